From an optimization exercise on the open Yosys and OpenROAD flow, aimed at small area; shortcuts taken in it are not production practice.
Where RTL was checked, it was by simulation tests only, not by an equivalence proof against the original.
The runs stand in the order in which they began. Some may have run side by side, so a run need not build on the results above it, and the first need not be the original design.
Not every run is shown, and edits may drop behaviour that the tests do not exercise.
No functional check of the RTL was part of run 2.
Power figures rest on the tool's default switching activity, not on a simulated workload.

**flow/design.v**
```verilog
module freq_decoder (
	input[3:0] decoder_in, 
	output reg[0:6] decoder_out
	);
	always@(*)
	begin
		case(decoder_in)
		0:
			decoder_out=7'b0000001;
		1:
			decoder_out=7'b1001111;
		2:
			decoder_out=7'b0010010;
		3:
			decoder_out=7'b0000110;
		4:
			decoder_out=7'b1001100;
		5:
			decoder_out=7'b0100100;
		6:
			decoder_out=7'b0100000;
		7:
			decoder_out=7'b0001111;
		8:
			decoder_out=7'b0000000;
		9:
			decoder_out=7'b0000100;
		default:
			decoder_out=7'b1111111;
		endcase
	end
endmodule
module frecuenciometro (
    input wire clk,
    input wire rst,
    input wire signal_in,
    output wire[0:6] display_unidad, display_decena, display_centena, display_mil, display_dmil, display_cmil
);
    reg [31:0] pulse_count;
    reg [31:0] time_count;
    reg [31:0] frequency;
    reg prev_signal;
	 wire [0:6] AUX_unidad;
     wire [0:6] AUX_decena;
     wire [0:6] AUX_centena;
     wire [0:6] AUX_mil;
     wire [0:6] AUX_dmil;
     wire [0:6] AUX_cmil;
    localparam BASE_TIME = 999_999;
    reg [23:0] freq_bcd;
    always @(posedge clk) begin
        prev_signal <= signal_in;
        if (rst) 
        begin
            pulse_count <= 0;
            time_count <= 0;
            frequency <= 0;
        end 
        else 
        begin
            if (prev_signal == 0 && signal_in == 1)
                pulse_count <= pulse_count + 1;
            if (time_count < BASE_TIME) 
            begin
                time_count <= time_count + 1;
            end 
            else 
            begin
                frequency <= pulse_count;
                pulse_count <= 0;
                time_count <= 0;
            end
        end
    end
    always @(posedge clk) begin
        freq_bcd[3:0]   <= frequency % 10;         
        freq_bcd[7:4]   <= (frequency / 10) % 10;  
        freq_bcd[11:8]  <= (frequency / 100) % 10; 
        freq_bcd[15:12] <= (frequency / 1000) % 10; 
        freq_bcd[19:16] <= (frequency / 10000) % 10; 
        freq_bcd[23:20] <= (frequency / 100000) % 10; 
    end
	freq_decoder decoder_unidades (
		.decoder_in(freq_bcd[3:0]),
		.decoder_out(AUX_unidad)
	);
	freq_decoder decoder_decenas (
		.decoder_in(freq_bcd[7:4]),
		.decoder_out(AUX_decena)
	);
	freq_decoder decoder_centenas (
		.decoder_in(freq_bcd[11:8]),
		.decoder_out(AUX_centena)
	);
	freq_decoder decoder_mil (
		.decoder_in(freq_bcd[15:12]),
		.decoder_out(AUX_mil)
	);
    freq_decoder decoder_dmil (
		.decoder_in(freq_bcd[19:16]),
		.decoder_out(AUX_dmil)
	);
	freq_decoder decoder_cmil (
		.decoder_in(freq_bcd[23:20]),
		.decoder_out(AUX_cmil)
	);
    assign display_unidad = AUX_unidad;
    assign display_decena = AUX_decena;
    assign display_centena = AUX_centena;
    assign display_mil = AUX_mil;
    assign display_dmil = AUX_dmil;
    assign display_cmil = AUX_cmil;
endmodule
```
**flow/run.sh**
```bash
#!/bin/bash
# synth_recipe.tcl (not shown) runs the flow's synth.tcl, then flattens the netlist and writes it again
# the make line also repeats each setting of config.mk as NAME=value (left out here)
make -C /OpenROAD-flow-scripts/flow DESIGN_CONFIG=/design/flow/config.mk WORK_HOME=/design/flow/orfs CLKGATE_MAP_FILE= SYNTH_SCRIPT=/design/flow/synth_recipe.tcl finish
```
**flow/config.mk**
```make
export PLATFORM = sky130hd
export DESIGN_NAME = frecuenciometro
export DESIGN_NICKNAME = frecuenciometro
export VERILOG_FILES = /design/flow/design.v
export SDC_FILE = /design/flow/constraint.sdc
export NUM_CORES = 4
export LEC_CHECK = 0
export CAP_MARGIN = 20
export CORE_MARGIN = 2
export CORE_UTILIZATION = 40
export SLEW_MARGIN = 20
```
**flow/constraint.sdc**
```tcl
create_clock -name core_clock -period 45.0 [get_ports {clk}]
set_input_delay 9.0000 -clock core_clock [delete_from_list [all_inputs] [get_ports {clk}]]
set_output_delay 9.0000 -clock core_clock [all_outputs]
set_load 0.01 [all_outputs]
```
==> run summary, run 1 <==
- Post-synth EDFFs: 0
- Distinct cells, synth: just under 200
- Maximum fanout along the worst path: 24
- Sequential share of the synthesized area: 5.39%
- Max_cap viols: 0
- Drt first pass iters: 6
- Data arrival, critical path: between 40 and 50 ns
- FFs w/ async S/R, synth: 0%
- Final Max Tran Viols: 0
- Row Count: 131
- Largest net degree at the start of global routing: 57
- Core Area: around 130000 um^2
- Initial antenna violation count: 0
- Die area: 132000 um^2
- Post-route cell area: ~57000 um^2
- Synth Instances: 7550
- Drt wl/cell: 19.8 um
- Fin crit period: 43.11 ns
- Post-DP Area: 55300 um^2
- Worst hold-check path type: reg2reg
- Drt drc: 0
- Hold Slack: roughly 0.47 ns
- Clock skew: 0.0210 ns
- GPL Wtd Cong: between 0.9 and 1
- Nets@finish: 7798
- Clock Tree Root: clkbuf_16
- Final period utilization: 95.8%
- H-tree Lvls: 4
- Sink Count: 139
- Vias post-DR: 60200
- Vias in the first global route: 54000
- Clk pin slew, worst setup/hold paths: 0.08 ns
- R2r startpoint: frequency[25]
- Critical path launch point type: register
- Final setup vio count: 0
- Num CTS Buffers: 17
- Most used cell, CP: buf_4
- Worst skew pair latency: about 0.46 ns
- CTS tree: built
- IO Port Bufs: 44
- Max Clk Rate: 23.2 MHz
- Ys Warns: 2
- Dpl ws: -0.277 ns
- Min-Delay Path Depth: 1
- Final ANT Viol Nets: 0
- Least-Margin Pin Slew: roughly 1.1 ns
- Worst r2r dst: display_dmil[5]
- Share of cells above drive strength 1: between 10% and 20%
- Final Hold Fails: 0
- Status: complete, no violations
- CP max stage delay: 0.75 ns
- Family with the most delay on the worst path: simple AND/OR/NAND/NOR gates
- Worst path buffer plus inverter count: 23
- Critical Path RT: roughly 45 ns
- Die H: 363 um
- Post-layout util: 44.8%
- Slew headroom: 28.0%
- Worst path depth: 148
- Critical path type: reg2reg
- Area growth, synth to finish: 10.9%
- FF-to-FF setup slack: 1.89 ns
- Post-DR vias/cell: 6.40
- HPWL Detailed: 147000 um
- GR Overflow Total: 0
- Top FF cell, synth: dfxtp_1
- Largest buffer count on any clock path: 2
- Yosys reg bits: about 140
- Mean Syn Cell Area: about 6.8 um^2
- Final Worst Setup Slack: approximately 1.9 ns
- Starting Density: 40.4%
- Worst reg-to-reg path cell count: 148
- Mapped cell area: 51700 um^2
- Starting DRT DRC Count: roughly 5800
- GRT Resource Usage Total: 26.5%
- Worst Hold Endpoint: time_count[0]
- Crit end category: register
- DRT Wirelength: 186000 um
- I/O pins: between 40 and 50
- First-pass GRT wire length: 296000 um
- Hold_sp: time_count[0]
- Die width: 363 um
- Critical path's slowest cell: or4_2
==> stage by stage <==
| stage | setup TNS, ns | instances |
|---|---|---|
| floorplan | 0 | 7561 |
| global placement | 0 | 9338 |
| detailed placement | -0.829 | 9338 |
| CTS | 0 | 9371 |
| global route | -0.347 | 9417 |
| finish | 0 | 9418 |
==> per-layer routing <==
metal	GRT usage, %	vias to the layer above	share of wire (%)
li1	-	29100	-
met1	36.6	28500	45
met2	44.1	2360	46
met3	2.41	299	6.4
met4	6.51	0	2.4
met5	0	-	0
==> placed cells by master, fill, tap and decap left out, drive strengths merged, types with 39 or more instances in the layout <==
cell type	synthesis	routed
and3	116	116
o2111ai	55	55
a31oi	138	138
dfxtp	139	139
nand3	305	305
and4	45	45
o21a	67	67
o31ai	103	103
mux2	47	47
nor2	859	859
and2	117	117
a21o	65	65
o221ai	39	39
nand2	720	720
a22oi	45	45
a311oi	41	41
ha	53	53
a21oi	543	543
nand2b	77	77
mux2i	181	181
or4	64	64
nand4	118	118
o21ai	450	450
xor2	230	230
xnor2	510	510
nor4	118	118
maj3	49	49
o22ai	57	57
nor3	304	304
or2	79	79
or3	101	101
inv	194	204
a211oi	105	105
buf	206	549
o211ai	129	129
clkdlybuf4s50	0	44
a2111oi	62	62
==> worst reg2reg max path: cells and delay by family, from the launching register on <==
family	cells	cell delay [ns]
AOI/OAI and AO/OA	61	16.81
xor gates and xnor gates	6	1.40
adders and majority gates	1	0.23
buffers and inverters	23	4.93
DFF	1	0.48
muxes	4	1.34
and+or+nand+nor	53	17.80
==> flip-flops by register name, summed over array words and instances (netlist names) <==
| register | flops |
|---|---|
| frequency | 32 |
| pulse_count | 32 |
| time_count | 32 |
| display_centena | 7 |
| display_cmil | 7 |
| display_decena | 7 |
| display_dmil | 7 |
| display_mil | 7 |
| display_unidad | 7 |
| prev_signal | 1 |
==> Yosys cell counts (31+ instances only) <==
cell,number,area share [%]
a21oi_1,519,5.0
o21a_1,60,0.87
nor2b_1,37,0.45
nor2_1,841,6.1
clkbuf_1,194,1.4
o31ai_1,89,1.3
buf_6,55,1.2
and2_1,104,1.3
a211oi_1,96,1.4
xnor2_1,493,8.4
or4_1,52,0.76
nand2_1,709,5.2
buf_4,83,1.2
o21ai_0,374,3.6
o221ai_1,35,0.59
o22ai_1,56,0.68
nand4_1,107,1.3
mux2i_1,175,3.4
o21ai_1,66,0.64
a211o_1,35,0.59
nor3b_1,31,0.45
o2111ai_1,51,0.86
ha_1,53,1.3
a21o_1,64,0.93
a311oi_1,32,0.54
a31oi_1,126,1.5
a22oi_1,41,0.60
nor3_1,280,2.7
and4_1,45,0.76
o211ai_1,115,1.7
or3_1,96,1.2
buf_2,37,0.36
and3_1,101,1.2
inv_1,189,1.4
dfxtp_1,139,5.4
nor4_1,100,1.2
or2_2,46,0.56
mux2_2,31,0.68
maj3_1,48,0.93
nand3_1,298,2.9
xor2_1,222,3.8
nand2b_1,74,0.90
==> area by class of cell <==
cell class	instances	area, um^2
clock buffers	18	429
multi-input cells	6789	46500
clock inverters	14	149
inverters	202	759
well taps	1662	2080
flip-flops and latches	139	2790
fillers	13100	70500
diodes	1	2.50
repair buffers	593	4590
==> how the worst max path moves through the flow <==
stage	startpoint	to	slack (ns)
4_1_cts	frequency[26]	display_dmil[5]	0.04
6_report	frequency[25]	display_dmil[5]	1.89
2_1_floorplan	frequency[31]	display_dmil[5]	4.30
5_1_grt	frequency[25]	display_dmil[5]	-0.20
3_3_place_gp	frequency[29]	display_dmil[5]	0.14
3_5_place_dp	frequency[26]	display_dmil[5]	-0.28
==> kinds of logic after synthesis <==
group           count (synthesis)  synth area share, %
simple gates                 3263                 33.4
compound gates               2441                 34.6
xor+xnor                      742                 13.0
buf+inv                       633                 6.78
mux                           229                 4.63
flops                         139                 5.39
fa+ha+maj                     102                 2.24
other cells                     1              0.00726
==> what timing repair did <==
| item | CTS | global route |
|---|---|---|
| hold buffers | 0 | 0 |
| pin swaps | 2 | 30 |
| gates resized for setup | 9 | 174 |
| setup endpoints to repair | 5 | 7 |
| setup buffers | 1 | 45 |
Power of run 1 is not shown: the default activity estimate is doubtful for this run.
==> run 2: changes to the inputs <==
==> flow/design.v (replaced) <==
module freq_decoder (
	input [3:0] decoder_in,
	output [0:6] decoder_out
	);
	assign decoder_out[0] = (decoder_in == 4'd1) | (decoder_in == 4'd4);
	assign decoder_out[1] = (decoder_in == 4'd5) | (decoder_in == 4'd6) | (decoder_in == 4'd13) | (decoder_in == 4'd14);
	assign decoder_out[2] = (decoder_in == 4'd2) | (decoder_in == 4'd10);
	assign decoder_out[3] = (decoder_in == 4'd1) | (decoder_in == 4'd4) | (decoder_in == 4'd7) | (decoder_in == 4'd15);
	assign decoder_out[4] = (decoder_in == 4'd1) | (decoder_in == 4'd3) | (decoder_in == 4'd4) | (decoder_in == 4'd5) | (decoder_in == 4'd7) | (decoder_in == 4'd9) | (decoder_in == 4'd11) | (decoder_in == 4'd12) | (decoder_in == 4'd13) | (decoder_in == 4'd15);
	assign decoder_out[5] = (decoder_in == 4'd1) | (decoder_in == 4'd2) | (decoder_in == 4'd3) | (decoder_in == 4'd7) | (decoder_in == 4'd11) | (decoder_in == 4'd15);
	assign decoder_out[6] = (decoder_in == 4'd0) | (decoder_in == 4'd1) | (decoder_in == 4'd7) | (decoder_in == 4'd15);
endmodule
module freq_decoder_top (
	input [2:0] decoder_in,
	output [0:6] decoder_out
	);
	assign decoder_out[0] = (decoder_in == 3'd1) | (decoder_in == 3'd4);
	assign decoder_out[1] = (decoder_in == 3'd5) | (decoder_in == 3'd7);
	assign decoder_out[2] = (decoder_in == 3'd2) | (decoder_in == 3'd6);
	assign decoder_out[3] = (decoder_in == 3'd1) | (decoder_in == 3'd4);
	assign decoder_out[4] = (decoder_in == 3'd1) | (decoder_in == 3'd3) | (decoder_in == 3'd4) | (decoder_in == 3'd5) | (decoder_in == 3'd6) | (decoder_in == 3'd7);
	assign decoder_out[5] = (decoder_in == 3'd1) | (decoder_in == 3'd2) | (decoder_in == 3'd3) | (decoder_in == 3'd6);
	assign decoder_out[6] = (decoder_in == 3'd0) | (decoder_in == 3'd1);
endmodule
module frecuenciometro (
    input wire clk,
    input wire rst,
    input wire signal_in,
    output wire[0:6] display_unidad, display_decena, display_centena, display_mil, display_dmil, display_cmil
);
    localparam [19:0] TEND = 20'hC3AF5;
    reg        prev_signal;
    reg [19:0] timer;
    reg        ld;             
    reg [22:0] cnt;            
    reg [22:0] disp;           
    wire tend = (timer == TEND);
    wire clr  = rst | tend;
    wire inc  = signal_in & ~prev_signal & ~clr;
    wire [22:0] base = (ld | rst) ? 23'd0 : cnt;
    wire c0 = inc;
    wire c1 = c0 & (base[3:0]   == 4'd9);
    wire c2 = c1 & (base[7:4]   == 4'd9);
    wire c3 = c2 & (base[11:8]  == 4'd9);
    wire c4 = c3 & (base[15:12] == 4'd9);
    wire c5 = c4 & (base[19:16] == 4'd9);
    function [3:0] dinc(input [3:0] d, input c);
        dinc = c ? ((d == 4'd9) ? 4'd0 : d + 4'd1) : d;
    endfunction
    always @(posedge clk) begin
        prev_signal <= signal_in;
        timer <= clr ? 20'd0 : {timer[18:0], ~(timer[19] ^ timer[16])};
        ld <= clr;
        if (ld) disp <= cnt;
        cnt[3:0]   <= dinc(base[3:0],   c0);
        cnt[7:4]   <= dinc(base[7:4],   c1);
        cnt[11:8]  <= dinc(base[11:8],  c2);
        cnt[15:12] <= dinc(base[15:12], c3);
        cnt[19:16] <= dinc(base[19:16], c4);
        cnt[22:20] <= c5 ? base[22:20] + 3'd1 : base[22:20];
    end
    freq_decoder decoder_unidades (.decoder_in(disp[3:0]),          .decoder_out(display_unidad));
    freq_decoder decoder_decenas  (.decoder_in(disp[7:4]),          .decoder_out(display_decena));
    freq_decoder decoder_centenas (.decoder_in(disp[11:8]),         .decoder_out(display_centena));
    freq_decoder decoder_mil      (.decoder_in(disp[15:12]),        .decoder_out(display_mil));
    freq_decoder decoder_dmil     (.decoder_in(disp[19:16]),        .decoder_out(display_dmil));
    freq_decoder_top decoder_cmil (.decoder_in(disp[22:20]), .decoder_out(display_cmil));
endmodule
--- a/flow/config.mk
+++ b/flow/config.mk
@@ -7,2 +7,3 @@
 export LEC_CHECK = 0
+export ABC_AREA = 1
 export CAP_MARGIN = 20
==> run 2 against run 1 <==
Net effect: still clean; die area is 94% lower; clock skew is 0.015 ns lower; non-clock buffer count is 549 lower; design area is 93% lower; critical path depth is 139 lower; sequential share of layout area is 36 points higher; hold slack worse by 0.043 ns.
==> run summary, run 2 <==
- Final std cells w/o fill: 551 (-94%)
- Largest buffer count on any clock path: 2 (unchanged)
- Mean Syn Cell Area: 7.91 um^2 (+16%)
- Static Leak: ~1.6 nW
- Slew headroom: 40.8% (+13 points)
- Die H: 92.3 um (-75%)
- Final period utilization: 25.1% (-71 points)
- Data arrival, critical path: 11.52 ns (-31.95 ns)
- Critical Path RT: 45.24 ns (-0.12 ns)
- Ys Warns: 1 (-1)
- Power Density: between 30 and 40 nW/um^2
- Max_cap viols: 0 (unchanged)
- Final ANT Viol Nets: 0 (unchanged)
- Mapped cell area: 3120 um^2 (-94%)
- Starting Density: 40.8% (+0.35 points)
- Yosys top cell area share: 28.9% (+21 points)
- H-tree Lvls: 3 (-1)
- Critical path type: in2reg
- Drt first pass iters: 4 (-2)
- Num CTS Buffers: 9 (-8)
- Worst skew pair latency: 0.34 ns (-0.12 ns)
- Crit end category: register
- Critical path launch point type: input port
- Distinct cells, synth: 33 (-83%)
- Placed insts: 535 (-94%)
- Commonest non-fill, non-tap cells in the layout: nand2_1, nor2_1, inv_1, dfxtp_1, clkdlybuf4s50_1
- Clock skew: 0.00612 ns (-0.0149 ns)
- Clock Tree Root: clkbuf_8
- Critical path's slowest cell: nor2_2
- Vias in the first global route: 2380 (-96%)
- Fin crit period: 11.28 ns (-31.83 ns)
- Least-Margin Pin Slew: 0.887 ns (-0.190 ns)
- Top-count cell post-synth: nand2_1
- Final setup vio count: 0 (unchanged)
- Final Hold Fails: 0 (unchanged)
- I/O pins: 45 (unchanged)
- CP cell instances: clkdlybuf4s50_1 > nor2_2 > nand3_1 > nor2_4 > nand4_4 > nor3_4 > nand2_2 > nand2_1 > nand2_1
- Synth area leader: dfxtp_1
- HPWL Detailed: 4080 um (-97%)
- Hold_buf cts: 0 (unchanged)
- Synth Instances: 394 (-95%)
- Nets@finish: 448 (-94%)
- Starting DRT DRC Count: 125 (-98%)
- FFs w/ async S/R, synth: 0% (unchanged)
- Setup TNS: 0 ns (unchanged)
- Post_cts resized: 0 (-9)
- Initial antenna violation count: 0 (unchanged)
- Max Clk Rate: 88.7 MHz (+280%)
- DRT Wirelength: 5420 um (-97%)
- Top cells by count, synth: nand2_1, nor2_1, inv_1
- GR Overflow Total: 0 (unchanged)
- GRT Resource Usage Total: 14.1% (-12 points)
- CTS tree: built
- Post-layout util: 50.6% (+5.8 points)
- CP max stage delay: 0.72 ns (-0.03 ns)
- Regs by FF count: cnt x23, disp x23, timer x20
- Final Max Tran Viols: 0 (unchanged)
- Post CTS Setup Buffer Count: 0 (-1)
- Clk pin slew, worst setup/hold paths: 0.07 ns (about the same)
- Worst-case vdd ir drop: approximately 24 uV
- Core Area: 7650 um^2 (-94%)
- RSZ-0062 raised after global routing: false
- IO Port Bufs: 44 (unchanged)
- Synth top area cells: dfxtp_1, edfxtp_1, nand2_1, nor2_1, inv_1
- Most used cell, CP: nand2_1
- Die width: 92.3 um (-75%)
- Worst hold-check path type: reg2reg
- Drt drc: 0 (unchanged)
- Area growth, synth to finish: 24.2%
- Die area: 8510 um^2 (-94%)
- First-pass GRT wire length: 9560 um (-97%)
- Yosys reg bits: 68 (-51%)
- Row Count: 32 (-76%)
- Most common cell after layout, fill and taps aside: nand2_1
- Largest net degree at the start of global routing: 26 (-54%)
- Inserted Diodes: 0 (-1)
- Vias post-DR: 2502 (-96%)
- GPL Wtd Cong: 0.817 (-17%)
- Maximum fanout along the worst path: 20 (-17%)
- Drt wl/cell: 9.83 um (-50%)
- Post-DR vias/cell: 4.54 (-29%)
- Status: complete, no violations
- Top FF cell, synth: dfxtp_1
- Share of cells above drive strength 1: 8.91% (-6.9 points)
- Post-synth EDFFs: 23 (+23)
- Sequential share of the synthesized area: 51.1% (+46 points)
- Sink Count: 68 (-51%)
[run 2: metrics by stage]
step	power (mW)	instance area [um^2]	setup slack, ns	hold WS [ns]
after floorplan	0.0726	3120	34.81	0.408
after global placement	0.0780	3650	33.42	0.414
after detailed placement	0.0782	3650	33.34	0.418
after CTS	0.132	3870	33.70	0.429
after global routing	0.136	3870	33.48	0.438
final	0.130	3870	33.72	0.425
[run 2: worst paths after layout]
check	start	endpoint	slack [ns]	cells after the start
worst max-delay path	rst	cnt[17]	33.72	9
worst min register to register	timer[11]	timer[12]	0.43	2
worst max register to register	ld	cnt[17]	42.32	8
worst min-delay path	timer[11]	timer[12]	0.43	2
[run 2: power by group]
| part | switching, mW | total [mW] | leakage, nW | internal, mW |
|---|---|---|---|---|
| registers | 0.00142 | 0.0662 | 0.587 | 0.0648 |
| logic | 0.00505 | 0.0105 | 0.901 | 0.00540 |
| clock network | 0.0221 | 0.0533 | 0.102 | 0.0312 |
[run 2: logic make-up after synthesis]
family                     Yosys count  synth area share (%)
buffers and inverters               71                  8.95
xor gates and xnor gates             6                  1.69
and+or+nand+nor                    211                  30.9
DFF                                 68                  51.1
adders and majority gates            1                 0.401
AOI/OAI and AO/OA                   37                  7.03
[run 2: area by class of cell]
type / count / area (um^2)
Tap cell: 102 / 128
Inverter: 66 / 248
Clock inverter: 6 / 88.8
Sequential cell: 68 / 1590
Multi-Input combinational cell: 255 / 1250
Clock buffer: 10 / 128
Timing Repair Buffer: 44 / 440
Fill cell: 759 / 3780
[run 2: worst max-delay path, delay by kind of cell]
| kind | cells | cell delay, ns |
|---|---|---|
| and+or+nand+nor | 8 | 2.04 |
| buffers and inverters | 1 | 0.47 |
[run 2: routing by layer]
layer	GRT usage [%]	vias up	part of all wire (%)
met4	6.47	0	2.0
met5	0	-	0
met2	23.4	48	47
li1	-	1327	-
met3	4.35	10	4.8
met1	16.8	1117	46
==> run 3: changes to the inputs <==
--- a/flow/design.v
+++ b/flow/design.v
@@ -30,3 +30,3 @@
 );
-    localparam [19:0] TEND = 20'hC3AF5;
+    localparam [19:0] TEND = 20'h41653;
     reg        prev_signal;
@@ -51,3 +51,3 @@
         prev_signal <= signal_in;
-        timer <= clr ? 20'd0 : {timer[18:0], ~(timer[19] ^ timer[16])};
+        timer <= ~({timer[18:0], timer[19] ^ timer[16]} | {20{clr}});
         ld <= clr;
==> run 3 against run 2 <==
Net effect: global-route usage fell by 0.24 points; via count decreased by 2.5%; wire length grew 0.87%; critical endpoint is now cnt[19]; critical path type unchanged; core utilization increased by 1.1 points.
==> run summary, run 3 <==
- HPWL Detailed: 3920 um (-3.8%)
- Final period utilization: 24.6% (-0.46 points)
- Yosys top cell area share: 29.6% (+0.70 points)
- Nets@finish: 431 (-3.8%)
- Area growth, synth to finish: 24.1%
- Ys Warns: 1 (unchanged)
- I/O pins: 45 (unchanged)
- Fin crit period: 11.07 ns (-0.208 ns)
- Post-DR vias/cell: 4.60 (+1.2%)
- GPL Wtd Cong: 0.784 (-4.1%)
- Die H: 91.2 um (-1.1%)
- CTS tree: built
- Distinct cells, synth: 33 (unchanged)
- Final Max Tran Viols: 0 (unchanged)
- Post_cts resized: 0 (unchanged)
- Inserted Diodes: 0 (unchanged)
- Die area: 8320 um^2 (-2.3%)
- Post CTS Setup Buffer Count: 0 (unchanged)
- Row Count: 31 (-3.1%)
- Worst skew pair latency: 0.34 ns (about the same)
- Mean Syn Cell Area: 8.09 um^2 (+2.3%)
- Filler Cells Inserted: 736 (-3.0%)
- Crit end category: register
- Commonest non-fill, non-tap cells in the layout: nand2_1, nor2_1, dfxtp_1, clkdlybuf4s50_1, inv_1
- Top FF cell, synth: dfxtp_1
- Regs by FF count: cnt x23, disp x23, timer x20
- Maximum fanout along the worst path: 22 (+10%)
- Hold_buf cts: 0 (unchanged)
- Critical path type: in2reg
- FFs w/ async S/R, synth: 0% (unchanged)
- Max Clk Rate: 90.3 MHz (+1.9%)
- GRT Resource Usage Total: 13.9% (-0.24 points)
- Mapped cell area: 3040 um^2 (-2.4%)
- Static Leak: 1.56 nW (-1.8%)
- GR Overflow Total: 0 (unchanged)
- Overall Power: 0.126 mW (-2.8%)
- Sink Count: 68 (unchanged)
- Vias post-DR: 2440 (-2.5%)
- Final setup vio count: 0 (unchanged)
- CP max stage delay: 0.50 ns (-0.22 ns)
- Clock Tree Root: clkbuf_8
- Clock skew: 0.00478 ns (-0.00134 ns)
- Top-count cell post-synth: nand2_1
- Synth top area cells: dfxtp_1, edfxtp_1, nand2_1, nor2_1, inv_1
- DRT Wirelength: 5460 um (+0.87%)
- Family with the most delay on the worst path: simple AND/OR/NAND/NOR gates
- Worst hold-check path type: reg2reg
- RSZ-0062 raised after global routing: false
- CP cell instances: clkdlybuf4s50_1 > nor2_4 > nand3_1 > nor2_4 > nand4_4 > nor3_4 > nand2_2 > nand2_1 > nand2_1
- Most common cell after layout, fill and taps aside: nand2_1
- Synth area leader: dfxtp_1
- Worst path buffer plus inverter count: 1 (unchanged)
- Drt wl/cell: 10.3 um (+4.7%)
- Largest net degree at the start of global routing: 25 (-3.8%)
- Largest buffer count on any clock path: 2 (unchanged)
- Setup TNS: 0 ns (unchanged)
- First-pass GRT wire length: 9270 um (-3.0%)
- Final ANT Viol Nets: 0 (unchanged)
- Worst-case vdd ir drop: 22.7 uV (-5.2%)
- Drt first pass iters: 4 (unchanged)
- Data arrival, critical path: 11.31 ns (-0.21 ns)
- Top cells by count, synth: nand2_1, nor2_1, dfxtp_1
- Critical Path RT: 45.24 ns (about the same)
- Critical path launch point type: input port
- Clk pin slew, worst setup/hold paths: 0.07 ns (about the same)
- H-tree Lvls: 3 (unchanged)
- Vias in the first global route: 2228 (-6.4%)
- IO Port Bufs: 44 (unchanged)
- Share of cells above drive strength 1: 8.33% (-0.58 points)
- Power Density: 33.4 nW/um^2 (-0.36%)
- Max_cap viols: 0 (unchanged)
- Num CTS Buffers: 9 (unchanged)
- Initial antenna violation count: 0 (unchanged)
- Drt drc: 0 (unchanged)
- Starting DRT DRC Count: 94 (-25%)
- Sequential share of the synthesized area: 52.3% (+1.2 points)
- Synth Instances: 376 (-4.6%)
- Final Hold Fails: 0 (unchanged)
- Post-synth EDFFs: 23 (unchanged)
- Critical path's slowest cell: clkdlybuf4s50_1
- Status: complete, no violations
- Yosys reg bits: 68 (unchanged)
- Slew headroom: 61.1% (+20 points)
- Starting Density: 41.7% (+0.97 points)
- Core Area: 7290 um^2 (-4.6%)
- Die width: 91.2 um (-1.1%)
- Least-Margin Pin Slew: 0.583 ns (-0.304 ns)
- FF-to-FF setup slack: 42.82 ns (+0.50 ns)
-- run 3: worst register-to-register path, stage by stage, from the launching register on --
cell     delay, ns
dfxtp_1       0.33
nor2_4        0.44
nand3_1       0.25
nor2_4        0.20
nand4_4       0.21
nor3_4        0.38
nand2_2       0.14
nand2_1       0.08
nand2_1       0.05
-- run 3: area by class of cell --
cell class              count  area (um^2)  share of cell area (%)
flip-flops and latches     68         1590                    42.2
multi-input cells         258         1250                    33.1
repair buffers             45          448                    11.9
clock buffers              15          186                    4.94
inverters                  45          169                    4.47
well taps                  99          124                    3.28
clock inverters             1         5.00                   0.133
-- run 3: metrics by stage --
step	instances	setup WS [ns]	hold WS, ns	instance area (um^2)	util (%)
2_1_floorplan	376	34.79	0.384	3040	-
3_3_place_gp	515	33.64	0.399	3580	49.1
3_5_place_dp	515	33.58	0.406	3580	49.1
4_1_cts	531	33.94	0.415	3770	51.8
5_1_grt	531	33.72	0.429	3770	51.8
6_report	531	33.93	0.411	3770	51.8
-- run 3: report_power, final --
group / total [mW] / switching, mW / internal (mW)
logic: 0.0119 / 0.00600 / 0.00594
clock network: 0.0468 / 0.0209 / 0.0260
registers: 0.0675 / 0.00157 / 0.0659
-- run 3: routing by layer --
metal / GRT usage [%] / vias up / routed length (um)
li1: - / 1304 / -
met1: 17.0 / 1078 / 2610
met2: 22.4 / 49 / 2480
met3: 3.49 / 9 / 232
met4: 7.45 / 0 / 143
met5: 0 / - / 0
-- run 3: final timing paths --
kind                 start       end  cells after the start
setup / recovery       rst   cnt[19]                      9
hold / removal    timer[1]  timer[2]                      1
setup reg to reg        ld   cnt[17]                      8
hold reg to reg   timer[1]  timer[2]                      1
-- run 3: cells by family (layout without fill, tap and decap cells) --
kind of cell / count (synthesis) / after routing / synth area share (%)
AO/OA/AOI/OAI: 37 / 37 / 7.20
XOR/XNOR: 7 / 7 / 2.01
adder cells (fa/ha/maj): 1 / 1 / 0.411
buffers and inverters: 50 / 106 / 6.58
flip-flops: 68 / 68 / 52.3
AND/OR/NAND/NOR: 213 / 213 / 31.5
==> run 4: changes to the inputs <==
==> flow/flow/run.sh (new file) <==
#!/bin/bash
# Standard ORFS layout with smaller port buffers and a leaner clock tree.
set -euo pipefail
W=$PWD
export BUFFER_PORTS_ARGS="-buffer_cell sky130_fd_sc_hd__buf_1"
export CTS_ARGS="-sink_clustering_enable -repair_clock_nets -dont_use_dummy_load"
bash standard.sh synth > $W/synth.log 2>&1
bash standard.sh finish > $W/finish.log 2>&1
==> flow/standard.sh (new file) <==
#!/bin/bash
# synth_recipe.tcl (not shown) runs the flow's synth.tcl, then flattens the netlist and writes it again
# the make line also repeats each setting of config.mk as NAME=value (left out here)
make -C /OpenROAD-flow-scripts/flow DESIGN_CONFIG=/design/flow/config.mk WORK_HOME=/design/flow/orfs CLKGATE_MAP_FILE= SYNTH_SCRIPT=/design/flow/synth_recipe.tcl "${@:-finish}"
removed: flow/run.sh
==> run 4 against run 3 <==
Net effect: wire length shrank 2.7%; power shrank 11%; first-iteration DRC count grew 27%; combinational power shrank about 30%; via count grew 0.70%; sequential share of layout area grew 4.3 points; core utilization shrank 4.8 points; worst setup slack gained 0.41 ns; clock power shrank 23%; sequential power grew 0.7%; critical path type unchanged; highest routed layer unchanged.
==> run summary, run 4 <==
- Num CTS Buffers: 9 (unchanged)
- Commonest non-fill, non-tap cells in the layout: nand2_1, nor2_1, dfxtp_1, buf_1, inv_1
- Final Hold Fails: 0 (unchanged)
- Drt wl/cell: 10.2 um (-1.2%)
- Largest net degree at the start of global routing: 26 (+4.0%)
- Final Max Tran Viols: 0 (unchanged)
- Die H: 91.2 um (unchanged)
- Core Area: 7290 um^2 (unchanged)
- Nets@finish: 430 (-0.23%)
- Die area: 8320 um^2 (unchanged)
- Yosys reg bits: 68 (unchanged)
- Worst hold-check path type: reg2reg
- Distinct cells, synth: 33 (unchanged)
- Critical path launch point type: input port
- Top FF cell, synth: dfxtp_1
- Final ANT Viol Nets: 0 (unchanged)
- Ys Warns: 1 (unchanged)
- Post-synth EDFFs: 23 (unchanged)
- Starting Density: 41.7% (unchanged)
- Vias in the first global route: 2164 (-2.9%)
- Status: complete, no violations
- HPWL Detailed: 3790 um (-3.3%)
- Post CTS Setup Buffer Count: 0 (unchanged)
- GRT Resource Usage Total: 13.7% (-0.16 points)
- Clock skew: 0.00818 ns (+0.00339 ns)
- Post-route cell area: 3430 um^2 (-9.2%)
- Static Leak: 1.41 nW (-9.7%)
- Critical path's slowest cell: nor2_4
- GPL Wtd Cong: 0.799 (+1.9%)
- Sequential share of the synthesized area: 52.3% (unchanged)
- Mean Syn Cell Area: 8.09 um^2 (unchanged)
- Regs by FF count: cnt x23, disp x23, timer x20
- Least-Margin Pin Slew: 0.635 ns (+0.0518 ns)
- Synth Instances: 376 (unchanged)
- Synth area leader: dfxtp_1
- Largest buffer count on any clock path: 2 (unchanged)
- I/O pins: 45 (unchanged)
- Critical Path RT: 45.23 ns (about the same)
- Final period utilization: 23.7% (-0.91 points)
- Starting DRT DRC Count: 119 (+27%)
- Worst-case vdd ir drop: 20.0 uV (-12%)
- Hold_buf cts: 0 (unchanged)
- Post-DR vias/cell: 4.70 (+2.2%)
- CTS tree: built
- Drt first pass iters: 4 (unchanged)
- RSZ-0062 raised after global routing: false
- Max Clk Rate: 93.8 MHz (+3.9%)
- Die width: 91.2 um (unchanged)
- DRT Wirelength: 5320 um (-2.7%)
- CP max stage delay: 0.47 ns (-0.03 ns)
- Synth top area cells: dfxtp_1, edfxtp_1, nand2_1, nor2_1, inv_1
- Yosys top cell area share: 29.6% (unchanged)
- Area growth, synth to finish: 12.6%
- Max_cap viols: 0 (unchanged)
- Clock Tree Root: clkbuf_8
- Placed insts: 514 (-0.19%)
- Most common cell after layout, fill and taps aside: nand2_1
- Critical path type: in2reg
- Inserted Diodes: 0 (unchanged)
- Final setup vio count: 0 (unchanged)
- Hold Slack: 0.407 ns (-0.00386 ns)
- Sink Count: 68 (unchanged)
- Row Count: 31 (unchanged)
- Drt drc: 0 (unchanged)
- Power Density: 32.9 nW/um^2 (-1.7%)
- H-tree Lvls: 3 (unchanged)
- Fin crit period: 10.66 ns (-0.411 ns)
- First-pass GRT wire length: 9160 um (-1.3%)
- Top-count cell post-synth: nand2_1
- Initial antenna violation count: 0 (unchanged)
- Final std cells w/o fill: 523 (-1.5%)
- Crit end category: register
- Worst skew pair latency: 0.33 ns (about the same)
- Clk pin slew, worst setup/hold paths: 0.06 ns (about the same)
- Maximum fanout along the worst path: 22 (unchanged)
- Top cells by count, synth: nand2_1, nor2_1, dfxtp_1
- Post-DP Area: 3300 um^2 (-7.9%)
- Setup TNS: 0 ns (unchanged)
- GR Overflow Total: 0 (unchanged)
- Data arrival, critical path: 10.89 ns (-0.42 ns)
- Worst path buffer plus inverter count: 1 (unchanged)
- Slew headroom: 57.7% (-3.4 points)
- Share of cells above drive strength 1: 7.31% (-1.0 points)
- Mapped cell area: 3040 um^2 (unchanged)
- CP cell instances: buf_1 > nor2_4 > nand3_1 > nor2_4 > nand4_4 > nor3_4 > nand2_2 > nand2_1 > nand2_1
- Post_cts resized: 0 (unchanged)
- Vias post-DR: 2457 (+0.70%)
- Family with the most delay on the worst path: simple AND/OR/NAND/NOR gates
- FFs w/ async S/R, synth: 0% (unchanged)
- IO Port Bufs: 44 (unchanged)
## run 4: worst paths after layout
path,from,end,slack [ns],depth (start not counted)
worst max-delay path,rst,cnt[19],34.34,9
worst min register to register,timer[18],timer[19],0.41,1
worst max register to register,ld,cnt[19],42.58,8
worst min-delay path,timer[18],timer[19],0.41,1
## run 4: report_power, final
group / total, mW / leakage, nW / internal [mW] / switching [mW]
clock network: 0.0362 / 0.0647 / 0.0178 / 0.0185
registers: 0.0680 / 0.593 / 0.0660 / 0.00202
logic: 0.00836 / 0.753 / 0.00286 / 0.00550
## run 4: logic make-up (layout without fill, tap and decap cells)
kind of cell / Yosys count / after routing / share of synthesized area [%]
AOI/OAI and AO/OA: 37 / 37 / 7.20
buffers and inverters: 50 / 98 / 6.58
DFF: 68 / 68 / 52.3
adders and majority gates: 1 / 1 / 0.411
and+or+nand+nor: 213 / 213 / 31.5
xor gates and xnor gates: 7 / 7 / 2.01
## run 4: layout make-up
type                    instances  area, um^2
clock buffers                   9         124
multi-input cells             258        1250
fillers                       748        3870
repair buffers                 44         165
flip-flops and latches         68        1590
inverters                      45         169
well taps                      99         124
## run 4: per-stage QoR
| stage | setup slack (ns) | total power [mW] | util, % |
|---|---|---|---|
| floorplan | 34.79 | 0.0750 | - |
| detailed placement | 33.97 | 0.0778 | 45.3 |
| global placement | 34.04 | 0.0775 | 45.3 |
| global route | 34.19 | 0.118 | 47.0 |
| CTS | 34.33 | 0.114 | 47.0 |
| finish | 34.34 | 0.113 | 47.0 |
## run 4: metal layers
layer,vias up,routed length (um),global-route usage [%]
met5,-,0,0
met4,0,106,6.82
met3,10,253,3.90
met2,58,2370,21.9
met1,1095,2590,17.0
li1,1294,-,-
## run 4: worst register-to-register path: stages, from the launching register on
cell     delay, ns
dfxtp_2       0.52
nor2_4        0.52
nand3_1       0.25
nor2_4        0.19
nand4_4       0.20
nor3_4        0.36
nand2_2       0.14
nand2_1       0.08
nand2_1       0.05
==> run 5: changes to the inputs <==
==> flow/flow/run.sh (replaced) <==
#!/bin/bash
# Own layout flow: the standard synthesis, then the combinational logic
# between the (unchanged) registers is re-mapped by ABC for area; then the
# standard ORFS layout, with buf_1 port buffers and a leaner clock tree.
# Every tool writes its full output to a log file in this folder.
set -euo pipefail
W=$PWD
F=$W/flow
R=$W/orfs/results/sky130hd/frecuenciometro/base
LIB=$FLOW_HOME/platforms/sky130hd/lib/sky130_fd_sc_hd__tt_025C_1v80.lib
YOSYS=$(command -v yosys || echo "$FLOW_HOME/../tools/install/yosys/bin/yosys")

bash standard.sh synth > "$W/synth.log" 2>&1
cp "$R/1_2_yosys.v" "$W/std_synth.v"

cat > "$W/remap.ys" <<EOS
read_liberty -ignore_miss_func $LIB
read_verilog $W/std_synth.v
hierarchy -top $FLOW_TOP
setattr -mod -set keep_hierarchy 1 sky130_fd_sc_hd__dfxtp_1 sky130_fd_sc_hd__edfxtp_1
flatten
opt_clean
abc -liberty $LIB -dont_use sky130_fd_sc_hd__lpflow_* -dont_use sky130_fd_sc_hd__probe* -script $F/remap.abc
opt_clean -purge
setundef -zero
splitnets
opt_clean -purge
hilomap -singleton -hicell sky130_fd_sc_hd__conb_1 HI -locell sky130_fd_sc_hd__conb_1 LO
insbuf -buf sky130_fd_sc_hd__buf_1 A X
blackbox sky130_fd_sc_hd__dfxtp_1 sky130_fd_sc_hd__edfxtp_1
tee -o $W/remap_stat.txt stat -liberty $LIB
write_verilog -noattr -nohex -nodec $W/remap.v
EOS
"$YOSYS" -s "$W/remap.ys" > "$W/remap.log" 2>&1
cp "$W/remap.v" "$R/1_2_yosys.v"
rm -f "$R/1_synth.odb" "$R/1_synth.sdc"

export BUFFER_PORTS_ARGS="-buffer_cell sky130_fd_sc_hd__buf_1"
export CTS_ARGS="-sink_clustering_enable -repair_clock_nets -dont_use_dummy_load"
bash standard.sh finish > "$W/finish.log" 2>&1
==> flow/flow/remap.abc (new file) <==
strash
&get -n
&deepsyn -T 10
&put
&get -n
&dch -f
&nf -R 1000
&put
==> run 5 against run 4 <==
Net effect: still clean on timing, DRC and antenna; clock skew up 0.0027 ns; power down 0.57%; die area down 15%; sequential share of layout area up 7.3 points; register-to-register slack worse by 1.9 ns; clock-buffer cell count unchanged; fmax down 16%; final cell count down 28%.
==> run summary, run 5 <==
- Status: complete, no violations
- Post-layout util: 47.1% (+0.16 points)
- Most common cell after layout, fill and taps aside: nor2_1
- Row Count: 29 (-6.5%)
- Initial antenna violation count: 0 (unchanged)
- First-pass GRT wire length: 7130 um (-22%)
- Hold_buf cts: 0 (unchanged)
- Drt first pass iters: 4 (unchanged)
- Worst Hold Endpoint: timer[16]
- Final ANT Viol Nets: 0 (unchanged)
- HPWL Detailed: 2940 um (-22%)
- CTS tree: built
- Final Max Tran Viols: 0 (unchanged)
- Drt wl/cell: 10.9 um (+7.3%)
- Worst reg-to-reg path cell count: 16 (+8)
- DRT Wirelength: 4140 um (-22%)
- I/O pins: 45 (unchanged)
- FF-to-FF setup slack: 40.70 ns (-1.88 ns)
- Setup TNS: 0 ns (unchanged)
- Hold_sp: timer[15]
- Post-DR vias/cell: 4.93 (+4.9%)
- Die width: 84.3 um (-7.6%)
- Clock skew: 0.0109 ns (+0.00274 ns)
- Final Worst Setup Slack: 32.26 ns (-2.09 ns)
- Commonest non-fill, non-tap cells in the layout: nor2_1, dfxtp_1, buf_1, edfxtp_1, o21ai_0
- Static Leak: 1.06 nW (-25%)
- Final period utilization: 28.3% (+4.6 points)
- Critical Path RT: 45.22 ns (about the same)
- Nets@finish: 307 (-29%)
- Critical path launch point type: input port
- Starting DRT DRC Count: 90 (-24%)
- Regs by FF count: cnt x23, disp x23, timer x20
- Final setup vio count: 0 (unchanged)
- Least-Margin Pin Slew: 0.915 ns (+0.280 ns)
- Share of cells above drive strength 1: 3.31% (-4.0 points)
- Synth Instances: 250 (-34%)
- Vias post-DR: 1868 (-24%)
- IO Port Bufs: 44 (unchanged)
- Core Area: 6280 um^2 (-14%)
- GR Overflow Total: 0 (unchanged)
- Post CTS Setup Buffer Count: 0 (unchanged)
- Worst skew pair latency: 0.33 ns (about the same)
- Ys Warns: 1 (unchanged)
- GRT Resource Usage Total: 12.6% (-1.1 points)
- Starting Density: 41.0% (-0.69 points)
- Max Clk Rate: 78.5 MHz (-16%)
- Sink Count: 68 (unchanged)
- Data arrival, critical path: 12.96 ns (+2.07 ns)
- Mean Syn Cell Area: 10.3 um^2 (+27%)
- Worst-case vdd ir drop: 24.1 uV (+20%)
- Fin crit period: 12.74 ns (+2.09 ns)
- Clock Tree Root: clkbuf_8
- Largest net degree at the start of global routing: 29 (+12%)
- Hold Slack: 0.401 ns (-0.00605 ns)
- Vias in the first global route: 1610 (-26%)
- Worst r2r dst: cnt[22]
- Inserted Diodes: 0 (unchanged)
- Clk pin slew, worst setup/hold paths: 0.06 ns (about the same)
- Largest buffer count on any clock path: 2 (unchanged)
- Area growth, synth to finish: 14.9%
- Min-Delay Path Depth: 1 (unchanged)
- RSZ-0062 raised after global routing: false
- Power Density: 37.8 nW/um^2 (+15%)
- Max_cap viols: 0 (unchanged)
- Critical path type: in2reg
- Dpl ws: 31.91 ns (-2.06 ns)
- Maximum fanout along the worst path: 20 (-9.1%)
- GPL Wtd Cong: 0.748 (-6.4%)
- Post_cts resized: 0 (unchanged)
- Crit end category: register
- Die H: 84.3 um (-7.6%)
- R2r startpoint: timer[9]
- Num CTS Buffers: 9 (unchanged)
- Drt drc: 0 (unchanged)
- Slew headroom: 38.8% (-19 points)
- Die area: 7100 um^2 (-15%)
- Worst hold-check path type: reg2reg
- Mapped cell area: 2580 um^2 (-15%)
- Final Hold Fails: 0 (unchanged)
- H-tree Lvls: 3 (unchanged)
==> run 5: changes by cell type in the layout (fill, tap and decap cells not counted), sizes merged, moves of 6 or more <==
cell and change:
nor3b +7, nand4 -7, nor2 -39, nand2 -83, nor2b +10, inv -45
clkinv +7, nand3 -6, o21ai +7, nand2b +7
==> run 5: worst max-delay path by stage <==
| stage | startpoint | end | slack [ns] |
|---|---|---|---|
| after detailed placement | rst | cnt[22] | 31.91 |
| after global placement | rst | cnt[22] | 32.08 |
| final | rst | cnt[22] | 32.26 |
| after floorplan | rst | cnt[22] | 32.75 |
| after global routing | rst | cnt[21] | 31.73 |
| after CTS | rst | cnt[22] | 32.25 |
==> run 5: layer usage <==
| metal | share of wire (%) | vias up | track usage, % |
|---|---|---|---|
| met4 | 2.0 | 0 | 7.04 |
| met3 | 6.1 | 9 | 3.83 |
| met1 | 48 | 817 | 16.6 |
| met5 | 0 | - | 0 |
| met2 | 44 | 51 | 18.4 |
| li1 | - | 991 | - |
==> run 5: layout make-up <==
type	instances	area, um^2
clock buffer	9	124
fill	594	3320
inverter	7	26.3
multi-input combinational	174	955
sequential	68	1590
tap	77	96.3
timing repair buffer	44	165
==> run 5: power breakdown <==
| group | switching, mW | internal (mW) | leakage, nW |
|---|---|---|---|
| registers | 0.00249 | 0.0661 | 0.597 |
| clock network | 0.0181 | 0.0178 | 0.0647 |
| logic | 0.00444 | 0.00298 | 0.397 |
| total | 0.0251 | 0.0869 | 1.06 |
==> run 5: per-stage QoR <==
stage / instance area [um^2] / power (mW) / std cells
floorplan: 2580 / 0.0745 / 250
global placement: 2830 / 0.0773 / 370
detailed placement: 2830 / 0.0775 / 370
CTS: 2960 / 0.113 / 379
global route: 2960 / 0.117 / 379
finish: 2960 / 0.112 / 379
==> run 5: critical path, stage by stage <==
cell and delay (ns):
buf_1 0.20, a41o_1 0.48, nor3b_1 0.50, nand3_1 0.21
nor3b_1 0.40, nand2_1 0.12, nor3_1 0.24, nand2_1 0.11
nor3_1 0.19, and2_0 0.28, nor2b_1 0.22, and3_1 0.29
nor2b_1 0.22, and4_1 0.27, nand2_1 0.08, xor2_1 0.14
==> run 6: changes to the inputs <==
==> flow/design.v (replaced) <==
module freq_decoder #(
	parameter W = 4,
	parameter [111:0] TT = 112'h0
	) (
	input [3:0] decoder_in,
	output [0:6] decoder_out
	);
	genvar s;
	generate
		for (s = 0; s < 7; s = s + 1) begin : seg
			wire [15:0] t = TT[(6 - s) * 16 +: 16];
			assign decoder_out[s] = t[decoder_in];
		end
	endgenerate
endmodule
module frecuenciometro (
    input wire clk,
    input wire rst,
    input wire signal_in,
    output wire[0:6] display_unidad, display_decena, display_centena, display_mil, display_dmil, display_cmil
);
    localparam [19:0] TEND = 20'h41653;
    localparam [3:0] C0 = 4'd12, C1 = 4'd9;
    localparam [2:0] T0 = 3'd0;
    localparam [15:0] NX0 = 16'h7777, NX1 = 16'hec00, NX2 = 16'ha0af, NX3 = 16'hf8f8;
    localparam [15:0] L9 = 16'h00cc;
    localparam [7:0] TX0 = 8'h76, TX1 = 8'hee, TX2 = 8'h33;
    reg        prev_signal;
    reg [19:0] timer;
    reg        ld;             
    reg [22:0] cnt;            
    reg [22:0] disp;           
    wire tend = (timer == TEND);
    wire clr  = rst | tend;
    wire inc  = signal_in & ~prev_signal & ~clr;
    wire cc   = ld | rst;      
    function [3:0] nxt(input [3:0] q);
        nxt = {NX3[q], NX2[q], NX1[q], NX0[q]};
    endfunction
    function [2:0] nxt_top(input [2:0] q);
        nxt_top = {TX2[q], TX1[q], TX0[q]};
    endfunction
    wire [5:0] en;             
    assign en[0] = inc;
    assign en[1] = en[0] & L9[cnt[3:0]];
    assign en[2] = en[1] & L9[cnt[7:4]];
    assign en[3] = en[2] & L9[cnt[11:8]];
    assign en[4] = en[3] & L9[cnt[15:12]];
    assign en[5] = en[4] & L9[cnt[19:16]];
    always @(posedge clk) begin
        prev_signal <= signal_in;
        timer <= ~({timer[18:0], timer[19] ^ timer[16]} | {20{clr}});
        ld <= clr;
        if (ld) disp <= cnt;
        cnt[3:0]   <= cc ? (inc ? C1 : C0) : (inc ? nxt(cnt[3:0]) : cnt[3:0]);
        cnt[7:4]   <= cc ? C0 : (en[1] ? nxt(cnt[7:4])   : cnt[7:4]);
        cnt[11:8]  <= cc ? C0 : (en[2] ? nxt(cnt[11:8])  : cnt[11:8]);
        cnt[15:12] <= cc ? C0 : (en[3] ? nxt(cnt[15:12]) : cnt[15:12]);
        cnt[19:16] <= cc ? C0 : (en[4] ? nxt(cnt[19:16]) : cnt[19:16]);
        cnt[22:20] <= cc ? T0 : (en[5] ? nxt_top(cnt[22:20]) : cnt[22:20]);
    end
    freq_decoder #(.W(4), .TT({16'h2200, 16'hc000, 16'h0003, 16'h2a00, 16'haaa8, 16'h0a33, 16'h1b11})) decoder_unidades (.decoder_in(disp[3:0]),   .decoder_out(display_unidad));
    freq_decoder #(.W(4), .TT({16'h2200, 16'hc000, 16'h0003, 16'h2a00, 16'haaa8, 16'h0a33, 16'h1b11})) decoder_decenas  (.decoder_in(disp[7:4]),   .decoder_out(display_decena));
    freq_decoder #(.W(4), .TT({16'h2200, 16'hc000, 16'h0003, 16'h2a00, 16'haaa8, 16'h0a33, 16'h1b11})) decoder_centenas (.decoder_in(disp[11:8]),  .decoder_out(display_centena));
    freq_decoder #(.W(4), .TT({16'h2200, 16'hc000, 16'h0003, 16'h2a00, 16'haaa8, 16'h0a33, 16'h1b11})) decoder_mil      (.decoder_in(disp[15:12]), .decoder_out(display_mil));
    freq_decoder #(.W(4), .TT({16'h2200, 16'hc000, 16'h0003, 16'h2a00, 16'haaa8, 16'h0a33, 16'h1b11})) decoder_dmil     (.decoder_in(disp[19:16]), .decoder_out(display_dmil));
    freq_decoder #(.W(3), .TT({16'h5454, 16'h0a0a, 16'h2222, 16'h5454, 16'hdcdc, 16'hf0f0, 16'h1111})) decoder_cmil (.decoder_in({1'b0, disp[22:20]}), .decoder_out(display_cmil));
endmodule
--- a/flow/flow/run.sh
+++ b/flow/flow/run.sh
@@ -38,3 +38,3 @@
 export BUFFER_PORTS_ARGS="-buffer_cell sky130_fd_sc_hd__buf_1"
-export CTS_ARGS="-sink_clustering_enable -repair_clock_nets -dont_use_dummy_load"
+export CTS_ARGS="-sink_clustering_enable -repair_clock_nets -dont_use_dummy_load -buf_list sky130_fd_sc_hd__clkbuf_4"
 bash standard.sh finish > "$W/finish.log" 2>&1
==> run 6 against run 5 <==
Net effect: final cell count is 11% lower; first-iteration DRC count increased by 27%; highest routed layer unchanged; critical endpoint is now cnt[20]; worst setup slack better by 0.84 ns; combinational power down 27%; critical path depth is 2 lower; clock-buffer cell count unchanged; hold slack got worse by 0.014 ns; design area decreased by 8.4%; wire length is 7.0% lower; register-to-register slack better by 0.64 ns; non-clock buffer count unchanged.
==> run summary, run 6 <==
- Sink Count: 68 (unchanged)
- Slew headroom: 51.1% (+12 points)
- Clock Tree Root: clkbuf_4
- Critical path's slowest cell: nor3b_1
- I/O pins: 45 (unchanged)
- NetSw: 0.0222 mW (-11%)
- Worst hold-check path type: reg2reg
- IO Port Bufs: 44 (unchanged)
- Sw frac: 22.2% (-0.17 points)
- GPL Wtd Cong: 0.720 (-3.7%)
- Ys Warns: 1 (unchanged)
- Post_cts resized: 0 (unchanged)
- Die area: 6610 um^2 (-6.9%)
- Inserted Diodes: 0 (unchanged)
- Worst skew pair latency: 0.40 ns (+0.07 ns)
- Static Leak: 0.944 nW (-11%)
- Most common cell after layout, fill and taps aside: buf_1
- Overall Power: 0.100 mW (-11%)
- Filler Cells Inserted: 574 (-3.4%)
- Critical Path RT: 45.31 ns (+0.09 ns)
- Num CTS Buffers: 9 (unchanged)
- Regs by FF count: cnt x23, disp x23, timer x20
- CTS tree: built
- Internal power: 0.0778 mW (-10%)
- Final setup vio count: 0 (unchanged)
- Power Density: 36.9 nW/um^2 (-2.4%)
- Final Max Tran Viols: 0 (unchanged)
- Area growth, synth to finish: 13.4%
- DRT Wirelength: 3850 um (-7.0%)
- Fin crit period: 11.90 ns (-0.841 ns)
- GRT Resource Usage Total: 12.5% (-0.064 points)
- Crit end category: register
- Mapped cell area: 2390 um^2 (-7.2%)
- Commonest non-fill, non-tap cells in the layout: buf_1, dfxtp_1, nor2_1, edfxtp_1, nand2_1
- Gr busiest metal: met2
- Max Clk Rate: 84.0 MHz (+7.1%)
- FF-to-FF setup slack: 41.34 ns (+0.64 ns)
- Hold_buf cts: 0 (unchanged)
- Nets@finish: 269 (-12%)
- H-tree Lvls: 3 (unchanged)
- Die H: 81.3 um (-3.5%)
- Largest buffer count on any clock path: 2 (unchanged)
- Routing usage on met3: 3.33% (-0.50 points)
- Starting DRT DRC Count: 114 (+27%)
- Clock skew: 0.0334 ns (+0.0225 ns)
- Final period utilization: 26.5% (-1.9 points)
- RSZ-0062 raised after global routing: false
- Clock power frac: 26.2% (-5.9 points)
- Largest net degree at the start of global routing: 28 (-3.4%)
- Drt drc: 0 (unchanged)
- First-pass GRT wire length: 6070 um (-15%)
- Logic pwr share: 5.4% (-1.2 points)
- Row Count: 28 (-3.4%)
- Vias post-DR: 1716 (-8.1%)
- Clk pin slew, worst setup/hold paths: 0.11 ns (+0.05 ns)
- Least-Margin Pin Slew: 0.733 ns (-0.182 ns)
- Die width: 81.3 um (-3.5%)
- Core Area: 5850 um^2 (-6.8%)
- Post-DR vias/cell: 5.06 (+2.7%)
- Critical path type: in2reg
- GR Overflow Total: 0 (unchanged)
- Grt met1 use: 15.5% (-1.1 points)
- Drt first pass iters: 5 (+1)
- Post CTS Setup Buffer Count: 0 (unchanged)
- Vias in the first global route: 1403 (-13%)
- Max_cap viols: 0 (unchanged)
- CP max stage delay: 0.47 ns (-0.03 ns)
- Maximum fanout along the worst path: 20 (unchanged)
- Sequential power share: 68.4% (+7.1 points)
- Drt wl/cell: 11.3 um (+4.0%)
- CP cell instances: buf_1 > a41o_1 > nor3b_1 > and3b_1 > and2_0 > nand2_1 > nor2_1 > nand2_1 > nor2_1 > nand2_1 > nor2_1 > and2_0 > a21oi_1 > a311oi_1
- Share of cells above drive strength 1: 3.79% (+0.48 points)
- Status: complete, no violations
- HPWL Detailed: 2650 um (-9.7%)
- Mean Syn Cell Area: 11.2 um^2 (+8.9%)
- Synth Instances: 213 (-15%)
- Worst-case vdd ir drop: 23.8 uV (-1.1%)
- Met2 usage: 18.5% (+0.13 points)
- Data arrival, critical path: 12.22 ns (-0.74 ns)
- Final Hold Fails: 0 (unchanged)
- Setup TNS: 0 ns (unchanged)
- Final ANT Viol Nets: 0 (unchanged)
- Starting Density: 40.8% (-0.19 points)
- Initial antenna violation count: 0 (unchanged)
- Critical path launch point type: input port
## run 6: cell count changes in the layout (fill, tap and decap cells not counted), sizes merged, moves of 6 or more
cell / delta
nor2: -14
clkinv: -6
o21ai: -16
o22ai: +14
nand2: +10
## run 6: cell type report
type | instances | area [um^2] | share of cell area (%)
Multi-Input combinational cell | 142 | 747 | 27.6
Clock buffer | 9 | 67.6 | 2.49
Inverter | 1 | 3.75 | 0.139
Tap cell | 75 | 93.8 | 3.46
Timing Repair Buffer | 44 | 165 | 6.09
Sequential cell | 68 | 1630 | 60.2
## run 6: path summary, 6_finish.rpt
check                                from  cells past startpoint   endpoint
worst max-delay path                  rst                     14    cnt[20]
worst min-delay path            timer[10]                      1  timer[11]
worst max register to register  timer[15]                     15    cnt[20]
worst min register to register  timer[10]                      1  timer[11]
## run 6: per-layer routing
| layer | routed length [um] | vias up |
|---|---|---|
| met5 | 0 | - |
| met1 | 1860 | 766 |
| met4 | 87 | 0 |
| li1 | - | 886 |
| met3 | 223 | 8 |
| met2 | 1680 | 56 |
## run 6: stage by stage
step	setup WS [ns]	cells	utilization [%]	area (um^2)	hold WS (ns)
global route	32.66	339	46.3	2710	0.413
detailed placement	32.69	330	45.1	2640	0.402
floorplan	33.36	213	-	2390	0.383
global placement	32.90	330	45.1	2640	0.397
CTS	33.11	339	46.3	2710	0.398
finish	33.10	339	46.3	2710	0.386
## run 6: power by group through the flow
stage	logic, mW	registers (mW)	clock network [mW]
after CTS	0.00551	0.0685	0.0272
after global routing	0.00622	0.0689	0.0293
after global placement	0.00542	0.0699	0
after floorplan	0.00382	0.0693	0
after detailed placement	0.00551	0.0699	0
final	0.00540	0.0685	0.0262
## run 6: critical path: cells and delay by family
family | cells | cell delay [ns]
and+or+nand+nor | 10 | 2.33
AOI/OAI and AO/OA | 3 | 0.76
buffers and inverters | 1 | 0.13
==> run 7: changes to the inputs <==
--- a/flow/design.v
+++ b/flow/design.v
@@ -26,3 +26,3 @@
     localparam [15:0] L9 = 16'h00cc;
-    localparam [7:0] TX0 = 8'h76, TX1 = 8'hee, TX2 = 8'h33;
+    localparam [7:0] TX0 = 8'h0f, TX1 = 8'h3e, TX2 = 8'hfc;
     reg        prev_signal;
@@ -66,3 +66,3 @@
     freq_decoder #(.W(4), .TT({16'h2200, 16'hc000, 16'h0003, 16'h2a00, 16'haaa8, 16'h0a33, 16'h1b11})) decoder_dmil     (.decoder_in(disp[19:16]), .decoder_out(display_dmil));
-    freq_decoder #(.W(3), .TT({16'h5454, 16'h0a0a, 16'h2222, 16'h5454, 16'hdcdc, 16'hf0f0, 16'h1111})) decoder_cmil (.decoder_in({1'b0, disp[22:20]}), .decoder_out(display_cmil));
+    freq_decoder #(.W(3), .TT({16'h3232, 16'h4444, 16'h0c0c, 16'h3232, 16'hf2f2, 16'haaaa, 16'h0303})) decoder_cmil (.decoder_in({1'b0, disp[22:20]}), .decoder_out(display_cmil));
 endmodule
==> run 7 against run 6 <==
Net effect: core utilization is 0.19 points higher; critical endpoint is now cnt[21]; combinational power is 1% lower; synthesized cell count is 0.94% higher; sequential cell count stayed put; synthesized area is 0.47% higher; fmax is 1.3% higher; sequential share of layout area is 0.25 points lower; design area is 0.42% higher; hold slack better by 0.019 ns; clock power hardly changed; sequential power hardly changed.
==> run summary, run 7 <==
- Status: complete, no violations
- Final Hold Fails: 0 (unchanged)
- CTS tree: built
- Critical path's slowest cell: nor3b_1
- Largest buffer count on any clock path: 2 (unchanged)
- DRT Wirelength: 3790 um (-1.4%)
- Critical Path RT: 45.33 ns (+0.02 ns)
- Critical path type: in2reg
- Fin crit period: 11.75 ns (-0.152 ns)
- Share of cells above drive strength 1: 3.76% (-0.028 points)
- Regs by FF count: cnt x23, disp x23, timer x20
- Hold_buf cts: 0 (unchanged)
- Drt drc: 0 (unchanged)
- FF+latch area: 1630 um^2 (unchanged)
- Power Density: 36.6 nW/um^2 (-0.87%)
- Drt wl/cell: 11.1 um (-2.0%)
- Starting Density: 41.0% (+0.19 points)
- CP cell instances: buf_1 > a41o_1 > nor3b_1 > nand3b_1 > nor2_1 > nand2_1 > or3_1 > nor2_1 > nand2_1 > nor3b_1 > o21a_1 > o21ai_0 > a31oi_1
- Clock skew: 0.0165 ns (-0.0169 ns)
- Starting DRT DRC Count: 65 (-43%)
- Max Clk Rate: 85.1 MHz (+1.3%)
- Post CTS Setup Buffer Count: 0 (unchanged)
- Final Max Tran Viols: 0 (unchanged)
- Crit end category: register
- Setup TNS: 0 ns (unchanged)
- Mapped cell area: 2400 um^2 (+0.47%)
- Slew headroom: 50.6% (-0.49 points)
- Post-DR vias/cell: 4.97 (-1.8%)
- Most common cell after layout, fill and taps aside: buf_1
- RSZ-0062 raised after global routing: false
- Nets@finish: 271 (+0.74%)
- Worst path buffer plus inverter count: 1 (unchanged)
- Filler Cells Inserted: 547 (-4.7%)
- Worst hold-check path type: reg2reg
- Largest net degree at the start of global routing: 28 (unchanged)
- First-pass GRT wire length: 5940 um (-2.1%)
- Final setup vio count: 0 (unchanged)
- CP max stage delay: 0.46 ns (about the same)
- Inserted Diodes: 0 (unchanged)
- Synth Instances: 215 (+0.94%)
- Die area: 6640 um^2 (+0.44%)
- Multi-input gate area: 754 um^2 (+1.0%)
- Worst-case vdd ir drop: 21.0 uV (-12%)
- Mean Syn Cell Area: 11.2 um^2 (-0.46%)
- Worst skew pair latency: 0.40 ns (about the same)
- Die width: 81.5 um (+0.22%)
- Post-route cell area: 2720 um^2 (+0.42%)
- Die H: 81.5 um (+0.22%)
- Final ANT Viol Nets: 0 (unchanged)
- Post_cts resized: 0 (unchanged)
- Least-Margin Pin Slew: 0.738 ns (+0.00470 ns)
- Static Leak: 0.940 nW (-0.41%)
- Drt first pass iters: 4 (-1)
- Critical path launch point type: input port
- Clock Tree Root: clkbuf_4
- Max_cap viols: 0 (unchanged)
- IO Port Bufs: 44 (unchanged)
- Clk pin slew, worst setup/hold paths: 0.08 ns (-0.03 ns)
- Family with the most delay on the worst path: simple AND/OR/NAND/NOR gates
- Sink Count: 68 (unchanged)
- GR Overflow Total: 0 (unchanged)
- Commonest non-fill, non-tap cells in the layout: buf_1, nor2_1, dfxtp_1, edfxtp_1, nand2_1
- Post-DP Area: 2650 um^2 (+0.43%)
- Vias in the first global route: 1381 (-1.6%)
- GPL Wtd Cong: 0.750 (+4.2%)
- H-tree Lvls: 3 (unchanged)
- Row Count: 28 (unchanged)
- Vias post-DR: 1695 (-1.2%)
- Num CTS Buffers: 9 (unchanged)
- Ys Warns: 1 (unchanged)
- HPWL Detailed: 2730 um (+2.9%)
- Area growth, synth to finish: 13.3% (about the same)
- Maximum fanout along the worst path: 20 (unchanged)
- Core Area: 5850 um^2 (unchanged)
- Final period utilization: 26.1% (-0.34 points)
- Data arrival, critical path: 12.08 ns (-0.14 ns)
- GRT Resource Usage Total: 12.4% (-0.17 points)
- I/O pins: 45 (unchanged)
- Initial antenna violation count: 0 (unchanged)
-- run 7: final cells by class --
| class | count | area share (%) |
|---|---|---|
| clock buffers | 9 | 2.48 |
| inverters | 2 | 0.276 |
| multi-input cells | 143 | 27.7 |
| flip-flops and latches | 68 | 60.0 |
| well taps | 75 | 3.45 |
| repair buffers | 44 | 6.07 |
-- run 7: layer usage --
layer  global-route usage (%)  vias to the layer above  routed length (um)
met5                        0                        -                   0
met4                     6.10                        0                  62
met3                     5.93                        8                 229
met2                     18.9                       41                1730
met1                     14.6                      756                1770
li1                         -                      890                   -
-- run 7: where the power goes --
group | total [mW] | switching [mW] | internal (mW) | leakage [nW]
registers | 0.0684 | 0.00200 | 0.0664 | 0.577
logic | 0.00532 | 0.00322 | 0.00211 | 0.322
clock network | 0.0259 | 0.0167 | 0.00927 | 0.0414
-- run 7: worst register-to-register path, stage by stage (launching register included) --
cell and delay [ns]:
dfxtp_1 0.33, nand2b_1 0.13, nor4_1 0.06, a41o_1 0.38, nor3b_1 0.44, nand3b_1 0.17, nor2_1 0.27, nand2_1 0.15
or3_1 0.37, nor2_1 0.13, nand2_1 0.10, nor3b_1 0.46, o21a_1 0.19, o21ai_0 0.07, a31oi_1 0.17
-- run 7: stage by stage --
| stage | setup WS (ns) | instances | hold slack, ns | utilization [%] | power (mW) |
|---|---|---|---|---|---|
| final | 33.25 | 341 | 0.405 | 46.5 | 0.0996 |
| after detailed placement | 32.82 | 332 | 0.396 | 45.3 | 0.0753 |
| after CTS | 33.24 | 341 | 0.402 | 46.5 | 0.102 |
| after global routing | 32.83 | 341 | 0.426 | 46.5 | 0.105 |
| after global placement | 32.92 | 332 | 0.392 | 45.3 | 0.0752 |
| after floorplan | 33.42 | 215 | 0.383 | - | 0.0731 |
-- run 7: path summary, 6_finish.rpt --
check | from | depth (start not counted) | slack, ns | endpoint
worst max-delay path | rst | 13 | 33.25 | cnt[21]
worst min-delay path | timer[12] | 1 | 0.41 | timer[13]
worst max register to register | timer[7] | 14 | 41.53 | cnt[21]
worst min register to register | timer[12] | 1 | 0.41 | timer[13]
==> run 8: changes to the inputs <==
==> flow/flow/remap.abc (replaced) <==
strash
&get -n
&deepsyn -T 30
&put
&get -n
&dch -f
&nf -R 1000
&put
--- a/flow/config.mk
+++ b/flow/config.mk
@@ -7,3 +7,2 @@
 export LEC_CHECK = 0
-export ABC_AREA = 1
 export CAP_MARGIN = 20
==> run 8 against run 7 <==
Net effect: hold slack worse by 0.0022 ns; power is 0.75% higher; synthesized cell count is 1.4% lower; clock power is 3% higher; via count is 1.0% lower; non-clock buffer count stayed put; largest cell class unchanged.
==> run summary, run 8 <==
- Status: complete, no violations
- Worst path buffer plus inverter count: 1 (unchanged)
- GR Overflow Total: 0 (unchanged)
- Critical Path RT: 45.35 ns (+0.02 ns)
- Final Worst Setup Slack: 33.24 ns (-0.0133 ns)
- Post CTS Setup Buffer Count: 0 (unchanged)
- Least-Margin Pin Slew: 0.716 ns (-0.0220 ns)
- Max Clk Rate: 85.0 MHz (-0.11%)
- Sink Count: 68 (unchanged)
- Critical path's slowest cell: nor3b_1
- Family with the most delay on the worst path: simple AND/OR/NAND/NOR gates
- Drt first pass iters: 4 (unchanged)
- Maximum fanout along the worst path: 14 (-30%)
- Power Density: 37.3 nW/um^2 (+1.8%)
- Hold_sp: timer[6]
- Post-route cell area: 2690 um^2 (-1.1%)
- Worst skew pair latency: 0.41 ns (about the same)
- Critical path launch point type: input port
- H-tree Lvls: 3 (unchanged)
- Area growth, synth to finish: 13.5%
- Data arrival, critical path: 12.12 ns (+0.04 ns)
- CTS tree: built
- CP max stage delay: 0.42 ns (-0.04 ns)
- Worst r2r dst: cnt[21]
- Mapped cell area: 2370 um^2 (-1.2%)
- Drt drc: 0 (unchanged)
- Clk pin slew, worst setup/hold paths: 0.11 ns (+0.03 ns)
- Mean Syn Cell Area: 11.2 um^2 (+0.20%)
- Post_cts resized: 0 (unchanged)
- Worst hold-check path type: reg2reg
- Max_cap viols: 0 (unchanged)
- Clock skew: 0.0379 ns (+0.0214 ns)
- GPL Wtd Cong: 0.738 (-1.6%)
- Largest net degree at the start of global routing: 28 (unchanged)
- Static Leak: 0.952 nW (+1.3%)
- Share of cells above drive strength 1: 3.80% (+0.043 points)
- Post-layout util: 46.3% (-0.21 points)
- Commonest non-fill, non-tap cells in the layout: buf_1, dfxtp_1, nor2_1, edfxtp_1, nand2_1
- HPWL Detailed: 2590 um (-5.0%)
- Fin crit period: 11.76 ns (+0.0133 ns)
- Worst reg-to-reg path cell count: 15 (+1)
- Die width: 81.0 um (-0.57%)
- Critical path type: in2reg
- Final setup vio count: 0 (unchanged)
- Worst Hold Endpoint: timer[7]
- GRT Resource Usage Total: 12.4% (+0.082 points)
- Largest buffer count on any clock path: 2 (unchanged)
- Starting DRT DRC Count: 98 (+51%)
- R2r startpoint: timer[12]
- Most common cell after layout, fill and taps aside: buf_1
- Drt wl/cell: 11.1 um (-0.23%)
- Vias in the first global route: 1404 (+1.7%)
- Regs by FF count: cnt x23, disp x23, timer x20
- DRT Wirelength: 3750 um (-1.1%)
- Synth Instances: 212 (-1.4%)
- Setup TNS: 0 ns (unchanged)
- IO Port Bufs: 44 (unchanged)
- Nets@finish: 268 (-1.1%)
- Initial antenna violation count: 0 (unchanged)
- Slew headroom: 52.3% (+1.6 points)
- Min-Delay Path Depth: 1 (unchanged)
- RSZ-0062 raised after global routing: false
- CP cell instances: buf_1 > a41o_1 > nor3b_1 > and3b_1 > and2_0 > nand2_1 > nor2_1 > nand2_1 > nor2_1 > nand2_1 > nor2_1 > and2_0 > o21a_1 > o21ai_0 > a31oi_1
- Ys Warns: 1 (unchanged)
- First-pass GRT wire length: 6020 um (+1.4%)
- Final Max Tran Viols: 0 (unchanged)
- Row Count: 28 (unchanged)
- Starting Density: 40.8% (-0.25 points)
- Final ANT Viol Nets: 0 (unchanged)
- Crit end category: register
- I/O pins: 45 (unchanged)
- Dpl ws: 32.83 ns (+0.0152 ns)
- Vias post-DR: 1678 (-1.0%)
- Post-DR vias/cell: 4.96 (-0.12%)
- FF-to-FF setup slack: 41.61 ns (+0.08 ns)
- Num CTS Buffers: 9 (unchanged)
- Die area: 6560 um^2 (-1.1%)
- Worst-case vdd ir drop: 18.3 uV (-13%)
- Final Hold Fails: 0 (unchanged)
- Core Area: 5820 um^2 (-0.60%)
- Hold_buf cts: 0 (unchanged)
- Post-DP Area: 2620 um^2 (-1.1%)
- Clock Tree Root: clkbuf_4
- Die H: 81.0 um (-0.57%)
- Inserted Diodes: 0 (unchanged)
- Final period utilization: 26.1% (+0.030 points)
[run 8: worst max path at each step]
| stage | start | end | slack, ns | cells past startpoint |
|---|---|---|---|---|
| 2_1_floorplan | rst | cnt[21] | 33.53 | 14 |
| 3_3_place_gp | rst | cnt[21] | 32.96 | 15 |
| 3_5_place_dp | rst | cnt[21] | 32.83 | 15 |
| 4_1_cts | rst | cnt[21] | 33.26 | 15 |
| 5_1_grt | rst | cnt[21] | 32.78 | 15 |
| 6_report | rst | cnt[21] | 33.24 | 15 |
[run 8: area by class of cell]
class                           count  area [um^2]
Tap cell                           75         93.8
Fill cell                         553         3120
Sequential cell                    68         1630
Clock buffer                        9         67.6
Inverter                            1         3.75
Timing Repair Buffer               44          165
Multi-Input combinational cell    141          729
[run 8: metal layers]
| layer | track usage, % | vias up | wire [um] |
|---|---|---|---|
| met5 | 0 | - | 0 |
| met4 | 9.66 | 0 | 119 |
| met3 | 3.67 | 12 | 182 |
| met2 | 19.3 | 40 | 1610 |
| met1 | 14.5 | 757 | 1830 |
| li1 | - | 869 | - |
[run 8: power breakdown]
group | switching (mW) | total [mW] | internal [mW]
clock network | 0.0173 | 0.0266 | 0.00927
logic | 0.00323 | 0.00533 | 0.00210
registers | 0.00208 | 0.0685 | 0.0664
[run 8: per-stage QoR]
step / hold slack (ns) / cells / total power [mW]
2_1_floorplan: 0.378 / 212 / 0.0731
3_3_place_gp: 0.385 / 329 / 0.0752
3_5_place_dp: 0.405 / 329 / 0.0753
4_1_cts: 0.405 / 338 / 0.101
5_1_grt: 0.415 / 338 / 0.105
6_report: 0.403 / 338 / 0.100

[what the ideal ports hide]
In the flow no input, the clock included, has a driving cell. The finished layouts below were timed again as built, in two steps.
Step 1 (the two cells are an assumption about what drives the block):
set clk [get_ports {clk}]
set_driving_cell -lib_cell sky130_fd_sc_hd__clkbuf_16 $clk
set_driving_cell -lib_cell sky130_fd_sc_hd__buf_2 [delete_from_list [all_inputs] $clk]
Step 2 times the ports against the registers' clock, not the clock port: input delays grow and output delays shrink by t, the midpoint of the rising clock arrivals with the driver on.
Slacks: ideal ports / drivers / drivers and shift; pairs: ideal ports / drivers.
| run | t (ns) | slack for setup (ns) | worst hold slack (ns) | worst setup path after step 2 |
|---|---|---|---|---|
| run 1 | 0.514 | 1.893 / 1.893 / 1.893 | 0.469 / 0.469 / 0.469 | register to register |
| run 2 | 0.363 | 33.722 / 33.723 / 33.360 | 0.425 / 0.425 / 0.425 | input to register |
| run 3 | 0.369 | 33.931 / 33.934 / 33.564 | 0.411 / 0.411 / 0.411 | input to register |
| run 4 | 0.358 | 34.342 / 34.341 / 33.983 | 0.407 / 0.407 / 0.407 | input to register |
| run 5 | 0.350 | 32.256 / 32.261 / 31.911 | 0.401 / 0.401 / 0.401 | input to register |
| run 6 | 0.402 | 33.097 / 33.101 / 32.699 | 0.386 / 0.386 / 0.386 | input to register |
| run 7 | 0.411 | 33.249 / 33.253 / 32.842 | 0.405 / 0.405 / 0.405 | input to register |
| run 8 | 0.417 | 33.235 / 33.234 / 32.817 | 0.403 / 0.403 / 0.403 | input to register |
After both steps setup and hold are still met in every run listed. The setup slack of run 8, which loses most, moves by -0.001 ns with the drivers and by -0.418 ns with both steps.
